This is an optimization exercise on Yosys and OpenROAD, whose aim is small area, not a production implementation.
In this exercise RTL edits were held to simulation tests only and were not proved equivalent to the original.
Runs are listed by start time; runs that overlapped did not see each other's results, and the first one shown may already differ from the original design.
Not every run is shown, and edits may drop behaviour that the tests do not exercise.
No driver is modelled on the clock port, so clocking that relies on it looks cheaper here than on a real chip.

File: flow/config.mk
export PLATFORM = sky130hd
export DESIGN_NAME = sd_controller
export DESIGN_NICKNAME = sd_controller
export VERILOG_FILES = /design/flow/design.v
export SDC_FILE = /design/flow/constraint.sdc
export NUM_CORES = 4
export LEC_CHECK = 0
export CAP_MARGIN = 20
export CORE_MARGIN = 2
export CORE_UTILIZATION = 40
export SLEW_MARGIN = 20
File: flow/constraint.sdc
create_clock -name core_clock -period 6.0 [get_ports {clk}]
set_input_delay 1.2000 -clock core_clock [delete_from_list [all_inputs] [get_ports {clk}]]
set_output_delay 1.2000 -clock core_clock [all_outputs]
set_load 0.01 [all_outputs]
File: flow/design.v
`timescale 1ns / 1ps
module sd_controller(
    output reg cs,  
    output mosi,  
    input miso,  
    output sclk,  
    input rd,    
    output reg [7:0] dout,  
    output reg byte_available,  
    input wr,    
    input [7:0] din,  
    output reg ready_for_next_byte,  
    input reset,  
    output ready,  
    input [31:0] address,    
    input clk,   
    output [4:0] status,  
    output reg [7:0] recv_data
);
    parameter RST = 0;
    parameter INIT = 1;
    parameter CMD0 = 2;
    parameter CMD8 = 20;
    parameter CMD55 = 3;
    parameter CMD41 = 4;
    parameter POLL_CMD = 5;
    parameter IDLE = 6;
    parameter READ_BLOCK = 7;
    parameter READ_BLOCK_WAIT = 8;
    parameter READ_BLOCK_DATA = 9;
    parameter READ_BLOCK_CRC = 10;
    parameter SEND_CMD = 11;
    parameter RECEIVE_BYTE_WAIT = 12;
    parameter RECEIVE_BYTE = 13;
    parameter WRITE_BLOCK_CMD = 14;
    parameter WRITE_BLOCK_INIT = 15;
    parameter WRITE_BLOCK_DATA = 16;
    parameter WRITE_BLOCK_BYTE = 17;
    parameter WRITE_BLOCK_WAIT = 18;
    parameter WRITE_DATA_SIZE = 515;
    parameter BOOT_TICKS = 27'd1_000;
    (*mark_debug = "true"*) reg [4:0] state;
    assign status = state;
    reg [4:0] return_state;
    reg sclk_sig;
    reg [55:0] cmd_out;
    reg cmd_mode;
    reg [7:0] data_sig;
    reg [2:0] response_type;
    reg [9:0] byte_counter;
    reg [9:0] bit_counter;
    reg [26:0] boot_counter;
    reg [7:0] reset_counter;
    reg [7:0] slow_div; 
    reg [3:0] fast_div;       
    reg high_speed_mode;
    always @(posedge clk) begin
        if (reset) begin
            slow_div <= 0;
            fast_div <= 0;
            high_speed_mode <= 0;
        end else begin
            slow_div <= slow_div + 1;
            fast_div <= fast_div + 1;
            if (state >= 6) high_speed_mode <= 1; 
        end
    end
    wire tick_slow = (slow_div == 0);
    wire tick_fast = (fast_div == 0);
    wire clock_enable = high_speed_mode ? tick_fast : tick_slow; 
    always @(posedge clk) begin
        if(reset == 1) begin
            state <= RST;
            sclk_sig <= 0;
            boot_counter <= BOOT_TICKS;
            cmd_mode <= 1;
            cs <= 1;
            cmd_out <= {56{1'b1}};
            data_sig <= 8'hFF;
            byte_available <= 0;
            ready_for_next_byte <= 0;
            dout <= 8'h00;
            recv_data <= 8'h00;
            byte_counter <= 0;
            bit_counter <= 0;
            return_state <= RST;
            response_type <= 3'b1;
            if (clock_enable) begin
                reset_counter <= reset_counter + 1;
                if (reset_counter[2]) sclk_sig <= ~sclk_sig;
            end
        end
        else begin
            if (clock_enable) begin
            case(state)
                RST: begin
                    if(boot_counter == 0) begin
                        sclk_sig <= 0;
                        cmd_out <= {56{1'b1}};
                        byte_counter <= 0;
                        byte_available <= 0;
                        ready_for_next_byte <= 0;
                        cmd_mode <= 1;
                        bit_counter <= 160;
                        cs <= 1;
                        state <= INIT;
                    end
                    else begin
                        boot_counter <= boot_counter - 1;
                        sclk_sig <= 1;  
                    end
                end
                INIT: begin
                    if(bit_counter == 0) begin
                        cs <= 0;
                        state <= CMD0;
                    end
                    else begin
                        bit_counter <= bit_counter - 1;
                        sclk_sig <= ~sclk_sig;
                    end
                end
                CMD0: begin
                    cmd_out <= 56'hFF_40_00_00_00_00_95;
                    bit_counter <= 55;
                    response_type <= 3'b1;
                    return_state <= CMD8;
                    state <= SEND_CMD;
                end
                CMD8: begin
                    cmd_out <= 56'hFF_48_00_00_01_AA_87;
                    bit_counter <= 55;
                    response_type <= 3'b111;
                    return_state <= CMD55;
                    state <= SEND_CMD;
                end
                CMD55: begin
                    cmd_out <= 56'hFF_77_00_00_00_00_01;
                    bit_counter <= 55;
                    response_type <= 3'b1;
                    return_state <= CMD41;
                    state <= SEND_CMD;
                end
                CMD41: begin
                    cmd_out <= 56'hFF_69_40_00_00_00_01;
                    bit_counter <= 55;
                    response_type <= 3'b1;
                    return_state <= POLL_CMD;
                    state <= SEND_CMD;
                end
                POLL_CMD: begin
                    if(recv_data[0] == 0) begin
                        state <= IDLE;  
                    end
                    else begin
                        state <= CMD55;  
                    end
                end
                IDLE: begin
                    byte_available <= 0;
                    if(rd == 1) begin
                        state <= READ_BLOCK;
                    end
                    else if(wr == 1) begin
                        state <= WRITE_BLOCK_CMD;
                    end
                    else begin
                        state <= IDLE;
                    end
                end
                READ_BLOCK: begin
                    cmd_out <= {16'hFF_51, address, 8'hFF};
                    bit_counter <= 55;
                    response_type <= 3'b1;
                    boot_counter <= 65_000;  
                    return_state <= READ_BLOCK_WAIT;
                    state <= SEND_CMD;
                end
                READ_BLOCK_WAIT: begin
                    if(sclk_sig == 1 && miso == 0) begin
                        byte_counter <= 511;
                        bit_counter <= 7;
                        return_state <= READ_BLOCK_DATA;
                        state <= RECEIVE_BYTE;
                    end else if (boot_counter == 0) begin
                        state <= IDLE;  
                    end else begin
                        boot_counter <= boot_counter - 1;
                    end
                    sclk_sig <= ~sclk_sig;
                end
                READ_BLOCK_DATA: begin
                    dout <= recv_data;
                    byte_available <= 1;
                    if (rd) begin  
                        if (byte_counter == 0) begin
                            bit_counter <= 7;
                            return_state <= READ_BLOCK_CRC;
                            state <= RECEIVE_BYTE;
                        end
                        else begin
                            byte_counter <= byte_counter - 1;
                            return_state <= READ_BLOCK_DATA;
                            bit_counter <= 7;
                            state <= RECEIVE_BYTE;
                        end
                    end
                end
                READ_BLOCK_CRC: begin
                    bit_counter <= 7;
                    return_state <= IDLE;
                    state <= RECEIVE_BYTE;
                end
                SEND_CMD: begin
                    if (sclk_sig == 1) begin
                        if (bit_counter == 0) begin
                            state <= RECEIVE_BYTE_WAIT;
                        end
                        else begin
                            bit_counter <= bit_counter - 1;
                            cmd_out <= {cmd_out[54:0], 1'b1};
                        end
                    end
                    sclk_sig <= ~sclk_sig;
                end
                RECEIVE_BYTE_WAIT: begin
                    if (sclk_sig == 1) begin
                        if (miso == 0) begin
                            recv_data <= 0;
                            case (response_type)
                                1: bit_counter <= 6;
                                7: bit_counter <= 38;
                                default: bit_counter <= 6;
                            endcase
                            state <= RECEIVE_BYTE;
                        end
                    end
                    sclk_sig <= ~sclk_sig;
                end
                RECEIVE_BYTE: begin
                    byte_available <= 0;
                    if (sclk_sig == 1) begin
                        recv_data <= {recv_data[6:0], miso};
                        if (bit_counter == 0) begin
                            state <= return_state;
                        end
                        else begin
                            bit_counter <= bit_counter - 1;
                        end
                    end
                    sclk_sig <= ~sclk_sig;
                end
                WRITE_BLOCK_CMD: begin
                    cmd_out <= {16'hFF_58, address, 8'hFF};
                    bit_counter <= 55;
                    return_state <= WRITE_BLOCK_INIT;
                    response_type <= 1;
                    state <= SEND_CMD;
                    ready_for_next_byte <= 1;
                end
                WRITE_BLOCK_INIT: begin
                    cmd_mode <= 0;
                    byte_counter <= WRITE_DATA_SIZE; 
                    state <= WRITE_BLOCK_DATA;
                    ready_for_next_byte <= 0;
                end
                WRITE_BLOCK_DATA: begin
                    if (byte_counter == 0) begin
                        state <= RECEIVE_BYTE_WAIT;
                        return_state <= WRITE_BLOCK_WAIT;
                    end
                    else begin
                        if ((byte_counter == 2) || (byte_counter == 1)) begin
                            data_sig <= 8'hFF;
                        end
                        else if (byte_counter == WRITE_DATA_SIZE) begin
                            data_sig <= 8'hFE;
                        end
                        else begin
                            data_sig <= din;
                            ready_for_next_byte <= 1;
                        end
                        bit_counter <= 7;
                        state <= WRITE_BLOCK_BYTE;
                        byte_counter <= byte_counter - 1;
                    end
                end
                WRITE_BLOCK_BYTE: begin
                    if (sclk_sig == 1) begin
                        if (bit_counter == 0) begin
                            state <= WRITE_BLOCK_DATA;
                            ready_for_next_byte <= 0;
                        end
                        else begin
                            data_sig <= {data_sig[6:0], 1'b1};
                            bit_counter <= bit_counter - 1;
                        end;
                    end;
                    sclk_sig <= ~sclk_sig;
                end
                WRITE_BLOCK_WAIT: begin
                    if (sclk_sig == 1) begin
                        if (miso == 1) begin
                            state <= IDLE;
                            cmd_mode <= 1;
                        end
                    end
                    sclk_sig <= ~sclk_sig;
                end
                default: begin
                    state <= RST;
                    sclk_sig <= 0;
                    boot_counter <= 27'd005_000;
                    cmd_mode <= 1;
                    cs <= 1;
                    cmd_out <= {56{1'b1}};
                    data_sig <= 8'hFF;
                end
            endcase
            end
        end
    end
    assign sclk = sclk_sig;
    assign mosi = cmd_mode ? cmd_out[55] : data_sig[7];
    assign ready = (state == IDLE);
endmodule
File: flow/run.sh
#!/bin/bash
# synth_recipe.tcl (not shown) runs the flow's synth.tcl, then flattens the netlist and writes it again
# the make line also repeats each setting of config.mk as NAME=value (left out here)
make -C /OpenROAD-flow-scripts/flow DESIGN_CONFIG=/design/flow/config.mk WORK_HOME=/design/flow/orfs CLKGATE_MAP_FILE= SYNTH_SCRIPT=/design/flow/synth_recipe.tcl finish
==> results of run 1 <==
critical path, stage by stage, from the launching register on:
cell and delay, ns:
dfxtp_1 0.30, buf_4 0.39, nand2b_1 0.33, nor4_1 0.48, clkdlybuf4s50_1 0.64
cell families after synthesis:
kind of cell	count (synthesis)	synth area share
buffers and inverters	119	0.0567
multiplexers	10	0.0115
AO/OA/AOI/OAI	375	0.286
AND/OR/NAND/NOR	410	0.248
flip-flops	158	0.356
adder cells (fa/ha/maj)	13	0.0178
XOR/XNOR	26	0.0253
Yosys cell counts, types with 6 or more instances:
library cell  instances
a211o_1              44
a211oi_1             14
a21oi_1              86
a221oi_1             36
a22oi_1               7
a2bb2oi_1             7
a31oi_1              25
and3_1                7
and4_1               11
buf_1                 8
buf_6                 7
clkbuf_1             72
dfxtp_1             154
ha_1                 12
inv_1                22
mux2i_1               7
nand2_1              69
nand2b_1             17
nand3_1              27
nand4_1               6
nor2_1               94
nor2b_1              17
nor3_1               36
nor3b_1               7
nor4_1               61
nor4b_1               6
o21ai_0              75
o22ai_1               9
or2_2                10
or3_1                 7
or4_1                 8
xnor2_1              19
xor2_1                7
stage by stage:
stage	util	hold WS (ns)	setup slack, ns	std cells	instance area, sq um
2_1_floorplan	-	0.426	3.11	1111	9010
3_3_place_gp	0.449	0.441	2.18	1390	9850
3_5_place_dp	0.449	0.446	2.18	1390	9850
4_1_cts	0.478	0.454	2.19	1422	10500
5_1_grt	0.478	0.480	2.08	1422	10500
6_report	0.478	0.452	2.23	1422	10500
layout make-up:
| class | count | share of cell area |
|---|---|---|
| multi-input combinational | 834 | 0.508 |
| clock inverter | 12 | 0.0172 |
| tap | 280 | 0.0333 |
| sequential | 158 | 0.305 |
| clock buffer | 20 | 0.0444 |
| inverter | 25 | 0.00893 |
| timing repair buffer | 93 | 0.0831 |
how the worst max path moves through the flow:
stage | cells past startpoint | endpoint | slack, ns | from
floorplan | 7 | byte_counter[0] | 3.11 | miso
global placement | 7 | boot_counter[9] | 2.18 | miso
detailed placement | 7 | boot_counter[9] | 2.18 | miso
CTS | 4 | ready | 2.19 | state[2]
global route | 4 | ready | 2.08 | state[2]
finish | 4 | ready | 2.23 | state[2]
placed cells by master, fill, tap and decap left out, drive strengths merged, types with 6 or more instances in the layout:
cell type,n
inv,25
nand2,70
o22ai,9
clkbuf,20
a211oi,14
a22oi,7
nand2b,17
clkdlybuf4s50,70
clkinv,8
nor2b,17
o21ai,76
or4,10
ha,12
or3,7
nor2,96
xor2,7
a2bb2oi,7
mux2i,7
a211o,44
nand3,29
a2111oi,6
nor4b,7
nor4,62
a31oi,25
xnor2,19
dfxtp,154
nor3,37
or2,14
nor3b,7
a21oi,86
nand4,6
a221oi,37
buf,23
and4,11
and3,8
state kept, by name, summed over array words and instances (netlist names):
signal,cells
state,5
slow_div,8
response_type,1
bit_counter,10
dout,8
cmd_out,55
high_speed_mode,1
cs,1
ready_for_next_byte,1
boot_counter,27
return_state,5
reset_counter,3
data_sig,8
recv_data,8
byte_available,1
sclk_sig,1
cmd_mode,1
fast_div,4
byte_counter,10
metal layers:
metal | GRT usage | vias to the layer above
li1 | - | 4278
met1 | 0.317 | 4216
met2 | 0.333 | 325
met3 | 0.0443 | 43
met4 | 0.0668 | 0
met5 | 0 | -
==> results.cfg, run 1 <==
[finish]
layout-drive-gt1-share = 0.0814
multi_input_area_sq_um = 5340
layout.nets = 1186
register_area_sq_um = 3210
fill_cells = 2150
diodes = 0
area_delta_synth_final_pct = 16.6

[synthesis]
yosysWarnings = 1
syn_nets = 1168
yosysTopAreaCell = dfxtp_1
synth-main-ff-cell = dfxtp_1
ys_ff_latch = 158
synth_cell_type_count = 85
syn-cell-area_sq_um = 9010
synth_seq_area_share = 0.356
synth_top_area_share = 0.342
netlist_instances = 1111
synth_edf_count = 4
synth.top_cells.by_area = dfxtp_1 34%, a21oi_1 4.8%, a211o_1 4.3%, nor4_1 4.2%, o21ai_0 4.2%
async_reset_ff_frac = 0
synth_area_per_cell_sq_um = 8.11

[grt]
grt_usage = 0.221
grt_pass1_vias = 8083
grt_overflow_total = 0
grt_max_degree = 73
antenna_found_initial = 0
grt_pass1_wl_microns = 42900

[worst_setup_path]
critical_path.max_fanout = 44
rr_startpoint = boot_counter[18]
cp.required_ns = 4.80
r2r_cells = 6
cp-end-kind = output pin
path_class = reg2out
r2r_setup_slack_ns = 2.51
r2r-end = byte_counter[0]
cp-start-kind = register
arrival_ns = 2.57

[drt]
met1_length_microns = 12800
first_iter_violations = 830
avgRoutedWirePerCell_microns = 18.6
route.met2.wl_microns = 11500
drc_errors = 0
top_layer = met4
vias_per_cell = 6.23
first_pass_iters = 5
wl_met3_microns = 1530
drtAntennaViolNets = 0
drt-total-wl_microns = 26400
vias = 8862

[sta]
rsz0062_at_grt = no
max_freq_mhz = 265
worst_slew_pin_slew_ns = 1.09
finalCritPeriodShare = 0.628
finClkSkew_ns = 0.00853
report.final.hold_viol_count = 0
tns_ns = 0
drv_slew = 0
relSlewSlack = 0.267
finalSetupViolCount = 0
period_needed_ns = 3.77

[placement]
dp_hpwl_microns = 17000
portBuffers = 71
routabilityCongestion = 0.958

[job]
drv_cap = 0

[die]
rows = 54
die_w_microns = 154
dieArea_sq_um = 23700
fp.dieH_microns = 154
core_sq_um = 22000
initial_core_util = 0.410
ios = 72

[clocking]
cts_resized = 0
clockBufferDepth = 2
post_cts_buffers = 0
root_buffer = clkbuf_16
cts.clk_slew.worst_paths_ns = 0.07
cts_tree = done
cts_hold_buffers = 0
clk_latency_ns = 0.44
htreeDepth = 4
cts_inserted_buffers = 17
cts.sinks = 158

[min_path]
hp-start = dout[2]
hold_depth = 2
min_to = dout[2]
min_path_type = reg2reg

[outcome]
outcome = complete, no violations
Power of run 1 is not shown: the default activity estimate is doubtful for this run.
==> run 2, diff against run 1 <==
==> flow/design.v (replaced) <==
module sd_controller(
    output cs,
    output mosi,
    input miso,
    output sclk,
    input rd,
    output reg [7:0] dout,
    output reg byte_available,
    input wr,
    input [7:0] din,
    output reg ready_for_next_byte,
    input reset,
    output ready,
    input [31:0] address,
    input clk,
    output [4:0] status,
    output reg [7:0] recv_data
);
    localparam RST = 5'd0;
    localparam INIT = 5'd1;
    localparam CMD0 = 5'd2;
    localparam CMD8 = 5'd20;
    localparam CMD55 = 5'd3;
    localparam CMD41 = 5'd4;
    localparam POLL_CMD = 5'd5;
    localparam IDLE = 5'd6;
    localparam READ_BLOCK = 5'd7;
    localparam READ_BLOCK_WAIT = 5'd8;
    localparam READ_BLOCK_DATA = 5'd9;
    localparam READ_BLOCK_CRC = 5'd10;
    localparam SEND_CMD = 5'd11;
    localparam RECEIVE_BYTE_WAIT = 5'd12;
    localparam RECEIVE_BYTE = 5'd13;
    localparam WRITE_BLOCK_CMD = 5'd14;
    localparam WRITE_BLOCK_INIT = 5'd15;
    localparam WRITE_BLOCK_DATA = 5'd16;
    localparam WRITE_BLOCK_BYTE = 5'd17;
    localparam WRITE_BLOCK_WAIT = 5'd18;
    reg [4:0] state;
    reg [4:0] return_state;
    reg sclk_sig;
    reg [9:0] byte_counter;
    reg [7:0] bit_counter;
    reg [31:0] arg;
    reg [7:0] slow_div;
    assign status = state;
    assign sclk = sclk_sig;
    assign ready = (state == IDLE);
    assign cs = (state == RST) || (state == INIT);
    wire slow_mode = (state == RST) || (state == INIT) || (state == CMD0);
    wire tick_fast = (slow_div[3:0] == 4'd0);
    wire clock_enable = tick_fast && (!slow_mode || slow_div[7:4] == 4'd0);
    wire [7:0] bit_dec = bit_counter - 8'd1;
    wire [9:0] byte_dec = byte_counter - 10'd1;
    wire bit_zero = (bit_counter == 8'd0);
    wire byte_zero = (byte_counter == 10'd0);
    wire cnt_zero = bit_zero && byte_zero;
    always @(posedge clk) begin
        if (reset) slow_div <= 8'd0;
        else slow_div <= slow_div + 8'd1;
    end
    reg cmd_bit;
    always @(*) begin
        cmd_bit = 1'b1;
        if (bit_counter[5:0] >= 6'd48) cmd_bit = 1'b1;
        else if (bit_counter[5:0] >= 6'd40) begin
            case (return_state)
                CMD8: cmd_bit = 8'h40 >> (bit_counter[5:0] - 6'd40);
                CMD55: cmd_bit = 8'h48 >> (bit_counter[5:0] - 6'd40);
                CMD41: cmd_bit = 8'h77 >> (bit_counter[5:0] - 6'd40);
                POLL_CMD: cmd_bit = 8'h69 >> (bit_counter[5:0] - 6'd40);
                READ_BLOCK_WAIT: cmd_bit = 8'h51 >> (bit_counter[5:0] - 6'd40);
                default: cmd_bit = 8'h58 >> (bit_counter[5:0] - 6'd40);
            endcase
        end else if (bit_counter[5:0] >= 6'd8) begin
            case (return_state)
                CMD8: cmd_bit = 1'b0;
                CMD55: cmd_bit = 32'h0000_01AA >> (bit_counter[5:0] - 6'd8);
                CMD41: cmd_bit = 1'b0;
                POLL_CMD: cmd_bit = 32'h4000_0000 >> (bit_counter[5:0] - 6'd8);
                default: cmd_bit = arg[bit_counter[4:0]];
            endcase
        end else begin
            case (return_state)
                CMD8: cmd_bit = 8'h95 >> bit_counter[2:0];
                CMD55: cmd_bit = 8'h87 >> bit_counter[2:0];
                CMD41: cmd_bit = 8'h01 >> bit_counter[2:0];
                POLL_CMD: cmd_bit = 8'h01 >> bit_counter[2:0];
                default: cmd_bit = 1'b1;
            endcase
        end
    end
    wire first_wr = (byte_counter == 10'd515);
    assign mosi = (state == SEND_CMD) ? cmd_bit :
                  (state == WRITE_BLOCK_BYTE || (state == WRITE_BLOCK_DATA && !first_wr)) ? arg[bit_counter[2:0]] :
                  1'b1;
    always @(posedge clk) begin
        if (reset) begin
            state <= RST;
            byte_counter <= 10'd3;
            bit_counter <= 8'd232;
            byte_available <= 1'b0;
            ready_for_next_byte <= 1'b0;
            dout <= 8'h00;
            recv_data <= 8'h00;
            return_state <= RST;
        end else if (clock_enable) begin
            case (state)
                RST: begin
                    if (cnt_zero) begin
                        sclk_sig <= 1'b0;
                        bit_counter <= 8'd160;
                        state <= INIT;
                    end else begin
                        bit_counter <= bit_dec;
                        if (bit_zero) byte_counter <= byte_dec;
                        sclk_sig <= 1'b1;
                    end
                end
                INIT: begin
                    if (bit_zero) begin
                        state <= CMD0;
                    end else begin
                        bit_counter <= bit_dec;
                        sclk_sig <= ~sclk_sig;
                    end
                end
                CMD0: begin
                    bit_counter <= 8'd55;
                    return_state <= CMD8;
                    state <= SEND_CMD;
                end
                CMD8: begin
                    bit_counter <= 8'd55;
                    return_state <= CMD55;
                    state <= SEND_CMD;
                end
                CMD55: begin
                    bit_counter <= 8'd55;
                    return_state <= CMD41;
                    state <= SEND_CMD;
                end
                CMD41: begin
                    bit_counter <= 8'd55;
                    return_state <= POLL_CMD;
                    state <= SEND_CMD;
                end
                POLL_CMD: begin
                    if (recv_data[0] == 1'b0) state <= IDLE;
                    else state <= CMD55;
                end
                IDLE: begin
                    byte_available <= 1'b0;
                    if (rd) state <= READ_BLOCK;
                    else if (wr) state <= WRITE_BLOCK_CMD;
                end
                READ_BLOCK: begin
                    arg <= {address[23:0], address[31:24]};
                    bit_counter <= 8'd55;
                    return_state <= READ_BLOCK_WAIT;
                    state <= SEND_CMD;
                end
                READ_BLOCK_WAIT: begin
                    if (sclk_sig && !miso) begin
                        byte_counter <= 10'd511;
                        bit_counter <= 8'd7;
                        return_state <= READ_BLOCK_DATA;
                        state <= RECEIVE_BYTE;
                    end else if (cnt_zero) begin
                        state <= IDLE;
                    end else begin
                        bit_counter <= bit_dec;
                        if (bit_zero) byte_counter <= byte_dec;
                    end
                    sclk_sig <= ~sclk_sig;
                end
                READ_BLOCK_DATA: begin
                    dout <= recv_data;
                    byte_available <= 1'b1;
                    if (rd) begin
                        bit_counter <= 8'd7;
                        state <= RECEIVE_BYTE;
                        if (byte_zero) return_state <= READ_BLOCK_CRC;
                        else begin
                            byte_counter <= byte_dec;
                            return_state <= READ_BLOCK_DATA;
                        end
                    end
                end
                READ_BLOCK_CRC: begin
                    bit_counter <= 8'd7;
                    return_state <= IDLE;
                    state <= RECEIVE_BYTE;
                end
                SEND_CMD: begin
                    if (sclk_sig) begin
                        if (bit_zero) state <= RECEIVE_BYTE_WAIT;
                        else bit_counter <= bit_dec;
                    end
                    sclk_sig <= ~sclk_sig;
                end
                RECEIVE_BYTE_WAIT: begin
                    if (sclk_sig && !miso) begin
                        recv_data <= 8'h00;
                        bit_counter <= (return_state == CMD55) ? 8'd38 : 8'd6;
                        state <= RECEIVE_BYTE;
                    end
                    sclk_sig <= ~sclk_sig;
                end
                RECEIVE_BYTE: begin
                    byte_available <= 1'b0;
                    if (sclk_sig) begin
                        recv_data <= {recv_data[6:0], miso};
                        if (bit_zero) begin
                            state <= return_state;
                            if (return_state == READ_BLOCK_WAIT) begin
                                byte_counter <= 10'd253;
                                bit_counter <= 8'd232;
                            end
                        end else bit_counter <= bit_dec;
                    end
                    sclk_sig <= ~sclk_sig;
                end
                WRITE_BLOCK_CMD: begin
                    arg <= {address[23:0], address[31:24]};
                    bit_counter <= 8'd55;
                    return_state <= WRITE_BLOCK_INIT;
                    state <= SEND_CMD;
                    ready_for_next_byte <= 1'b1;
                end
                WRITE_BLOCK_INIT: begin
                    byte_counter <= 10'd515;
                    state <= WRITE_BLOCK_DATA;
                    ready_for_next_byte <= 1'b0;
                end
                WRITE_BLOCK_DATA: begin
                    if (byte_zero) begin
                        state <= RECEIVE_BYTE_WAIT;
                        return_state <= WRITE_BLOCK_WAIT;
                    end else begin
                        if (byte_counter == 10'd2 || byte_counter == 10'd1)
                            arg[7:0] <= 8'hFF;
                        else if (first_wr)
                            arg[7:0] <= 8'hFE;
                        else begin
                            arg[7:0] <= din;
                            ready_for_next_byte <= 1'b1;
                        end
                        bit_counter <= 8'd7;
                        state <= WRITE_BLOCK_BYTE;
                        byte_counter <= byte_dec;
                    end
                end
                WRITE_BLOCK_BYTE: begin
                    if (sclk_sig) begin
                        if (bit_zero) begin
                            state <= WRITE_BLOCK_DATA;
                            ready_for_next_byte <= 1'b0;
                        end else bit_counter <= bit_dec;
                    end
                    sclk_sig <= ~sclk_sig;
                end
                WRITE_BLOCK_WAIT: begin
                    if (sclk_sig && miso) state <= IDLE;
                    sclk_sig <= ~sclk_sig;
                end
                default: begin
                    state <= 5'bx;
                end
            endcase
        end
    end
endmodule
==> run 2 against run 1 <==
Maximum frequency shrank 18%. Die area fell by 39%. Setup slack worse by 0.85 ns. Synthesized area decreased by 40%. Worst hold slack better by 0.0094 ns. Global-route usage up 0.47 points. Sequential share of layout area is 1.1 points higher.
==> results.cfg, run 2 <==
[synthesis]
synth.most_common_cell = nor2_1
synth-main-ff-cell = dfxtp_1
syn_nets = 686
synth_cell_type_count = 75
ys_top_cells_by_count = 83 x nor2_1, 54 x dfxtp_1, 47 x nand2_1
synthXorXnorAreaFrac = 0.0274
synth_compound_area_frac = 0.232
syn-cell-area_sq_um = 5440
synth-adder-area-share = 0.0230
synth_seq_area_share = 0.381
yosys.area_share.simple = 0.222
async_reset_ff_frac = 0
ys_ff_latch = 87
synth_top_area_share = 0.199
yosysTopAreaCell = dfxtp_1
synth_edf_count = 33
yosysWarnings = 1
synth_area_per_cell_sq_um = 8.62
netlist_instances = 631
synth.top_cells.by_area = dfxtp_1 20%, edfxtp_1 18%, nor2_1 5.7%, o21ai_0 4.1%, a21oi_1 3.6%
synthMuxAreaShare = 0.0667
synth_top_family_by_area = compound AO/OA/AOI/OAI gates

[worst_setup_path]
cp-start-kind = register
cp.required_ns = 4.80
rr_startpoint = bit_counter[0]
path_class = reg2out
r2r-end = byte_counter[2]
arrival_ns = 3.42
r2r_setup_slack_ns = 2.16
cp-end-kind = output pin
critical_path.max_fanout = 14
r2r_cells = 9

[drt]
drc_errors = 0
vias_per_cell = 6.05
vias = 5188
avgRoutedWirePerCell_microns = 18.8
drtAntennaViolNets = 0
drt-total-wl_microns = 16100
first_pass_iters = 5
first_iter_violations = 514

[sta]
rsz0062_at_grt = no
period_needed_ns = 4.62
tns_ns = 0
max_freq_mhz = 216
worst_slew_pin_slew_ns = 0.834
relSlewSlack = 0.441
finalSetupViolCount = 0
report.final.hold_viol_count = 0
drv_slew = 0
finClkSkew_ns = 0.00622
finalCritPeriodShare = 0.771

[min_path]
hold_depth = 1
min_path_type = reg2reg
min_to = slow_div[0]
hp-start = slow_div[0]

[grt]
grt_max_degree = 51
antenna_found_initial = 0
grt_overflow_total = 0
grt_pass1_wl_microns = 25700
grt_usage = 0.225
grt_pass1_vias = 4796

[die]
ios = 72
core_sq_um = 13200
fp.dieH_microns = 121
die_w_microns = 121
rows = 42
dieArea_sq_um = 14600
initial_core_util = 0.411

[finish]
largest_register = arg
largest_reg_flops = 32
area_delta_synth_final_pct = 20.5
layout-drive-gt1-share = 0.0573
diodes = 0
layout_common_cells = 82 x nor2_1, 71 x clkdlybuf4s50_1, 54 x dfxtp_1
final_common_cell = nor2_1
layout.nets = 731
reg.largest.list = arg (32), byte_counter (10)

[job]
drv_cap = 0

[clocking]
clk_latency_ns = 0.36
clockBufferDepth = 2
post_cts_buffers = 0
cts_hold_buffers = 0
htreeDepth = 3
cts.sinks = 87
root_buffer = clkbuf_16
cts_resized = 0
cts_inserted_buffers = 9
cts.clk_slew.worst_paths_ns = 0.06
cts_tree = done

[placement]
dp_hpwl_microns = 11500
routabilityCongestion = 0.976
portBuffers = 71

[outcome]
outcome = complete, no violations
run 2: cell count changes after synthesis, moves of 21 or more:
cell and change:
nor4_1 -47, dfxtp_1 -100, nor3_1 -24, a31oi_1 -21, clkbuf_1 -38, o21ai_0 -30
a21oi_1 -47, a211o_1 -40, edfxtp_1 +29, nand2_1 -22, a221oi_1 -32
run 2: cell families after synthesis:
group,Yosys count
buffers and inverters,66
and+or+nand+nor,236
adders and majority gates,10
muxes,27
xor gates and xnor gates,17
AOI/OAI and AO/OA,188
DFF,87
run 2: layer usage:
layer	GRT usage	wire length, microns
met1	0.299	6900
met2	0.350	7230
met3	0.0547	1370
met4	0.0959	590
met5	0	0
run 2: area by class of cell:
cell class              count  area [sq um]
clock buffers              12           246
clock inverters             4          52.6
fillers                  1310          6690
inverters                  21          78.8
multi-input cells         478          3120
flip-flops and latches     87          2070
well taps                 176           220
repair buffers             79           771
run 2: how the worst max path moves through the flow:
| stage | from | to | slack (ns) | cells after the start |
|---|---|---|---|---|
| CTS | bit_counter[3] | mosi | 1.45 | 10 |
| global placement | bit_counter[2] | mosi | 2.04 | 8 |
| detailed placement | bit_counter[1] | mosi | 1.97 | 8 |
| global route | bit_counter[3] | mosi | 1.24 | 10 |
| floorplan | return_state[2] | mosi | 2.57 | 9 |
| finish | bit_counter[3] | mosi | 1.38 | 10 |
run 2: metrics by stage:
stage	hold WS, ns	instances	instance area [sq um]	setup slack (ns)	utilization
after floorplan	0.426	631	5440	2.57	-
after global placement	0.440	841	6250	2.04	0.472
after detailed placement	0.457	841	6250	1.97	0.472
after CTS	0.472	857	6550	1.45	0.495
after global routing	0.501	857	6560	1.24	0.495
final	0.462	857	6560	1.38	0.495
run 2: worst max-delay path, cell delays in order (launching register included):
cell,delay [ns]
dfxtp_1,0.61
inv_1,0.20
ha_1,0.37
nand4b_1,0.19
nor4_1,0.30
a31oi_1,0.11
o22ai_1,0.18
a211oi_1,0.06
a221oi_1,0.22
a2bb2oi_1,0.24
clkdlybuf4s50_1,0.58
Power of run 2 is not shown: the default activity estimate is doubtful for this run.
==> run 3, diff against run 2 <==
==> flow/flow/run.sh (new file) <==
#!/bin/bash
# Standard ORFS layout with smaller port buffers and a lighter clock tree.
set -uo pipefail
export BUFFER_PORTS_ARGS="-buffer_cell sky130_fd_sc_hd__buf_1"
export CTS_ARGS="-sink_clustering_enable -repair_clock_nets -dont_use_dummy_load -buf_list sky130_fd_sc_hd__clkbuf_8 -sink_clustering_size 30 -sink_clustering_max_diameter 80"
bash standard.sh > standard.log 2>&1
==> flow/standard.sh (new file) <==
#!/bin/bash
# synth_recipe.tcl (not shown) runs the flow's synth.tcl, then flattens the netlist and writes it again
# the make line also repeats each setting of config.mk as NAME=value (left out here)
make -C /OpenROAD-flow-scripts/flow DESIGN_CONFIG=/design/flow/config.mk WORK_HOME=/design/flow/orfs CLKGATE_MAP_FILE= SYNTH_SCRIPT=/design/flow/synth_recipe.tcl "${@:-finish}"
removed: flow/run.sh
==> run 3 against run 2 <==
Die area stayed put. First-iteration DRC count decreased by 3.3%. Sequential cell count stayed put. Setup slack better by 0.56 ns. Via count shrank 0.79%. Register-to-register slack gained 0.14 ns. Largest cell class unchanged.
==> results.cfg, run 3 <==
[outcome]
outcome = complete, no violations

[synthesis]
synth_area_per_cell_sq_um = 8.62
synth-adder-area-share = 0.0230
yosysTopAreaCell = dfxtp_1
netlist_instances = 631
ys_top_cells_by_count = 83 x nor2_1, 54 x dfxtp_1, 47 x nand2_1
synthXorXnorAreaFrac = 0.0274
yosys.area_share.simple = 0.222
synth_top_family_by_area = compound AO/OA/AOI/OAI gates
async_reset_ff_frac = 0
syn_nets = 686
synth_cell_type_count = 75
synthMuxAreaShare = 0.0667
synth_top_area_share = 0.199
synth.top_cells.by_area = dfxtp_1 20%, edfxtp_1 18%, nor2_1 5.7%, o21ai_0 4.1%, a21oi_1 3.6%
ys_ff_latch = 87
synth_seq_area_share = 0.381
synth-main-ff-cell = dfxtp_1
synth_edf_count = 33
synth.most_common_cell = nor2_1
syn-cell-area_sq_um = 5440
yosysWarnings = 1
synth_compound_area_frac = 0.232

[drt]
wl_met3_microns = 1220
top_layer = met4
vias_per_cell = 6.06
avgRoutedWirePerCell_microns = 18.4
first_pass_iters = 5
vias = 5147
route.met2.wl_microns = 7120
drt-total-wl_microns = 15600
drc_errors = 0
first_iter_violations = 497
drtAntennaViolNets = 0
met1_length_microns = 6910

[clocking]
cts_tree = done
clockBufferDepth = 2
cts_inserted_buffers = 9
cts.clk_slew.worst_paths_ns = 0.07
cts_resized = 0
post_cts_buffers = 0
clk_latency_ns = 0.38
cts.sinks = 87
cts_hold_buffers = 0
htreeDepth = 3
root_buffer = clkbuf_8

[die]
die_w_microns = 121
initial_core_util = 0.411
rows = 42
ios = 72
core_sq_um = 13200
dieArea_sq_um = 14600
fp.dieH_microns = 121

[sta]
finalCritPeriodShare = 0.677
finalSetupViolCount = 0
period_needed_ns = 4.06
rsz0062_at_grt = no
worst_slew_pin_slew_ns = 0.915
drv_slew = 0
relSlewSlack = 0.385
max_freq_mhz = 246
tns_ns = 0
finClkSkew_ns = 0.0231
report.final.hold_viol_count = 0

[worst_setup_path]
r2r-end = byte_counter[2]
rr_startpoint = bit_counter[0]
cp.required_ns = 4.80
critical_path.max_fanout = 21
r2r_cells = 9
cp-start-kind = register
path_cells = buf_4, nor3_1, nand2_1, o21ai_0, a2bb2oi_1, buf_1
critical_path.max_stage_delay_ns = 0.77
path_class = reg2out
arrival_ns = 2.86
r2r_setup_slack_ns = 2.30
cpMaxStageDelayCell = nor3_1
cp-end-kind = output pin

[grt]
grt_pass1_vias = 4669
antenna_found_initial = 0
grt_usage = 0.221
grt_max_degree = 51
grt_overflow_total = 0
grt_pass1_wl_microns = 25200

[min_path]
min_path_type = reg2reg
hp-start = byte_available
hold_depth = 2
min_to = byte_available

[placement]
routabilityCongestion = 0.970
dp_hpwl_microns = 11400
portBuffers = 71

[finish]
diodes = 0
largest_register = arg
largest_reg_flops = 32
fill_cells = 1346
layout.nets = 730
final_common_cell = nor2_1
layout_common_cells = 82 x nor2_1, 70 x buf_1, 54 x dfxtp_1
area_delta_synth_final_pct = 9.08
reg.largest.list = arg (32), byte_counter (10)
layout-drive-gt1-share = 0.0520

[job]
drv_cap = 0
[run 3: changes by cell type in the layout (fill, tap and decap cells not counted), moves of 2 or more]
| cell | before | now |
|---|---|---|
| clkbuf_1 | 2 | 0 |
| buf_1 | 0 | 70 |
| clkdlybuf4s50_1 | 71 | 0 |
| clkbuf_8 | 1 | 9 |
| clkbuf_16 | 9 | 0 |
[run 3: worst max-delay path: cells and delay by family, from the launching register on]
family,cells,cell delay (ns)
DFF,1,0.44
buffers and inverters,2,0.43
AOI/OAI and AO/OA,2,0.49
and+or+nand+nor,2,1.14
[run 3: through the flow]
| step | setup slack [ns] | cells | util | hold WS, ns | area [sq um] |
|---|---|---|---|---|---|
| final | 1.94 | 849 | 0.448 | 0.468 | 5940 |
| after global routing | 1.65 | 849 | 0.448 | 0.496 | 5940 |
| after CTS | 1.94 | 849 | 0.448 | 0.473 | 5930 |
| after detailed placement | 2.34 | 840 | 0.438 | 0.456 | 5810 |
| after global placement | 2.31 | 840 | 0.438 | 0.440 | 5800 |
| after floorplan | 2.57 | 631 | - | 0.426 | 5440 |
[run 3: layout make-up]
type | instances | area (sq um) | share of cell area
Multi-Input combinational cell | 478 | 3120 | 0.526
Sequential cell | 87 | 2070 | 0.349
Timing Repair Buffer | 78 | 320 | 0.0540
Tap cell | 176 | 220 | 0.0371
Clock buffer | 9 | 124 | 0.0209
Inverter | 21 | 78.8 | 0.0133
[run 3: kinds of logic (layout without fill, tap and decap cells)]
family,count (synthesis),count (layout)
muxes,27,27
buffers and inverters,66,108
AOI/OAI and AO/OA,188,188
xor gates and xnor gates,17,17
adders and majority gates,10,10
and+or+nand+nor,236,236
DFF,87,87
[run 3: metal layers]
| layer | vias to the layer above | track usage |
|---|---|---|
| met5 | - | 0 |
| met4 | 0 | 0.0858 |
| met3 | 31 | 0.0448 |
| met2 | 229 | 0.345 |
| met1 | 2422 | 0.302 |
| li1 | 2465 | - |
[run 3: worst max path at each step]
stage | start | cells after the start | endpoint | slack, ns
floorplan | return_state[2] | 9 | mosi | 2.57
global placement | state[1] | 6 | mosi | 2.31
detailed placement | state[1] | 6 | mosi | 2.34
CTS | state[1] | 6 | mosi | 1.94
global route | bit_counter[3] | 10 | mosi | 1.65
finish | state[1] | 6 | mosi | 1.94
Power of run 3 is not shown: the default activity estimate is doubtful for this run.
==> run 4, diff against run 3 <==
==> flow/flow/run.sh (replaced) <==
#!/bin/bash
# Layout flow: standard synthesis, then an area-oriented re-mapping of the
# combinational logic only (registers untouched), then the standard ORFS
# layout with minimum-size port buffers and a small clock tree.
set -uo pipefail
W=$(pwd)
R=$W/orfs/results/sky130hd/sd_controller/base
LIB=$FLOW_HOME/platforms/sky130hd/lib/sky130_fd_sc_hd__tt_025C_1v80.lib
export BUFFER_PORTS_ARGS="-buffer_cell sky130_fd_sc_hd__buf_1"
export CTS_ARGS="${CTS_ARGS_OVERRIDE:--sink_clustering_enable -repair_clock_nets -dont_use_dummy_load -buf_list sky130_fd_sc_hd__clkbuf_8 -sink_clustering_size 50 -sink_clustering_max_diameter 300}"

bash standard.sh synth > synth.log 2>&1 || exit 1

python3 flow/filt_lib.py $LIB flow/keep_cells.txt $W/comb.lib > filt.log 2>&1
cp $R/1_2_yosys.v $W/1_2_yosys.std.v
FFS=$(grep -oE "sky130_fd_sc_hd__(dfxtp|edfxtp|dfrtp|dfstp|sdfxtp|dfxbp|conb)_[0-9]+" $W/1_2_yosys.std.v | sort -u | tr '\n' ' ')
cat > $W/resynth.ys <<EOY
read_liberty -ignore_miss_func $LIB
read_verilog $W/1_2_yosys.std.v
hierarchy -top $FLOW_TOP
setattr -mod -set keep_hierarchy 1 $FFS
flatten
blackbox $FFS
hierarchy -top $FLOW_TOP
opt_clean -purge
abc -liberty $W/comb.lib -script $W/flow/deep.abc
opt_clean -purge
hilomap -singleton -hicell sky130_fd_sc_hd__conb_1 HI -locell sky130_fd_sc_hd__conb_1 LO
insbuf -buf sky130_fd_sc_hd__buf_4 A X
splitnets
opt_clean -purge
check -assert
stat -liberty $LIB
write_verilog -noattr -noexpr -nohex -nodec $W/1_2_yosys.resyn.v
EOY
# equivalence of the re-mapped logic with the standard netlist, registers cut
cat > $W/equiv.ys <<EOY
read_liberty -ignore_miss_func $LIB
read_verilog $W/1_2_yosys.std.v
rename $FLOW_TOP gold
read_verilog $W/1_2_yosys.resyn.v
rename $FLOW_TOP gate
setattr -mod -set keep_hierarchy 1 $FFS
flatten gold gate
blackbox $FFS
rename -hide w:_*
rename -hide w:*.*
opt_clean -purge
equiv_make gold gate equiv
hierarchy -top equiv
equiv_simple
equiv_status -assert
EOY
if yosys -s $W/resynth.ys > $W/resynth.log 2>&1 && yosys -s $W/equiv.ys > $W/equiv.log 2>&1; then
  cp $W/1_2_yosys.resyn.v $R/1_2_yosys.v
  rm -f $R/1_synth.odb $R/1_synth.sdc
  echo "using re-mapped netlist" > $W/resynth.status
else
  echo "re-mapping failed; using standard netlist" > $W/resynth.status
fi

bash standard.sh > standard.log 2>&1
==> flow/flow/deep.abc (new file) <==
strash
&get -n
&deepsyn -T 20
&put
dch -f
map -a
topo
==> flow/flow/filt_lib.py (new file) <==
import sys,re
lib, keep, out = sys.argv[1], set(open(sys.argv[2]).read().split()), sys.argv[3]
txt=open(lib).read()
res=[]; i=0
pat=re.compile(r'\n\s*cell\s*\(\s*"?([A-Za-z0-9_]+)"?\s*\)\s*\{')
pos=0
while True:
    m=pat.search(txt,pos)
    if not m: res.append(txt[pos:]); break
    res.append(txt[pos:m.start()])
    # find matching brace
    depth=0; j=m.end()-1
    while True:
        c=txt[j]
        if c=='{': depth+=1
        elif c=='}':
            depth-=1
            if depth==0: break
        j+=1
    if m.group(1) in keep: res.append(txt[m.start():j+1])
    pos=j+1
open(out,'w').write(''.join(res))
==> flow/flow/keep_cells.txt (new file) <==
sky130_fd_sc_hd__a2111o_1
sky130_fd_sc_hd__a2111oi_0
sky130_fd_sc_hd__a2111oi_1
sky130_fd_sc_hd__a211o_1
sky130_fd_sc_hd__a211oi_1
sky130_fd_sc_hd__a21bo_1
sky130_fd_sc_hd__a21boi_0
sky130_fd_sc_hd__a21boi_1
sky130_fd_sc_hd__a21o_1
sky130_fd_sc_hd__a21oi_1
sky130_fd_sc_hd__a221o_1
sky130_fd_sc_hd__a221oi_1
sky130_fd_sc_hd__a222oi_1
sky130_fd_sc_hd__a22o_1
sky130_fd_sc_hd__a22oi_1
sky130_fd_sc_hd__a2bb2o_1
sky130_fd_sc_hd__a2bb2oi_1
sky130_fd_sc_hd__a311o_1
sky130_fd_sc_hd__a311oi_1
sky130_fd_sc_hd__a31o_1
sky130_fd_sc_hd__a31oi_1
sky130_fd_sc_hd__a32o_1
sky130_fd_sc_hd__a32oi_1
sky130_fd_sc_hd__a41o_1
sky130_fd_sc_hd__a41oi_1
sky130_fd_sc_hd__and2_0
sky130_fd_sc_hd__and2_1
sky130_fd_sc_hd__and2b_1
sky130_fd_sc_hd__and3_1
sky130_fd_sc_hd__and3b_1
sky130_fd_sc_hd__and4_1
sky130_fd_sc_hd__and4b_1
sky130_fd_sc_hd__and4bb_1
sky130_fd_sc_hd__fa_1
sky130_fd_sc_hd__fah_1
sky130_fd_sc_hd__fahcin_1
sky130_fd_sc_hd__fahcon_1
sky130_fd_sc_hd__ha_1
sky130_fd_sc_hd__inv_1
sky130_fd_sc_hd__maj3_1
sky130_fd_sc_hd__mux2_1
sky130_fd_sc_hd__mux2i_1
sky130_fd_sc_hd__mux4_1
sky130_fd_sc_hd__nand2_1
sky130_fd_sc_hd__nand2b_1
sky130_fd_sc_hd__nand3_1
sky130_fd_sc_hd__nand3b_1
sky130_fd_sc_hd__nand4_1
sky130_fd_sc_hd__nand4b_1
sky130_fd_sc_hd__nand4bb_1
sky130_fd_sc_hd__nor2_1
sky130_fd_sc_hd__nor2b_1
sky130_fd_sc_hd__nor3_1
sky130_fd_sc_hd__nor3b_1
sky130_fd_sc_hd__nor4_1
sky130_fd_sc_hd__nor4b_1
sky130_fd_sc_hd__nor4bb_1
sky130_fd_sc_hd__o2111a_1
sky130_fd_sc_hd__o2111ai_1
sky130_fd_sc_hd__o211a_1
sky130_fd_sc_hd__o211ai_1
sky130_fd_sc_hd__o21a_1
sky130_fd_sc_hd__o21ai_0
sky130_fd_sc_hd__o21ai_1
sky130_fd_sc_hd__o21ba_1
sky130_fd_sc_hd__o21bai_1
sky130_fd_sc_hd__o221a_1
sky130_fd_sc_hd__o221ai_1
sky130_fd_sc_hd__o22a_1
sky130_fd_sc_hd__o22ai_1
sky130_fd_sc_hd__o2bb2a_1
sky130_fd_sc_hd__o2bb2ai_1
sky130_fd_sc_hd__o311a_1
sky130_fd_sc_hd__o311ai_0
sky130_fd_sc_hd__o311ai_1
sky130_fd_sc_hd__o31a_1
sky130_fd_sc_hd__o31ai_1
sky130_fd_sc_hd__o32a_1
sky130_fd_sc_hd__o32ai_1
sky130_fd_sc_hd__o41a_1
sky130_fd_sc_hd__o41ai_1
sky130_fd_sc_hd__or2_0
sky130_fd_sc_hd__or2_1
sky130_fd_sc_hd__or2b_1
sky130_fd_sc_hd__or3_1
sky130_fd_sc_hd__or3b_1
sky130_fd_sc_hd__or4_1
sky130_fd_sc_hd__or4b_1
sky130_fd_sc_hd__or4bb_1
sky130_fd_sc_hd__xnor2_1
sky130_fd_sc_hd__xnor3_1
sky130_fd_sc_hd__xor2_1
sky130_fd_sc_hd__xor3_1
==> run 4 against run 3 <==
Still clean. Sequential cell count unchanged. Clock-buffer cell count is the same. Worst hold slack unchanged. Core utilization unchanged. Global-route usage stayed put. Register-to-register slack about the same. Wire length is the same. Critical path depth is the same. First-iteration DRC count did not move. Sequential share of layout area unchanged. Die area unchanged. Largest cell class unchanged. Highest routed layer unchanged.
==> results.cfg, run 4 <==
[clocking]
clk_latency_ns = 0.38
cts_tree = done
cts.sinks = 87
cts_resized = 0
clockBufferDepth = 2
post_cts_buffers = 0
cts_hold_buffers = 0
htreeDepth = 3
cts_inserted_buffers = 9
root_buffer = clkbuf_8
cts.clk_slew.worst_paths_ns = 0.07

[sta]
max_freq_mhz = 246
report.final.hold_viol_count = 0
finClkSkew_ns = 0.0231
drv_slew = 0
period_needed_ns = 4.06
finalSetupViolCount = 0
worst_slew_pin_slew_ns = 0.915
tns_ns = 0
finalCritPeriodShare = 0.677
fin_ws_ns = 1.94
relSlewSlack = 0.385
rsz0062_at_grt = no

[synthesis]
synth_edf_count = 33
ys_ff_latch = 87
netlist_instances = 631
async_reset_ff_frac = 0
synth_seq_area_share = 0.381
synth.top_cells.by_area = dfxtp_1 20%, edfxtp_1 18%, nor2_1 5.7%, o21ai_0 4.1%, a21oi_1 3.6%
synth-main-ff-cell = dfxtp_1
ys_top_cells_by_count = 83 x nor2_1, 54 x dfxtp_1, 47 x nand2_1
syn-cell-area_sq_um = 5440
yosysWarnings = 1
syn_nets = 686
synth.most_common_cell = nor2_1
synth_area_per_cell_sq_um = 8.62
yosysTopAreaCell = dfxtp_1
synth_top_area_share = 0.199
synth_cell_type_count = 75

[grt]
use_met2 = 0.345
grt_use_met1 = 0.302
grt_pass1_vias = 4669
top_usage_layer = met2
grt_overflow_total = 0
antenna_found_initial = 0
grt_pass1_wl_microns = 25200
grt_usage = 0.221
grt_max_degree = 51
grtUsageMet3 = 0.0448

[die]
fp.dieH_microns = 121
ios = 72
rows = 42
dieArea_sq_um = 14600
die_w_microns = 121
core_sq_um = 13200
initial_core_util = 0.411

[finish]
layout.nets = 730
area_delta_synth_final_pct = 9.08
largest_reg_flops = 32
diodes = 0
largest_register = arg
layout_common_cells = 82 x nor2_1, 70 x buf_1, 54 x dfxtp_1
fill_cells = 1346
reg.largest.list = arg (32), byte_counter (10)
fin_area_sq_um = 5940
postLayoutCoreUtil = 0.448
layout-drive-gt1-share = 0.0520
final_common_cell = nor2_1

[drt]
first_iter_violations = 497
drt-total-wl_microns = 15600
vias_per_cell = 6.06
vias = 5147
drc_errors = 0
drtAntennaViolNets = 0
avgRoutedWirePerCell_microns = 18.4
first_pass_iters = 5

[placement]
pre_cts_slack_ns = 2.34
dp_hpwl_microns = 11400
place_area_sq_um = 5810
portBuffers = 71
routabilityCongestion = 0.970

[worst_setup_path]
cp-endpoint = mosi
critical_path.max_fanout = 21
r2r_cells = 9
crit_start = state[1]
cp-start-kind = register
arrival_ns = 2.86
r2r_setup_slack_ns = 2.30
path_class = reg2out
cp-end-kind = output pin
r2r-end = byte_counter[2]
rr_startpoint = bit_counter[0]
cp.required_ns = 4.80

[job]
drv_cap = 0

[min_path]
min_path_type = reg2reg

[outcome]
outcome = complete, no violations
run 4: cell counts in the layout (fill, tap and decap cells not counted):
No cell type changed its count.
run 4: worst min path at each step:
stage | start | end | slack [ns] | cells past startpoint
after floorplan | slow_div[0] | slow_div[0] | 0.43 | 1
after global placement | slow_div[0] | slow_div[0] | 0.44 | 1
after detailed placement | slow_div[0] | slow_div[0] | 0.46 | 1
after CTS | byte_available | byte_available | 0.47 | 2
after global routing | byte_available | byte_available | 0.50 | 2
final | byte_available | byte_available | 0.47 | 2
run 4: through the flow:
stage | hold slack (ns) | std cells
after floorplan | 0.426 | 631
after global placement | 0.440 | 840
after detailed placement | 0.456 | 840
after CTS | 0.473 | 849
after global routing | 0.496 | 849
final | 0.468 | 849
run 4: kinds of logic (layout without fill, tap and decap cells):
group,Yosys count,in the layout,synth area share
flip-flops,87,87,0.381
AO/OA/AOI/OAI,188,188,0.232
adder cells (fa/ha/maj),10,10,0.0230
XOR/XNOR,17,17,0.0274
AND/OR/NAND/NOR,236,236,0.222
multiplexers,27,27,0.0667
buffers and inverters,66,108,0.0481
run 4: layout make-up:
cell class | instances | area (sq um) | area share
Multi-Input combinational cell | 478 | 3120 | 0.526
Inverter | 21 | 78.8 | 0.0133
Timing Repair Buffer | 78 | 320 | 0.0540
Tap cell | 176 | 220 | 0.0371
Sequential cell | 87 | 2070 | 0.349
Clock buffer | 9 | 124 | 0.0209
run 4: layer usage:
layer / share of wire / up-vias
li1: - / 2465
met1: 0.44 / 2422
met2: 0.46 / 229
met3: 0.078 / 31
met4: 0.026 / 0
met5: 0 / -
run 4: worst max-delay path, stage by stage (launching register included):
cell and delay (ns):
dfxtp_1 0.44, buf_4 0.28, nor3_1 0.77, nand2_1 0.37, o21ai_0 0.37, a2bb2oi_1 0.12
buf_1 0.15
Power of run 4 is not shown: the default activity estimate is doubtful for this run.
==> run 5, diff against run 4 <==
--- a/flow/flow/run.sh
+++ b/flow/flow/run.sh
@@ -20,7 +20,9 @@
 hierarchy -top $FLOW_TOP
 setattr -mod -set keep_hierarchy 1 $FFS
 flatten
-blackbox $FFS
+hierarchy -top $FLOW_TOP
+delete $FFS
+read_liberty -lib $LIB
 hierarchy -top $FLOW_TOP
 opt_clean -purge
 abc -liberty $W/comb.lib -script $W/flow/deep.abc
==> run 5 against run 4 <==
Still clean on timing, DRC and antenna. Worst hold slack worse by 0.0097 ns. First-iteration DRC count shrank 34%. Synthesized cell count shrank 14%. Clock-buffer cell count is the same. Cell count is 13% lower. Critical path depth is 14 higher. Critical endpoint is now byte_counter[7].
==> results.cfg, run 5 <==
[die]
initial_core_util = 0.413
die_w_microns = 107
dieArea_sq_um = 11500
ios = 72
core_sq_um = 10400
fp.dieH_microns = 107
rows = 37

[clocking]
htreeDepth = 3
cts.sinks = 87
post_cts_buffers = 0
cts_resized = 0
cts_inserted_buffers = 9
cts.clk_slew.worst_paths_ns = 0.09
cts_tree = done
clockBufferDepth = 2
root_buffer = clkbuf_8
clk_latency_ns = 0.37
cts_hold_buffers = 0

[worst_setup_path]
critical_path.max_fanout = 11
crit_buf_inv = 5
path_class = reg2reg
cp-start-kind = register
r2r_cells = 20
cp.depth = 20
crit_top_cell = inv_1
crit_family = simple AND/OR/NAND/NOR gates
r2r-end = byte_counter[7]
arrival_ns = 4.69
critical_path.max_stage_delay_ns = 0.79
rr_startpoint = state[2]
path_cells = inv_1, nand2_1, nor3_1, inv_1, a21oi_1, a21oi_1, a21oi_1, nand2_1, a21oi_1, inv_1, nor2_1, inv_1, nor2_1, inv_1, nor3_1, or2_1, nand2_1, nor2_1, o21ai_0, o21ai_0
r2r_setup_slack_ns = 1.58
cp.required_ns = 6.28
cpMaxStageDelayCell = nor3_1
cp-end-kind = register

[placement]
pre_cts_slack_ns = 1.69
portBuffers = 71
dp_hpwl_microns = 8900
routabilityCongestion = 0.990

[grt]
grt_max_degree = 29
grt_pass1_vias = 3845
grt_usage = 0.218
grt_pass1_wl_microns = 19300
antenna_found_initial = 0
grt_overflow_total = 0

[drt]
first_iter_violations = 326
drt-total-wl_microns = 12000
drc_errors = 0
avgRoutedWirePerCell_microns = 16.2
first_pass_iters = 6
drtAntennaViolNets = 0
vias = 4074
vias_per_cell = 5.52

[sta]
relSlewSlack = 0.276
finalCritPeriodShare = 0.736
rsz0062_at_grt = no
finalSetupViolCount = 0
drv_slew = 0
max_freq_mhz = 226
finClkSkew_ns = 0.0195
report.final.hold_viol_count = 0
fin_ws_ns = 1.58
worst_slew_pin_slew_ns = 1.08
period_needed_ns = 4.42
tns_ns = 0

[finish]
layout.nets = 649
postLayoutCoreUtil = 0.454
largest_register = arg
reg.largest.list = arg (32), byte_counter (10)
final_common_cell = nor2_1
diodes = 0
layout-drive-gt1-share = 0.0199
area_delta_synth_final_pct = 9.91
largest_reg_flops = 32
layout_common_cells = 86 x nor2_1, 80 x inv_1, 71 x buf_1

[job]
drv_cap = 0

[min_path]
min_path_type = reg2reg
hp-start = slow_div[7]
min_to = slow_div[7]
hold_depth = 1

[synthesis]
synth_area_per_cell_sq_um = 7.91
yosysWarnings = 1
netlist_instances = 541
syn-cell-area_sq_um = 4280
syn_nets = 586

[outcome]
outcome = complete, no violations
run 5: worst max-delay path by stage:
stage / start / endpoint / slack, ns
after floorplan: state[3] / arg[0] / 1.35
after global placement: state[2] / byte_counter[5] / 1.91
after detailed placement: state[2] / byte_counter[7] / 1.69
after CTS: state[2] / byte_counter[5] / 1.62
after global routing: state[2] / byte_counter[5] / 0.82
final: state[2] / byte_counter[7] / 1.58
run 5: cell type report:
type,count,area (sq um)
sequential,87,2070
multi-input combinational,353,1760
clock buffer,9,124
tap,136,170
timing repair buffer,73,282
inverter,80,300
fill,1067,5670
run 5: per-stage QoR:
| step | instances | hold WS [ns] | instance area, sq um |
|---|---|---|---|
| floorplan | 541 | 0.407 | 4280 |
| global placement | 729 | 0.422 | 4580 |
| detailed placement | 729 | 0.436 | 4580 |
| CTS | 738 | 0.455 | 4700 |
| global route | 738 | 0.475 | 4700 |
| finish | 738 | 0.459 | 4700 |
run 5: layer usage:
metal	share of wire	global-route usage	routed length (microns)
met1	0.44	0.278	5280
met2	0.45	0.348	5370
met3	0.089	0.0581	1070
met4	0.022	0.0952	260
met5	0	0	0
Power of run 5 is not shown: the default activity estimate is doubtful for this run.
==> run 6, diff against run 5 <==
--- a/flow/design.v
+++ b/flow/design.v
@@ -40,7 +40,7 @@
     reg [4:0] return_state;
     reg sclk_sig;
     reg [9:0] byte_counter;
-    reg [7:0] bit_counter;
+    reg [6:0] bit_counter;
     reg [31:0] arg;
     reg [7:0] slow_div;
     assign status = state;
@@ -50,9 +50,9 @@
     wire slow_mode = (state == RST) || (state == INIT) || (state == CMD0);
     wire tick_fast = (slow_div[3:0] == 4'd0);
     wire clock_enable = tick_fast && (!slow_mode || slow_div[7:4] == 4'd0);
-    wire [7:0] bit_dec = bit_counter - 8'd1;
+    wire [6:0] bit_dec = bit_counter - 7'd1;
     wire [9:0] byte_dec = byte_counter - 10'd1;
-    wire bit_zero = (bit_counter == 8'd0);
+    wire bit_zero = (bit_counter == 7'd0);
     wire byte_zero = (byte_counter == 10'd0);
     wire cnt_zero = bit_zero && byte_zero;
     always @(posedge clk) begin
@@ -97,19 +97,18 @@
     always @(posedge clk) begin
         if (reset) begin
             state <= RST;
-            byte_counter <= 10'd3;
-            bit_counter <= 8'd232;
+            byte_counter <= 10'd7;
+            bit_counter <= 7'd104;
             byte_available <= 1'b0;
             ready_for_next_byte <= 1'b0;
             dout <= 8'h00;
             recv_data <= 8'h00;
-            return_state <= RST;
         end else if (clock_enable) begin
             case (state)
                 RST: begin
                     if (cnt_zero) begin
                         sclk_sig <= 1'b0;
-                        bit_counter <= 8'd160;
+                        bit_counter <= 7'd80;
                         state <= INIT;
                     end else begin
                         bit_counter <= bit_dec;
@@ -121,27 +120,27 @@
                     if (bit_zero) begin
                         state <= CMD0;
                     end else begin
-                        bit_counter <= bit_dec;
+                        if (sclk_sig) bit_counter <= bit_dec;
                         sclk_sig <= ~sclk_sig;
                     end
                 end
                 CMD0: begin
-                    bit_counter <= 8'd55;
+                    bit_counter <= 7'd55;
                     return_state <= CMD8;
                     state <= SEND_CMD;
                 end
                 CMD8: begin
-                    bit_counter <= 8'd55;
+                    bit_counter <= 7'd55;
                     return_state <= CMD55;
                     state <= SEND_CMD;
                 end
                 CMD55: begin
-                    bit_counter <= 8'd55;
+                    bit_counter <= 7'd55;
                     return_state <= CMD41;
                     state <= SEND_CMD;
                 end
                 CMD41: begin
-                    bit_counter <= 8'd55;
+                    bit_counter <= 7'd55;
                     return_state <= POLL_CMD;
                     state <= SEND_CMD;
                 end
@@ -156,14 +155,14 @@
                 end
                 READ_BLOCK: begin
                     arg <= {address[23:0], address[31:24]};
-                    bit_counter <= 8'd55;
+                    bit_counter <= 7'd55;
                     return_state <= READ_BLOCK_WAIT;
                     state <= SEND_CMD;
                 end
                 READ_BLOCK_WAIT: begin
                     if (sclk_sig && !miso) begin
                         byte_counter <= 10'd511;
-                        bit_counter <= 8'd7;
+                        bit_counter <= 7'd7;
                         return_state <= READ_BLOCK_DATA;
                         state <= RECEIVE_BYTE;
                     end else if (cnt_zero) begin
@@ -178,7 +177,7 @@
                     dout <= recv_data;
                     byte_available <= 1'b1;
                     if (rd) begin
-                        bit_counter <= 8'd7;
+                        bit_counter <= 7'd7;
                         state <= RECEIVE_BYTE;
                         if (byte_zero) return_state <= READ_BLOCK_CRC;
                         else begin
@@ -188,7 +187,7 @@
                     end
                 end
                 READ_BLOCK_CRC: begin
-                    bit_counter <= 8'd7;
+                    bit_counter <= 7'd7;
                     return_state <= IDLE;
                     state <= RECEIVE_BYTE;
                 end
@@ -202,7 +201,7 @@
                 RECEIVE_BYTE_WAIT: begin
                     if (sclk_sig && !miso) begin
                         recv_data <= 8'h00;
-                        bit_counter <= (return_state == CMD55) ? 8'd38 : 8'd6;
+                        bit_counter <= (return_state == CMD55) ? 7'd38 : 7'd6;
                         state <= RECEIVE_BYTE;
                     end
                     sclk_sig <= ~sclk_sig;
@@ -214,8 +213,8 @@
                         if (bit_zero) begin
                             state <= return_state;
                             if (return_state == READ_BLOCK_WAIT) begin
-                                byte_counter <= 10'd253;
-                                bit_counter <= 8'd232;
+                                byte_counter <= 10'd507;
+                                bit_counter <= 7'd104;
                             end
                         end else bit_counter <= bit_dec;
                     end
@@ -223,7 +222,7 @@
                 end
                 WRITE_BLOCK_CMD: begin
                     arg <= {address[23:0], address[31:24]};
-                    bit_counter <= 8'd55;
+                    bit_counter <= 7'd55;
                     return_state <= WRITE_BLOCK_INIT;
                     state <= SEND_CMD;
                     ready_for_next_byte <= 1'b1;
@@ -246,7 +245,7 @@
                             arg[7:0] <= din;
                             ready_for_next_byte <= 1'b1;
                         end
-                        bit_counter <= 8'd7;
+                        bit_counter <= 7'd7;
                         state <= WRITE_BLOCK_BYTE;
                         byte_counter <= byte_dec;
                     end
--- a/flow/flow/run.sh
+++ b/flow/flow/run.sh
@@ -7,7 +7,7 @@
 R=$W/orfs/results/sky130hd/sd_controller/base
 LIB=$FLOW_HOME/platforms/sky130hd/lib/sky130_fd_sc_hd__tt_025C_1v80.lib
 export BUFFER_PORTS_ARGS="-buffer_cell sky130_fd_sc_hd__buf_1"
-export CTS_ARGS="${CTS_ARGS_OVERRIDE:--sink_clustering_enable -repair_clock_nets -dont_use_dummy_load -buf_list sky130_fd_sc_hd__clkbuf_8 -sink_clustering_size 50 -sink_clustering_max_diameter 300}"
+export CTS_ARGS="-repair_clock_nets -dont_use_dummy_load -buf_list sky130_fd_sc_hd__clkbuf_16 -root_buf sky130_fd_sc_hd__clkbuf_16 -sink_clustering_enable -sink_clustering_size 100 -sink_clustering_max_diameter 1000 -sink_clustering_levels 1"
 
 bash standard.sh synth > synth.log 2>&1 || exit 1
 
==> flow/flow/deep.abc (replaced) <==
strash
&get -n
&deepsyn -T 20
&put
dch -f
amap
topo
==> run 6 against run 5 <==
Design area fell by 0.27%. Still clean. Synthesized area fell by 2.6%. Non-clock buffer count did not move. Die area fell by 2.5%. First-iteration DRC count rose by 2.1%. Highest routed layer unchanged.
==> results.cfg, run 6 <==
[worst_setup_path]
crit_top_cell = inv_1
r2r-end = byte_counter[8]
cp-end-kind = output pin
cp.depth = 10
crit_family = compound AO/OA/AOI/OAI gates
path_cells = inv_1, nor2_1, inv_1, o22a_1, a31oi_1, a22oi_1, o21ai_0, a21oi_1, o31a_1, buf_1
critical_path.max_stage_delay_ns = 0.67
cp-start-kind = register
path_class = reg2out
rr_startpoint = bit_counter[0]
arrival_ns = 3.04
crit_buf_inv = 3
critical_path.max_fanout = 9
cp.required_ns = 4.80
cpMaxStageDelayCell = nor2_1
r2r_setup_slack_ns = 2.05
r2r_cells = 21

[clocking]
cts_tree = done
root_buffer = clkbuf_16
cts.clk_slew.worst_paths_ns = 0.06
post_cts_buffers = 0
cts_resized = 0
cts_hold_buffers = 0
cts.sinks = 86
clk_latency_ns = 0.33
htreeDepth = 3
cts_inserted_buffers = 9
clockBufferDepth = 2

[drt]
first_iter_violations = 333
drtAntennaViolNets = 0
drt-total-wl_microns = 11100
first_pass_iters = 5
avgRoutedWirePerCell_microns = 16.3
vias_per_cell = 5.51
vias = 3758
drc_errors = 0

[sta]
tns_ns = 0
rsz0062_at_grt = no
relSlewSlack = 0.340
period_needed_ns = 4.24
worst_slew_pin_slew_ns = 0.981
finalSetupViolCount = 0
finalCritPeriodShare = 0.706
report.final.hold_viol_count = 0
finClkSkew_ns = 0.0113
drv_slew = 0
max_freq_mhz = 236

[grt]
grt_usage = 0.206
grt_overflow_total = 0
grt_pass1_vias = 3473
grt_max_degree = 26
grt_pass1_wl_microns = 17900
antenna_found_initial = 0

[synthesis]
syn-cell-area_sq_um = 4170
netlist_instances = 485
synth_area_per_cell_sq_um = 8.59
syn_nets = 530
yosysWarnings = 1

[job]
drv_cap = 0

[finish]
layout_common_cells = 83 x nor2_1, 71 x buf_1, 63 x inv_1
fill_cells = 1022
layout.nets = 593
area_delta_synth_final_pct = 12.6
final_common_cell = nor2_1
largest_reg_flops = 32
largest_register = arg
diodes = 0
layout-drive-gt1-share = 0.0220
reg.largest.list = arg (32), byte_counter (10)
multi_input_area_sq_um = 1680
register_area_sq_um = 2100

[min_path]
min_to = slow_div[0]
hold_depth = 1
min_path_type = reg2reg
hp-start = slow_div[0]

[die]
die_w_microns = 106
fp.dieH_microns = 106
initial_core_util = 0.407
dieArea_sq_um = 11300
core_sq_um = 10200
rows = 37
ios = 72

[outcome]
outcome = complete, no violations

[placement]
portBuffers = 71
dp_hpwl_microns = 8270
routabilityCongestion = 0.959
run 6: metal layers:
layer	vias up	global-route usage	routed length [microns]
li1	1847	-	-
met1	1745	0.285	5140
met2	143	0.313	4970
met3	23	0.0448	759
met4	0	0.0827	252
met5	-	0	0
run 6: worst max-delay path by stage:
stage,start,end
floorplan,reset,arg[0]
finish,bit_counter[0],mosi
global route,bit_counter[0],byte_counter[8]
CTS,bit_counter[0],mosi
detailed placement,miso,byte_counter[9]
global placement,miso,byte_counter[9]
run 6: layout make-up:
cell class | count | area share
timing repair buffer | 73 | 0.0600
multi-input combinational | 315 | 0.357
tap | 136 | 0.0363
clock buffer | 9 | 0.0480
sequential | 86 | 0.448
inverter | 63 | 0.0504
run 6: per-stage QoR:
step	util	instances	hold WS (ns)	cell area (sq um)	setup WS (ns)
final	0.459	682	0.431	4690	1.76
after global routing	0.459	682	0.471	4690	1.46
after CTS	0.459	682	0.429	4690	1.77
after detailed placement	0.437	673	0.415	4470	2.06
after global placement	0.437	673	0.409	4470	2.10
after floorplan	-	485	0.398	4170	2.15
run 6: worst reg2reg max path, cell delays in order (launching register included):
cell     delay, ns
dfxtp_1       0.37
nor2_1        0.50
inv_1         0.24
nor4_1        0.35
nand2_1       0.13
nor2_1        0.18
a31oi_1       0.13
nor2_1        0.09
o21ai_0       0.12
nor2_1        0.20
nand2_1       0.13
nor3_1        0.24
inv_1         0.09
nor2_1        0.13
inv_1         0.07
nor2_1        0.12
inv_1         0.08
nor3_1        0.22
inv_1         0.09
nor2_1        0.16
xnor2_1       0.13
o21ai_0       0.08
Power of run 6 is not shown: the default activity estimate is doubtful for this run.
==> run 7, diff against run 6 <==
==> flow/flow/run.sh (replaced) <==
#!/bin/bash
# Layout flow: the standard synthesis, then an area-oriented re-mapping of the
# combinational logic only (registers and their names untouched, each result
# proven equivalent to the standard netlist), then the standard ORFS layout
# with minimum-size port buffers and no CTS dummy loads.
set -uo pipefail
W=$(pwd)
R=$W/orfs/results/sky130hd/sd_controller/base
LIB=$FLOW_HOME/platforms/sky130hd/lib/sky130_fd_sc_hd__tt_025C_1v80.lib
export BUFFER_PORTS_ARGS="-buffer_cell sky130_fd_sc_hd__buf_1"
export CTS_ARGS="-sink_clustering_enable -repair_clock_nets -dont_use_dummy_load -buf_list sky130_fd_sc_hd__clkbuf_8 -sink_clustering_size 50 -sink_clustering_max_diameter 300"

bash standard.sh synth > synth.log 2>&1 || exit 1

python3 flow/filt_lib.py $LIB flow/keep_cells.txt $W/comb.lib > filt.log 2>&1
cp $R/1_2_yosys.v $W/1_2_yosys.std.v
FFS=$(grep -oE "sky130_fd_sc_hd__(dfxtp|edfxtp|dfrtp|dfstp|sdfxtp|dfxbp|conb)_[0-9]+" $W/1_2_yosys.std.v | sort -u | tr '\n' ' ')

remap() {
  local k=$1
  cat > $W/resynth_$k.ys <<EOY
read_liberty -ignore_miss_func $LIB
read_verilog $W/1_2_yosys.std.v
hierarchy -top $FLOW_TOP
setattr -mod -set keep_hierarchy 1 $FFS
flatten
hierarchy -top $FLOW_TOP
delete $FFS
read_liberty -lib $LIB
hierarchy -top $FLOW_TOP
opt_clean -purge
abc -liberty $W/comb.lib -script $W/flow/$k.abc
opt_clean -purge
hilomap -singleton -hicell sky130_fd_sc_hd__conb_1 HI -locell sky130_fd_sc_hd__conb_1 LO
insbuf -buf sky130_fd_sc_hd__buf_4 A X
splitnets
opt_clean -purge
check -assert
tee -o $W/area_$k.txt stat -liberty $LIB
write_verilog -noattr -noexpr -nohex -nodec $W/1_2_yosys.$k.v
EOY
  # equivalence with the standard netlist, registers cut and paired by name
  cat > $W/equiv_$k.ys <<EOY
read_liberty -ignore_miss_func $LIB
read_verilog $W/1_2_yosys.std.v
rename $FLOW_TOP gold
read_verilog $W/1_2_yosys.$k.v
rename $FLOW_TOP gate
setattr -mod -set keep_hierarchy 1 $FFS
flatten gold gate
blackbox $FFS
rename -hide w:_*
rename -hide w:*.*
opt_clean -purge
equiv_make gold gate equiv
hierarchy -top equiv
equiv_simple
equiv_status -assert
EOY
  if yosys -s $W/resynth_$k.ys > $W/resynth_$k.log 2>&1 && yosys -s $W/equiv_$k.ys > $W/equiv_$k.log 2>&1; then
    awk '/Chip area/{print $NF}' $W/area_$k.txt > $W/ok_$k.txt
  fi
}
for k in s1 s2 s3 s4; do remap $k & done
wait
best=""; bestA=""
for k in s1 s2 s3 s4; do
  [ -s $W/ok_$k.txt ] || continue
  a=$(cat $W/ok_$k.txt)
  if [ -z "$best" ] || awk -v a=$a -v b=$bestA 'BEGIN{exit !(a<b)}'; then best=$k; bestA=$a; fi
done
if [ -n "$best" ]; then
  cp $W/1_2_yosys.$best.v $R/1_2_yosys.v
  rm -f $R/1_synth.odb $R/1_synth.sdc
  echo "using re-mapped netlist $best (area $bestA)" > $W/resynth.status
else
  echo "re-mapping failed; using standard netlist" > $W/resynth.status
fi

bash standard.sh > standard.log 2>&1
==> flow/flow/s1.abc (new file) <==
strash
&get -n
&deepsyn -T 20
&put
dch -f
amap
topo
==> flow/flow/s2.abc (new file) <==
strash
&get -n
&deepsyn -T 20
&put
dch -f
amap -m
topo
==> flow/flow/s3.abc (new file) <==
strash
&get -n
&deepsyn -T 20
&put
dch -f
map -a
topo
==> flow/flow/s4.abc (new file) <==
strash
&get -n
&deepsyn -T 20
&put
dch -f
amap
mfs2
strash
dch -f
amap
topo
removed: flow/flow/deep.abc
==> run 7 against run 6 <==
Still clean on timing, DRC and antenna. Synthesized area fell by 0.45%. Non-clock buffer count did not move. Maximum frequency down 6.8%. Sequential cell count stayed put. Sequential share of layout area is 1.2 points higher. Die area down 0.43%. Register-to-register slack lost 0.60 ns. Worst hold slack better by 0.026 ns. Setup slack worse by 0.31 ns. Wire length decreased by 0.77%. Cell count decreased by 1.2%. Global-route usage grew 0.14 points. Critical endpoint is now byte_counter[8].
==> results.cfg, run 7 <==
[min_path]
hp-start = slow_div[0]
hold_depth = 1
min_to = slow_div[0]
min_path_type = reg2reg

[synthesis]
netlist_instances = 477
synth_area_per_cell_sq_um = 8.70
yosysWarnings = 1
syn-cell-area_sq_um = 4150
syn_nets = 522

[placement]
dp_hpwl_microns = 8250
routabilityCongestion = 1.04
portBuffers = 71
place_area_sq_um = 4450

[worst_setup_path]
cp.required_ns = 6.24
path_cells = nor2_1, inv_1, nor4_1, nand2_1, nor2_1, a31oi_1, nor4_1, o21ai_0, or3_1, nor2_1, nand2_1, nor2_1, inv_1, nor2_1, nand2_1, nor3_1, a21o_1, o21ai_0
rr_startpoint = bit_counter[0]
critical_path.max_fanout = 8
arrival_ns = 4.78
cp-start-kind = register
path_class = reg2reg
cpMaxStageDelayCell = nor2_1
critical_path.max_stage_delay_ns = 0.50
crit_start = bit_counter[0]
crit_top_cell = nor2_1
r2r_cells = 18
cp-end-kind = register
r2r-end = byte_counter[8]
r2r_setup_slack_ns = 1.45

[die]
ios = 72
fp.dieH_microns = 106
dieArea_sq_um = 11200
rows = 37
core_sq_um = 10200
initial_core_util = 0.407
die_w_microns = 106

[sta]
relSlewSlack = 0.411
worst_slew_pin_slew_ns = 0.875
period_needed_ns = 4.55
report.final.hold_viol_count = 0
finClkSkew_ns = 0.0233
max_freq_mhz = 220
finalCritPeriodShare = 0.758
tns_ns = 0
drv_slew = 0
finalSetupViolCount = 0
rsz0062_at_grt = no

[clocking]
clockBufferDepth = 2
cts_inserted_buffers = 9
post_cts_buffers = 0
cts_resized = 0
htreeDepth = 3
cts.sinks = 86
cts_hold_buffers = 0
cts.clk_slew.worst_paths_ns = 0.08
clk_latency_ns = 0.36
cts_tree = done
root_buffer = clkbuf_8

[drt]
first_pass_iters = 5
drc_errors = 0
drtAntennaViolNets = 0
drt-total-wl_microns = 11000
vias_per_cell = 5.63
avgRoutedWirePerCell_microns = 16.4
first_iter_violations = 454
vias = 3795

[grt]
grt_usage = 0.207
grt_pass1_vias = 3619
grt_pass1_wl_microns = 18100
grt_overflow_total = 0
grt_max_degree = 26
antenna_found_initial = 0

[finish]
diodes = 0
final_common_cell = nor2_1
fin_area_sq_um = 4570
reg.largest.list = arg (32), byte_counter (10)
largest_reg_flops = 32
layout-drive-gt1-share = 0.0223
largest_register = arg
layout.nets = 585
layout_common_cells = 78 x nor2_1, 71 x buf_1, 58 x inv_1
fill_cells = 1034
area_delta_synth_final_pct = 10.2

[job]
drv_cap = 0

[outcome]
outcome = complete, no violations
==> run 7: metrics by stage <==
step	hold slack [ns]	setup WS [ns]	instances	utilization
floorplan	0.415	2.15	477	-
global placement	0.433	1.51	665	0.437
detailed placement	0.439	1.54	665	0.437
CTS	0.456	1.51	674	0.449
global route	0.471	0.997	674	0.449
finish	0.457	1.45	674	0.449
==> run 7: worst max-delay path by stage <==
stage	to	slack [ns]	cells after the start
after CTS	byte_counter[8]	1.51	18
after global placement	byte_counter[8]	1.51	18
after detailed placement	byte_counter[8]	1.54	18
after floorplan	arg[0]	2.15	11
after global routing	byte_counter[8]	1.0	18
final	byte_counter[8]	1.45	18
==> run 7: cell type report <==
| class | instances | area [sq um] | share of cell area |
|---|---|---|---|
| inverters | 58 | 218 | 0.0476 |
| repair buffers | 73 | 282 | 0.0616 |
| clock buffers | 9 | 124 | 0.0271 |
| multi-input cells | 312 | 1680 | 0.367 |
| flip-flops and latches | 86 | 2100 | 0.460 |
| well taps | 136 | 170 | 0.0372 |
==> run 7: worst max-delay path: cells and delay by family, from the launching register on <==
kind | cells | cell delay [ns]
flip-flops | 1 | 0.38
AO/OA/AOI/OAI | 4 | 0.66
buffers and inverters | 2 | 0.31
AND/OR/NAND/NOR | 12 | 3.08
==> run 7: layer usage <==
layer	up-vias	wire length, microns	global-route usage
li1	1827	-	-
met2	181	4860	0.316
met3	45	816	0.0495
met1	1742	4890	0.276
met5	-	0	0
met4	0	464	0.101
Power of run 7 is not shown: the default activity estimate is doubtful for this run.
==> run 8, diff against run 7 <==
==> flow/design.v (replaced) <==
module sd_controller(
    output cs,
    output mosi,
    input miso,
    output sclk,
    input rd,
    output reg [7:0] dout,
    output reg byte_available,
    input wr,
    input [7:0] din,
    output reg ready_for_next_byte,
    input reset,
    output ready,
    input [31:0] address,
    input clk,
    output [4:0] status,
    output reg [7:0] recv_data
);
    localparam RST = 5'd0;
    localparam INIT = 5'd1;
    localparam CMD0 = 5'd2;
    localparam CMD8 = 5'd20;
    localparam CMD55 = 5'd3;
    localparam CMD41 = 5'd4;
    localparam POLL_CMD = 5'd5;
    localparam IDLE = 5'd6;
    localparam READ_BLOCK = 5'd7;
    localparam READ_BLOCK_WAIT = 5'd8;
    localparam READ_BLOCK_DATA = 5'd9;
    localparam READ_BLOCK_CRC = 5'd10;
    localparam SEND_CMD = 5'd11;
    localparam RECEIVE_BYTE_WAIT = 5'd12;
    localparam RECEIVE_BYTE = 5'd13;
    localparam WRITE_BLOCK_CMD = 5'd14;
    localparam WRITE_BLOCK_INIT = 5'd15;
    localparam WRITE_BLOCK_DATA = 5'd16;
    localparam WRITE_BLOCK_BYTE = 5'd17;
    localparam WRITE_BLOCK_WAIT = 5'd18;
    reg [4:0] state;
    reg [4:0] return_state;
    reg sclk_sig;
    reg [11:0] byte_counter;
    reg [2:0] bit_counter;
    wire [14:0] cnt = {byte_counter, bit_counter};
    reg [31:0] arg;
    reg [3:0] fast_div;
    assign status = state;
    assign sclk = sclk_sig;
    assign ready = (state == IDLE);
    assign cs = (state == RST) || (state == INIT);
    wire slow_mode = (state == RST) || (state == INIT) || (state == CMD0);
    wire tick_fast = (fast_div == 4'd0);
    wire clock_enable = tick_fast && (!slow_mode || state == RST || cnt[3:0] == 4'd0);
    wire cnt_step = tick_fast && (slow_mode || sclk_sig);
    wire [14:0] cnt_dec = cnt - 15'd1;
    wire bit_zero = (bit_counter == 3'd0);
    wire byte_zero = (byte_counter == 12'd0);
    wire cnt_zero = bit_zero && byte_zero;
    always @(posedge clk) begin
        if (reset) fast_div <= 4'd0;
        else fast_div <= fast_div + 4'd1;
    end
    reg cmd_bit;
    always @(*) begin
        cmd_bit = 1'b1;
        if (cnt[5:0] >= 6'd48) cmd_bit = 1'b1;
        else if (cnt[5:0] >= 6'd40) begin
            case (return_state)
                CMD8: cmd_bit = 8'h40 >> (cnt[5:0] - 6'd40);
                CMD55: cmd_bit = 8'h48 >> (cnt[5:0] - 6'd40);
                CMD41: cmd_bit = 8'h77 >> (cnt[5:0] - 6'd40);
                POLL_CMD: cmd_bit = 8'h69 >> (cnt[5:0] - 6'd40);
                READ_BLOCK_WAIT: cmd_bit = 8'h51 >> (cnt[5:0] - 6'd40);
                default: cmd_bit = 8'h58 >> (cnt[5:0] - 6'd40);
            endcase
        end else if (cnt[5:0] >= 6'd8) begin
            case (return_state)
                CMD8: cmd_bit = 1'b0;
                CMD55: cmd_bit = 32'h0000_01AA >> (cnt[5:0] - 6'd8);
                CMD41: cmd_bit = 1'b0;
                POLL_CMD: cmd_bit = 32'h4000_0000 >> (cnt[5:0] - 6'd8);
                default: cmd_bit = arg[cnt[4:0]];
            endcase
        end else begin
            case (return_state)
                CMD8: cmd_bit = 8'h95 >> bit_counter[2:0];
                CMD55: cmd_bit = 8'h87 >> bit_counter[2:0];
                CMD41: cmd_bit = 8'h01 >> bit_counter[2:0];
                POLL_CMD: cmd_bit = 8'h01 >> bit_counter[2:0];
                default: cmd_bit = 1'b1;
            endcase
        end
    end
    wire first_wr = (byte_counter == 12'd515);
    assign mosi = (state == SEND_CMD) ? cmd_bit :
                  (state == WRITE_BLOCK_BYTE) ? arg[bit_counter[2:0]] :
                  (state == WRITE_BLOCK_DATA) ? (first_wr | arg[0]) :
                  1'b1;
    always @(posedge clk) begin
        if (reset) begin
            state <= RST;
            sclk_sig <= 1'b1;
            {byte_counter, bit_counter} <= 15'd16000;
            byte_available <= 1'b0;
            ready_for_next_byte <= 1'b0;
            dout <= 8'h00;
            recv_data <= 8'h00;
        end else begin
            if (cnt_step) {byte_counter, bit_counter} <= cnt_dec;
            if (clock_enable) begin
            case (state)
                RST: begin
                    if (cnt_zero) begin
                        sclk_sig <= 1'b0;
                        {byte_counter, bit_counter} <= 15'd2575;
                        state <= INIT;
                    end else begin
                        sclk_sig <= 1'b1;
                    end
                end
                INIT: begin
                    if (cnt_zero) begin
                        state <= CMD0;
                    end else begin
                        sclk_sig <= ~sclk_sig;
                    end
                end
                CMD0: begin
                    {byte_counter, bit_counter} <= 15'd55;
                    return_state <= CMD8;
                    state <= SEND_CMD;
                end
                CMD8: begin
                    {byte_counter, bit_counter} <= 15'd55;
                    return_state <= CMD55;
                    state <= SEND_CMD;
                end
                CMD55: begin
                    {byte_counter, bit_counter} <= 15'd55;
                    return_state <= CMD41;
                    state <= SEND_CMD;
                end
                CMD41: begin
                    {byte_counter, bit_counter} <= 15'd55;
                    return_state <= POLL_CMD;
                    state <= SEND_CMD;
                end
                POLL_CMD: begin
                    if (recv_data[0] == 1'b0) state <= IDLE;
                    else state <= CMD55;
                end
                IDLE: begin
                    byte_available <= 1'b0;
                    if (rd) state <= READ_BLOCK;
                    else if (wr) state <= WRITE_BLOCK_CMD;
                end
                READ_BLOCK: begin
                    arg <= {address[23:0], address[31:24]};
                    {byte_counter, bit_counter} <= 15'd55;
                    return_state <= READ_BLOCK_WAIT;
                    state <= SEND_CMD;
                end
                READ_BLOCK_WAIT: begin
                    if (sclk_sig && !miso) begin
                        {byte_counter, bit_counter} <= {12'd512, 3'd7};
                        return_state <= READ_BLOCK_DATA;
                        state <= RECEIVE_BYTE;
                    end else if (cnt_zero) begin
                        state <= IDLE;
                    end
                    sclk_sig <= ~sclk_sig;
                end
                READ_BLOCK_DATA: begin
                    dout <= recv_data;
                    byte_available <= 1'b1;
                    if (rd) begin
                        state <= RECEIVE_BYTE;
                        if (byte_zero) return_state <= READ_BLOCK_CRC;
                        else return_state <= READ_BLOCK_DATA;
                    end
                end
                READ_BLOCK_CRC: begin
                    return_state <= IDLE;
                    state <= RECEIVE_BYTE;
                end
                SEND_CMD: begin
                    if (sclk_sig && cnt_zero) state <= RECEIVE_BYTE_WAIT;
                    sclk_sig <= ~sclk_sig;
                end
                RECEIVE_BYTE_WAIT: begin
                    if (sclk_sig && !miso) begin
                        recv_data <= 8'h00;
                        {byte_counter, bit_counter} <= (return_state == CMD55) ? 15'd38 : 15'd6;
                        state <= RECEIVE_BYTE;
                    end
                    sclk_sig <= ~sclk_sig;
                end
                RECEIVE_BYTE: begin
                    byte_available <= 1'b0;
                    if (sclk_sig) begin
                        recv_data <= {recv_data[6:0], miso};
                        if (bit_zero && (byte_zero || return_state != CMD55)) begin
                            state <= return_state;
                            if (return_state == READ_BLOCK_WAIT) begin
                                {byte_counter, bit_counter} <= 15'd32500;
                            end
                        end
                    end
                    sclk_sig <= ~sclk_sig;
                end
                WRITE_BLOCK_CMD: begin
                    arg <= {address[23:0], address[31:24]};
                    {byte_counter, bit_counter} <= 15'd55;
                    return_state <= WRITE_BLOCK_INIT;
                    state <= SEND_CMD;
                    ready_for_next_byte <= 1'b1;
                end
                WRITE_BLOCK_INIT: begin
                    byte_counter <= 12'd515;
                    state <= WRITE_BLOCK_DATA;
                    ready_for_next_byte <= 1'b0;
                end
                WRITE_BLOCK_DATA: begin
                    if (byte_zero) begin
                        state <= RECEIVE_BYTE_WAIT;
                        return_state <= WRITE_BLOCK_WAIT;
                    end else begin
                        if (byte_counter == 12'd2 || byte_counter == 12'd1)
                            arg[7:0] <= 8'hFF;
                        else if (first_wr)
                            arg[7:0] <= 8'hFE;
                        else begin
                            arg[7:0] <= din;
                            ready_for_next_byte <= 1'b1;
                        end
                        state <= WRITE_BLOCK_BYTE;
                    end
                end
                WRITE_BLOCK_BYTE: begin
                    if (sclk_sig && bit_zero) begin
                        state <= WRITE_BLOCK_DATA;
                        ready_for_next_byte <= 1'b0;
                    end
                    sclk_sig <= ~sclk_sig;
                end
                WRITE_BLOCK_WAIT: begin
                    if (sclk_sig && miso) state <= IDLE;
                    sclk_sig <= ~sclk_sig;
                end
                default: begin
                    state <= 5'bx;
                end
            endcase
            end
        end
    end
endmodule
==> run 8 against run 7 <==
Wire length down 3.6%. Register-to-register slack better by 0.76 ns. Design area down 5.5%. Global-route usage up 0.26 points. Die area down 5.9%. Sequential share of layout area down 0.35 points. Non-clock buffer count unchanged. Critical path type is now reg2out.
==> results.cfg, run 8 <==
[grt]
grt_pass1_vias = 3304
grt_pass1_wl_microns = 16800
antenna_found_initial = 0
grt_max_degree = 26
grt_overflow_total = 0
grt_usage = 0.210

[die]
dieArea_sq_um = 10500
ios = 72
die_w_microns = 103
core_sq_um = 9590
fp.dieH_microns = 103
initial_core_util = 0.406
rows = 36

[drt]
drtAntennaViolNets = 0
drc_errors = 0
first_pass_iters = 5
wl_met3_microns = 748
top_layer = met4
met1_length_microns = 4750
drt-total-wl_microns = 10600
avgRoutedWirePerCell_microns = 16.4
first_iter_violations = 230
vias = 3525
route.met2.wl_microns = 4880
vias_per_cell = 5.44

[finish]
largest_register = arg
diodes = 0
postLayoutCoreUtil = 0.450
layout.nets = 562
largest_reg_flops = 32
area_delta_synth_final_pct = 10.9
layout_common_cells = 77 x nor2_1, 71 x buf_1, 55 x inv_1
final_common_cell = nor2_1
reg.largest.list = arg (32), byte_counter (12)
layout-drive-gt1-share = 0.0252

[synthesis]
yosysWarnings = 1
netlist_instances = 454
synth_area_per_cell_sq_um = 8.58
syn-cell-area_sq_um = 3900
syn_nets = 499

[clocking]
cts.clk_slew.worst_paths_ns = 0.09
clockBufferDepth = 2
htreeDepth = 3
cts_resized = 0
post_cts_buffers = 0
clk_latency_ns = 0.36
cts_tree = done
cts.sinks = 80
root_buffer = clkbuf_8
cts_inserted_buffers = 9
cts_hold_buffers = 0

[sta]
worst_slew_pin_slew_ns = 0.905
report.final.hold_viol_count = 0
period_needed_ns = 4.47
max_freq_mhz = 224
finalSetupViolCount = 0
finalCritPeriodShare = 0.745
rsz0062_at_grt = no
drv_slew = 0
relSlewSlack = 0.391
tns_ns = 0
finClkSkew_ns = 0.0267

[worst_setup_path]
cp.required_ns = 4.80
crit_buf_inv = 3
cp-start-kind = register
path_cells = nor2_1, inv_1, nor2_1, inv_1, nor2_1, nor3_1, a222oi_1, nor4_1, nor4_1, a21oi_1, nor3_1, nor2_1, o21a_1, buf_1
path_class = reg2out
crit_family = simple AND/OR/NAND/NOR gates
crit_top_cell = nor2_1
critical_path.max_fanout = 14
cpMaxStageDelayCell = dfxtp_1
critical_path.max_stage_delay_ns = 0.47
arrival_ns = 3.27
cp-end-kind = output pin

[placement]
portBuffers = 71
routabilityCongestion = 1.02
dp_hpwl_microns = 7850

[job]
drv_cap = 0

[outcome]
outcome = complete, no violations

[min_path]
min_path_type = reg2reg
run 8: cell types whose count changed in the layout (fill, tap and decap cells not counted), moves of 3 or more:
cell / delta
inv_1: -3
nand2_1: +8
dfxtp_1: -5
a222oi_1: -4
o21ai_0: -7
a21oi_1: -6
nor4_1: -3
and3_1: -4
o22ai_1: +4
run 8: worst paths after layout:
path | to | cells after the start | slack, ns | from
worst max register to register | arg[6] | 11 | 2.21 | bit_counter[0]
worst max-delay path | mosi | 14 | 1.53 | bit_counter[0]
worst min-delay path | fast_div[0] | 1 | 0.43 | fast_div[0]
worst min register to register | fast_div[0] | 1 | 0.43 | fast_div[0]
run 8: routing by layer:
| metal | global-route usage | up-vias |
|---|---|---|
| li1 | - | 1737 |
| met1 | 0.281 | 1606 |
| met2 | 0.326 | 162 |
| met3 | 0.0481 | 20 |
| met4 | 0.0913 | 0 |
| met5 | 0 | - |
run 8: area by class of cell:
cell class,count,area (sq um)
clock buffers,9,124
flip-flops and latches,80,1970
inverters,55,206
repair buffers,73,282
fillers,994,5270
multi-input cells,298,1570
well taps,133,166
run 8: per-stage QoR:
stage / hold WS, ns / cell area (sq um) / instances / setup WS, ns
final: 0.435 / 4320 / 648 / 1.53
after detailed placement: 0.415 / 4190 / 639 / 2.02
after global routing: 0.481 / 4320 / 648 / 1.25
after floorplan: 0.398 / 3900 / 454 / 1.89
after CTS: 0.437 / 4320 / 648 / 1.62
after global placement: 0.412 / 4190 / 639 / 2.05
run 8: worst register-to-register path, stage by stage, from the launching register on:
cell and delay [ns]:
dfxtp_1 0.47, nor2_1 0.40, inv_1 0.15, nor2_1 0.27, inv_1 0.18, o22ai_1 0.20, o21bai_1 0.24, nor2_1 0.50
inv_1 0.21, nor3_2 0.14, buf_4 0.33, a21o_1 0.35
Power of run 8 is not shown: the default activity estimate is doubtful for this run.
==> run 9, diff against run 8 <==
--- a/flow/design.v
+++ b/flow/design.v
@@ -42,7 +42,10 @@
     reg [11:0] byte_counter;
     reg [2:0] bit_counter;
     wire [14:0] cnt = {byte_counter, bit_counter};
-    reg [31:0] arg;
+    assign argv = {cnt[14:6], arg};
+    wire frame_end = (cnt[5:0] == 6'd0);
+    reg [22:0] arg;
+    wire [31:0] argv;
     reg [3:0] fast_div;
     assign status = state;
     assign sclk = sclk_sig;
@@ -79,7 +82,7 @@
                 CMD55: cmd_bit = 32'h0000_01AA >> (cnt[5:0] - 6'd8);
                 CMD41: cmd_bit = 1'b0;
                 POLL_CMD: cmd_bit = 32'h4000_0000 >> (cnt[5:0] - 6'd8);
-                default: cmd_bit = arg[cnt[4:0]];
+                default: cmd_bit = argv[cnt[4:0]];
             endcase
         end else begin
             case (return_state)
@@ -126,22 +129,26 @@
                     end
                 end
                 CMD0: begin
-                    {byte_counter, bit_counter} <= 15'd55;
+                    arg <= {address[14:0], address[31:24]};
+                    {byte_counter, bit_counter} <= {address[23:15], 6'd55};
                     return_state <= CMD8;
                     state <= SEND_CMD;
                 end
                 CMD8: begin
-                    {byte_counter, bit_counter} <= 15'd55;
+                    arg <= {address[14:0], address[31:24]};
+                    {byte_counter, bit_counter} <= {address[23:15], 6'd55};
                     return_state <= CMD55;
                     state <= SEND_CMD;
                 end
                 CMD55: begin
-                    {byte_counter, bit_counter} <= 15'd55;
+                    arg <= {address[14:0], address[31:24]};
+                    {byte_counter, bit_counter} <= {address[23:15], 6'd55};
                     return_state <= CMD41;
                     state <= SEND_CMD;
                 end
                 CMD41: begin
-                    {byte_counter, bit_counter} <= 15'd55;
+                    arg <= {address[14:0], address[31:24]};
+                    {byte_counter, bit_counter} <= {address[23:15], 6'd55};
                     return_state <= POLL_CMD;
                     state <= SEND_CMD;
                 end
@@ -155,8 +162,8 @@
                     else if (wr) state <= WRITE_BLOCK_CMD;
                 end
                 READ_BLOCK: begin
-                    arg <= {address[23:0], address[31:24]};
-                    {byte_counter, bit_counter} <= 15'd55;
+                    arg <= {address[14:0], address[31:24]};
+                    {byte_counter, bit_counter} <= {address[23:15], 6'd55};
                     return_state <= READ_BLOCK_WAIT;
                     state <= SEND_CMD;
                 end
@@ -184,7 +191,7 @@
                     state <= RECEIVE_BYTE;
                 end
                 SEND_CMD: begin
-                    if (sclk_sig && cnt_zero) state <= RECEIVE_BYTE_WAIT;
+                    if (sclk_sig && frame_end) state <= RECEIVE_BYTE_WAIT;
                     sclk_sig <= ~sclk_sig;
                 end
                 RECEIVE_BYTE_WAIT: begin
@@ -209,8 +216,8 @@
                     sclk_sig <= ~sclk_sig;
                 end
                 WRITE_BLOCK_CMD: begin
-                    arg <= {address[23:0], address[31:24]};
-                    {byte_counter, bit_counter} <= 15'd55;
+                    arg <= {address[14:0], address[31:24]};
+                    {byte_counter, bit_counter} <= {address[23:15], 6'd55};
                     return_state <= WRITE_BLOCK_INIT;
                     state <= SEND_CMD;
                     ready_for_next_byte <= 1'b1;
==> run 9 against run 8 <==
Global-route usage up 0.28 points. Design area decreased by 6.1%. Sequential share of layout area shrank 3.7 points. Worst hold slack got worse by 0.0024 ns. Still clean. Core utilization grew 1.0 points. Setup slack better by 0.38 ns. Cell count down 4.6%.
==> results.cfg, run 9 <==
[drt]
first_pass_iters = 5
drc_errors = 0
vias = 3473
avgRoutedWirePerCell_microns = 16.8
first_iter_violations = 269
drt-total-wl_microns = 10400
vias_per_cell = 5.62
drtAntennaViolNets = 0

[grt]
antenna_found_initial = 0
grt_usage = 0.212
grt_pass1_vias = 3294
grt_overflow_total = 0
grt_pass1_wl_microns = 16700
grt_max_degree = 22

[clocking]
clk_latency_ns = 0.35
cts_resized = 0
cts.clk_slew.worst_paths_ns = 0.06
post_cts_buffers = 0
cts_inserted_buffers = 9
cts_hold_buffers = 0
clockBufferDepth = 2
cts.sinks = 71
htreeDepth = 3
cts_tree = done
root_buffer = clkbuf_8

[sta]
finClkSkew_ns = 0.0257
rsz0062_at_grt = no
finalCritPeriodShare = 0.681
finalSetupViolCount = 0
worst_slew_pin_slew_ns = 1.12
tns_ns = 0
period_needed_ns = 4.09
max_freq_mhz = 245
report.final.hold_viol_count = 0
relSlewSlack = 0.245
drv_slew = 0
fin_ws_ns = 1.91

[placement]
pre_cts_slack_ns = 2.24
portBuffers = 71
dp_hpwl_microns = 7980
routabilityCongestion = 0.944

[synthesis]
synth_area_per_cell_sq_um = 8.19
netlist_instances = 449
syn_nets = 494
yosysWarnings = 1
syn-cell-area_sq_um = 3680

[worst_setup_path]
crit_buf_inv = 3
crit_start = bit_counter[0]
cpMaxStageDelayCell = dfxtp_1
cp-end-kind = output pin
cp-start-kind = register
crit_family = simple AND/OR/NAND/NOR gates
rr_startpoint = state[3]
path_cells = inv_1, nor2_1, inv_1, o22ai_1, a2111oi_0, or3_1, o2111a_1, o21ai_0, o311a_1, nor2_1, buf_1
critical_path.max_stage_delay_ns = 0.51
path_class = reg2out
arrival_ns = 2.89
cp.required_ns = 4.80
critical_path.max_fanout = 10

[finish]
postLayoutCoreUtil = 0.461
area_delta_synth_final_pct = 10.4
layout-drive-gt1-share = 0.0216
largest_register = arg
largest_reg_flops = 23
diodes = 0
fill_cells = 906
layout.nets = 557
reg.largest.list = arg (23), byte_counter (12)
final_common_cell = nor2_1
layout_common_cells = 80 x nor2_1, 71 x buf_1, 57 x inv_1

[die]
rows = 34
initial_core_util = 0.417
core_sq_um = 8810
fp.dieH_microns = 99.9
dieArea_sq_um = 9970
die_w_microns = 99.9
ios = 72

[min_path]
min_path_type = reg2reg
hp-start = fast_div[0]

[outcome]
outcome = complete, no violations

[job]
drv_cap = 0
[run 9: path summary, 6_finish.rpt]
path,slack (ns),endpoint,depth (start not counted)
max,1.91,mosi,11
min,0.43,fast_div[0],1
max reg2reg,2.21,byte_counter[11],20
min reg2reg,0.43,fast_div[0],1
[run 9: metal layers]
| metal | wire [microns] | track usage |
|---|---|---|
| met2 | 4600 | 0.314 |
| met5 | 0 | 0 |
| met3 | 584 | 0.0474 |
| met4 | 138 | 0.0759 |
| met1 | 5030 | 0.306 |
[run 9: worst register-to-register path, stage by stage (launching register included)]
cell and delay (ns):
dfxtp_1 0.38, nor3_1 0.33, o21bai_1 0.22, nor2_1 0.16, nand2_1 0.10, nor2_1 0.23
inv_1 0.09, nor2_1 0.16, nand2_1 0.12, nor2_1 0.20, nand2_1 0.13, nor2_1 0.17
nand2_1 0.11, nor2_1 0.17, nand2_1 0.11, nor2_1 0.18, nand2_1 0.12, nor2_1 0.17
nor2_1 0.06, a2111oi_0 0.40, a211o_1 0.14
[run 9: cell type report]
class,count,area [sq um],share of cell area
sequential,71,1700,0.419
multi-input combinational,300,1600,0.395
timing repair buffer,73,282,0.0694
inverter,57,214,0.0527
tap,108,135,0.0333
clock buffer,9,124,0.0305
[run 9: per-stage QoR]
stage	cell area (sq um)	hold slack (ns)	instances
finish	4060	0.432	618
global route	4060	0.465	618
CTS	4060	0.431	618
detailed placement	3940	0.420	609
global placement	3940	0.406	609
floorplan	3680	0.398	449
Power of run 9 is not shown: the default activity estimate is doubtful for this run.
==> run 10, diff against run 9 <==
--- a/flow/design.v
+++ b/flow/design.v
@@ -37,7 +37,10 @@
     localparam WRITE_BLOCK_BYTE = 5'd17;
     localparam WRITE_BLOCK_WAIT = 5'd18;
     reg [4:0] state;
-    reg [4:0] return_state;
+    reg [3:0] ret_code;
+    wire [4:0] return_state = {ret_code[3:2] == 2'b00 && ret_code[0] == 1'b0,
+                               ret_code[3], ret_code[2] | (ret_code == 4'd0),
+                               ret_code[1:0]};
     reg sclk_sig;
     reg [11:0] byte_counter;
     reg [2:0] bit_counter;
@@ -131,25 +134,25 @@
                 CMD0: begin
                     arg <= {address[14:0], address[31:24]};
                     {byte_counter, bit_counter} <= {address[23:15], 6'd55};
-                    return_state <= CMD8;
+                    ret_code <= 4'd0;
                     state <= SEND_CMD;
                 end
                 CMD8: begin
                     arg <= {address[14:0], address[31:24]};
                     {byte_counter, bit_counter} <= {address[23:15], 6'd55};
-                    return_state <= CMD55;
+                    ret_code <= CMD55[3:0];
                     state <= SEND_CMD;
                 end
                 CMD55: begin
                     arg <= {address[14:0], address[31:24]};
                     {byte_counter, bit_counter} <= {address[23:15], 6'd55};
-                    return_state <= CMD41;
+                    ret_code <= CMD41[3:0];
                     state <= SEND_CMD;
                 end
                 CMD41: begin
                     arg <= {address[14:0], address[31:24]};
                     {byte_counter, bit_counter} <= {address[23:15], 6'd55};
-                    return_state <= POLL_CMD;
+                    ret_code <= POLL_CMD[3:0];
                     state <= SEND_CMD;
                 end
                 POLL_CMD: begin
@@ -164,13 +167,13 @@
                 READ_BLOCK: begin
                     arg <= {address[14:0], address[31:24]};
                     {byte_counter, bit_counter} <= {address[23:15], 6'd55};
-                    return_state <= READ_BLOCK_WAIT;
+                    ret_code <= READ_BLOCK_WAIT[3:0];
                     state <= SEND_CMD;
                 end
                 READ_BLOCK_WAIT: begin
                     if (sclk_sig && !miso) begin
                         {byte_counter, bit_counter} <= {12'd512, 3'd7};
-                        return_state <= READ_BLOCK_DATA;
+                        ret_code <= READ_BLOCK_DATA[3:0];
                         state <= RECEIVE_BYTE;
                     end else if (cnt_zero) begin
                         state <= IDLE;
@@ -182,12 +185,12 @@
                     byte_available <= 1'b1;
                     if (rd) begin
                         state <= RECEIVE_BYTE;
-                        if (byte_zero) return_state <= READ_BLOCK_CRC;
-                        else return_state <= READ_BLOCK_DATA;
+                        if (byte_zero) ret_code <= READ_BLOCK_CRC[3:0];
+                        else ret_code <= READ_BLOCK_DATA[3:0];
                     end
                 end
                 READ_BLOCK_CRC: begin
-                    return_state <= IDLE;
+                    ret_code <= IDLE[3:0];
                     state <= RECEIVE_BYTE;
                 end
                 SEND_CMD: begin
@@ -218,7 +221,7 @@
                 WRITE_BLOCK_CMD: begin
                     arg <= {address[14:0], address[31:24]};
                     {byte_counter, bit_counter} <= {address[23:15], 6'd55};
-                    return_state <= WRITE_BLOCK_INIT;
+                    ret_code <= WRITE_BLOCK_INIT[3:0];
                     state <= SEND_CMD;
                     ready_for_next_byte <= 1'b1;
                 end
@@ -230,7 +233,7 @@
                 WRITE_BLOCK_DATA: begin
                     if (byte_zero) begin
                         state <= RECEIVE_BYTE_WAIT;
-                        return_state <= WRITE_BLOCK_WAIT;
+                        ret_code <= WRITE_BLOCK_WAIT[3:0];
                     end else begin
                         if (byte_counter == 12'd2 || byte_counter == 12'd1)
                             arg[7:0] <= 8'hFF;
==> run 10 against run 9 <==
Still clean on timing, DRC and antenna. Via count grew 3.4%. Non-clock buffer count grew 1. Synthesized area grew 0.14%. Sequential cell count shrank 1. Clock-buffer cell count is the same. Design area grew 0.40%. Register-to-register slack lost 0.25 ns. Sequential share of layout area shrank 0.90 points. Synthesized cell count is the same. Die area grew 0.13%. Critical path depth grew 3.
==> results.cfg, run 10 <==
[grt]
grt_overflow_total = 0
grt_pass1_wl_microns = 17300
grt_max_degree = 22
grt_usage = 0.222
grt_pass1_vias = 3480
antenna_found_initial = 0

[drt]
vias = 3591
met1_length_microns = 4860
wl_met3_microns = 746
route.met2.wl_microns = 4850
vias_per_cell = 5.77
drc_errors = 0
top_layer = met4
drtAntennaViolNets = 0
drt-total-wl_microns = 10800
first_pass_iters = 5
avgRoutedWirePerCell_microns = 17.4
first_iter_violations = 185

[worst_setup_path]
cp-end-kind = output pin
path_cells = inv_1, nor2_1, inv_1, o221a_1, o221ai_1, o2111ai_1, nand2_1, a21oi_1, nor3_1, a21oi_1, nor4_1, o21bai_1, nor2b_1, buf_1
arrival_ns = 2.95
cpMaxStageDelayCell = dfxtp_1
rr_startpoint = state[3]
critical_path.max_fanout = 12
cp-start-kind = register
path_class = reg2out
r2r_cells = 23
r2r-end = byte_counter[11]
r2r_setup_slack_ns = 1.96
cp.required_ns = 4.80
critical_path.max_stage_delay_ns = 0.58

[synthesis]
synth_area_per_cell_sq_um = 8.20
syn-cell-area_sq_um = 3680
syn_nets = 494
netlist_instances = 449
yosysWarnings = 1

[min_path]
min_path_type = reg2reg
min_to = fast_div[0]
hold_depth = 1
hp-start = fast_div[0]

[sta]
finalCritPeriodShare = 0.692
max_freq_mhz = 241
drv_slew = 0
period_needed_ns = 4.15
rsz0062_at_grt = no
finClkSkew_ns = 0.0385
hold_ws_ns = 0.472
finalSetupViolCount = 0
report.final.hold_viol_count = 0
relSlewSlack = 0.426
tns_ns = 0
worst_slew_pin_slew_ns = 0.852

[clocking]
root_buffer = clkbuf_8
cts_tree = done
cts_inserted_buffers = 9
post_cts_buffers = 0
cts_hold_buffers = 0
cts.sinks = 70
cts_resized = 0
cts.clk_slew.worst_paths_ns = 0.10
htreeDepth = 3
clockBufferDepth = 2
clk_latency_ns = 0.35

[finish]
fin_area_sq_um = 4080
reg.largest.list = arg (23), byte_counter (12)
diodes = 0
largest_reg_flops = 23
largest_register = arg
layout_common_cells = 74 x nor2_1, 71 x buf_1, 54 x inv_1
final_common_cell = nor2_1
layout-drive-gt1-share = 0.0235
area_delta_synth_final_pct = 10.7
layout.nets = 558

[die]
core_sq_um = 9060
rows = 35
die_w_microns = 99.9
dieArea_sq_um = 9990
initial_core_util = 0.406
fp.dieH_microns = 99.9
ios = 72

[placement]
dp_hpwl_microns = 7950
routabilityCongestion = 0.968
place_area_sq_um = 3950
portBuffers = 71

[outcome]
outcome = complete, no violations

[job]
drv_cap = 0
-- run 10: worst max-delay path: cells and delay by family (launching register included) --
kind / cells / cell delay (ns)
AOI/OAI and AO/OA: 6 / 0.78
and+or+nand+nor: 5 / 0.85
buffers and inverters: 3 / 0.39
DFF: 1 / 0.58
-- run 10: per-layer routing --
| metal | track usage | vias to the layer above |
|---|---|---|
| li1 | - | 1732 |
| met1 | 0.289 | 1667 |
| met2 | 0.354 | 161 |
| met3 | 0.0578 | 31 |
| met4 | 0.0854 | 0 |
| met5 | 0 | - |
-- run 10: cell type report --
cell class / count / area (sq um)
Sequential cell: 70 / 1670
Timing Repair Buffer: 74 / 289
Multi-Input combinational cell: 304 / 1650
Clock buffer: 9 / 124
Tap cell: 111 / 139
Fill cell: 948 / 4990
Inverter: 54 / 203
-- run 10: worst max path at each step --
stage / start / end / slack [ns]
2_1_floorplan: state[3] / byte_counter[11] / 2.62
3_3_place_gp: state[3] / byte_counter[11] / 2.29
3_5_place_dp: state[3] / byte_counter[11] / 2.04
4_1_cts: bit_counter[1] / mosi / 1.86
5_1_grt: state[3] / byte_counter[11] / 1.53
6_report: bit_counter[1] / mosi / 1.85
-- run 10: metrics by stage --
stage	instances	util	setup WS (ns)
CTS	622	0.450	1.86
detailed placement	613	0.436	2.04
finish	622	0.450	1.85
global route	622	0.450	1.53
global placement	613	0.436	2.29
floorplan	449	-	2.62
Power of run 10 is not shown: the default activity estimate is doubtful for this run.
==> run 11, diff against run 10 <==
--- a/flow/design.v
+++ b/flow/design.v
@@ -8,7 +8,7 @@
     output reg byte_available,
     input wr,
     input [7:0] din,
-    output reg ready_for_next_byte,
+    output ready_for_next_byte,
     input reset,
     output ready,
     input [31:0] address,
@@ -97,6 +97,10 @@
             endcase
         end
     end
+    assign ready_for_next_byte =
+        ((return_state == WRITE_BLOCK_INIT) &&
+         (state == SEND_CMD || state == RECEIVE_BYTE_WAIT || state == RECEIVE_BYTE || state == WRITE_BLOCK_INIT)) ||
+        ((state == WRITE_BLOCK_BYTE) && !(byte_counter == 12'd515 || byte_counter == 12'd2 || byte_counter == 12'd1));
     wire first_wr = (byte_counter == 12'd515);
     assign mosi = (state == SEND_CMD) ? cmd_bit :
                   (state == WRITE_BLOCK_BYTE) ? arg[bit_counter[2:0]] :
@@ -105,10 +109,8 @@
     always @(posedge clk) begin
         if (reset) begin
             state <= RST;
-            sclk_sig <= 1'b1;
             {byte_counter, bit_counter} <= 15'd16000;
             byte_available <= 1'b0;
-            ready_for_next_byte <= 1'b0;
             dout <= 8'h00;
             recv_data <= 8'h00;
         end else begin
@@ -223,12 +225,10 @@
                     {byte_counter, bit_counter} <= {address[23:15], 6'd55};
                     ret_code <= WRITE_BLOCK_INIT[3:0];
                     state <= SEND_CMD;
-                    ready_for_next_byte <= 1'b1;
                 end
                 WRITE_BLOCK_INIT: begin
                     byte_counter <= 12'd515;
                     state <= WRITE_BLOCK_DATA;
-                    ready_for_next_byte <= 1'b0;
                 end
                 WRITE_BLOCK_DATA: begin
                     if (byte_zero) begin
@@ -241,7 +241,6 @@
                             arg[7:0] <= 8'hFE;
                         else begin
                             arg[7:0] <= din;
-                            ready_for_next_byte <= 1'b1;
                         end
                         state <= WRITE_BLOCK_BYTE;
                     end
@@ -249,7 +248,6 @@
                 WRITE_BLOCK_BYTE: begin
                     if (sclk_sig && bit_zero) begin
                         state <= WRITE_BLOCK_DATA;
-                        ready_for_next_byte <= 1'b0;
                     end
                     sclk_sig <= ~sclk_sig;
                 end
--- a/flow/flow/run.sh
+++ b/flow/flow/run.sh
@@ -61,10 +61,13 @@
     awk '/Chip area/{print $NF}' $W/area_$k.txt > $W/ok_$k.txt
   fi
 }
-for k in s1 s2 s3 s4; do remap $k & done
+# two rounds of four re-mappings (one per CPU); the smallest proven one is used
+for k in a b c d; do remap $k & done
+wait
+for k in e f g h; do remap $k & done
 wait
 best=""; bestA=""
-for k in s1 s2 s3 s4; do
+for k in a b c d e f g h; do
   [ -s $W/ok_$k.txt ] || continue
   a=$(cat $W/ok_$k.txt)
   if [ -z "$best" ] || awk -v a=$a -v b=$bestA 'BEGIN{exit !(a<b)}'; then best=$k; bestA=$a; fi
==> flow/flow/a.abc (new file) <==
strash
&get -n
&deepsyn -T 20 
&put
dch -f
amap
topo
==> flow/flow/b.abc (new file) <==
strash
&get -n
&deepsyn -T 20 
&put
dch -f
amap -m
topo
==> flow/flow/c.abc (new file) <==
strash
&get -n
&deepsyn -T 20 
&put
dch -f
amap
mfs2
strash
dch -f
amap
topo
==> flow/flow/d.abc (new file) <==
strash
&get -n
&deepsyn -T 20 -S 1
&put
dch -f
amap
mfs2
strash
dch -f
amap
topo
==> flow/flow/e.abc (new file) <==
strash
&get -n
&deepsyn -T 20 -S 2
&put
dch -f
amap -m
topo
==> flow/flow/f.abc (new file) <==
strash
&get -n
&deepsyn -T 20 -S 3
&put
dch -f
amap
topo
==> flow/flow/g.abc (new file) <==
strash
&get -n
&deepsyn -T 20 -o
&put
dch -f
amap
mfs2
strash
dch -f
amap
topo
==> flow/flow/h.abc (new file) <==
strash
&get -n
&deepsyn -T 20 
&put
dch -f
map -a
topo
removed: flow/flow/s1.abc
removed: flow/flow/s2.abc
removed: flow/flow/s3.abc
removed: flow/flow/s4.abc
==> run 11 against run 10 <==
Via count down 1.6%. Sequential share of layout area up 0.47 points. Register-to-register slack about the same. Clock skew down 0.013 ns. Synthesized cell count unchanged. First-iteration DRC count up 86%. Clock-buffer cell count unchanged. Design area down 1.7%. Setup slack better by 0.064 ns.
==> results.cfg, run 11 <==
[die]
initial_core_util = 0.412
rows = 34
dieArea_sq_um = 9810
core_sq_um = 8760
die_w_microns = 99.1
fp.dieH_microns = 99.1
ios = 72

[placement]
routabilityCongestion = 0.989
portBuffers = 71
pre_cts_slack_ns = 2.06
dp_hpwl_microns = 7640

[grt]
grt_pass1_wl_microns = 16700
grt_max_degree = 19
antenna_found_initial = 0
grt_usage = 0.215
grt_overflow_total = 0
grt_pass1_vias = 3299

[drt]
vias = 3532
first_pass_iters = 5
vias_per_cell = 5.71
first_iter_violations = 344
drc_errors = 0
drt-total-wl_microns = 10100
avgRoutedWirePerCell_microns = 16.4
drtAntennaViolNets = 0

[finish]
layout_common_cells = 79 x nor2_1, 71 x buf_1, 64 x inv_1
layout-drive-gt1-share = 0.0235
diodes = 0
area_delta_synth_final_pct = 10.8
reg.largest.list = arg (23), byte_counter (12)
layout.nets = 558
largest_register = arg
largest_reg_flops = 23
fill_cells = 917
final_common_cell = nor2_1

[clocking]
cts_inserted_buffers = 9
htreeDepth = 3
cts.sinks = 69
post_cts_buffers = 0
clockBufferDepth = 2
cts_hold_buffers = 0
root_buffer = clkbuf_8
clk_latency_ns = 0.35
cts_resized = 0
cts.clk_slew.worst_paths_ns = 0.06
cts_tree = done

[synthesis]
yosysWarnings = 1
syn-cell-area_sq_um = 3610
syn_nets = 494
synth_area_per_cell_sq_um = 8.05
netlist_instances = 449

[worst_setup_path]
path_class = reg2out
cpMaxStageDelayCell = nor3_1
crit_buf_inv = 1
arrival_ns = 2.89
critical_path.max_stage_delay_ns = 0.45
cp.required_ns = 4.80
path_cells = nand2_1, nor3_1, nor3_1, a21oi_1, o221ai_1, o21a_1, a311o_1, o32ai_1, nand2_1, o21a_1, o31a_1, buf_1
cp.depth = 12
r2r_setup_slack_ns = 1.95
cp-start-kind = register
critical_path.max_fanout = 6
cp-end-kind = output pin
r2r_cells = 30
crit_family = compound AO/OA/AOI/OAI gates

[sta]
max_freq_mhz = 245
finalSetupViolCount = 0
period_needed_ns = 4.09
worst_slew_pin_slew_ns = 0.884
finClkSkew_ns = 0.0254
rsz0062_at_grt = no
report.final.hold_viol_count = 0
drv_slew = 0
finalCritPeriodShare = 0.681
relSlewSlack = 0.405
tns_ns = 0
fin_ws_ns = 1.91

[job]
drv_cap = 0

[outcome]
outcome = complete, no violations

[min_path]
hold_depth = 1
min_path_type = reg2reg
==> run 11: per-layer routing <==
layer	vias up	wire [microns]	GRT usage
met5	-	0	0
met4	0	283	0.0759
met3	27	914	0.0539
met2	196	4570	0.329
met1	1600	4370	0.297
li1	1709	-	-
==> run 11: worst reg2reg max path, delay by kind of cell, from the launching register on <==
family | cells | cell delay, ns
AO/OA/AOI/OAI | 1 | 0.14
flip-flops | 1 | 0.39
AND/OR/NAND/NOR | 18 | 2.59
XOR/XNOR | 1 | 0.07
buffers and inverters | 10 | 0.77
==> run 11: path summary, 6_finish.rpt <==
path | endpoint | start
setup / recovery | mosi | ret_code[1]
hold / removal | fast_div[0] | fast_div[0]
setup reg to reg | byte_counter[11] | state[3]
hold reg to reg | fast_div[0] | fast_div[0]
==> run 11: area by class of cell <==
type / instances / area, sq um / share of cell area
Clock buffer: 9 / 124 / 0.0309
Inverter: 64 / 240 / 0.0600
Multi-Input combinational cell: 295 / 1560 / 0.388
Sequential cell: 69 / 1660 / 0.415
Tap cell: 108 / 135 / 0.0337
Timing Repair Buffer: 74 / 289 / 0.0722
==> run 11: per-stage QoR <==
stage	util	cell area (sq um)	hold WS (ns)	cells
after global placement	0.442	3870	0.409	609
final	0.457	4010	0.435	619
after CTS	0.457	4010	0.435	619
after floorplan	-	3610	0.398	449
after global routing	0.457	4010	0.449	619
after detailed placement	0.443	3880	0.423	610
Power of run 11 is not shown: the default activity estimate is doubtful for this run.
==> run 12, diff against run 11 <==
--- a/flow/flow/run.sh
+++ b/flow/flow/run.sh
@@ -2,13 +2,15 @@
 # Layout flow: the standard synthesis, then an area-oriented re-mapping of the
 # combinational logic only (registers and their names untouched, each result
 # proven equivalent to the standard netlist), then the standard ORFS layout
-# with minimum-size port buffers and no CTS dummy loads.
+# with minimum-size port buffers, no CTS dummy loads and small clock buffers
+# (upsized after CTS where a flip-flop clock pin would see too slow a slew).
 set -uo pipefail
 W=$(pwd)
 R=$W/orfs/results/sky130hd/sd_controller/base
 LIB=$FLOW_HOME/platforms/sky130hd/lib/sky130_fd_sc_hd__tt_025C_1v80.lib
 export BUFFER_PORTS_ARGS="-buffer_cell sky130_fd_sc_hd__buf_1"
-export CTS_ARGS="-sink_clustering_enable -repair_clock_nets -dont_use_dummy_load -buf_list sky130_fd_sc_hd__clkbuf_8 -sink_clustering_size 50 -sink_clustering_max_diameter 300"
+export CTS_ARGS="-sink_clustering_enable -repair_clock_nets -dont_use_dummy_load -buf_list sky130_fd_sc_hd__clkbuf_4"
+export POST_CTS_TCL=$W/flow/post_cts.tcl
 
 bash standard.sh synth > synth.log 2>&1 || exit 1
 
==> flow/flow/post_cts.tcl (new file) <==
# After CTS (built from clkbuf_4): upsize to clkbuf_8 every clock buffer
# whose flip-flop clock pins would see a slew above the threshold.
set thr 1.10e-10
estimate_parasitics -placement
set worst [dict create]
foreach pin [get_pins -hierarchical */CLK] {
  set s [get_property $pin slew_max]
  set n [get_full_name [get_nets -of_objects $pin]]
  if {![dict exists $worst $n] || [dict get $worst $n] < $s} { dict set worst $n $s }
}
set block [ord::get_db_block]
set m8 [[ord::get_db] findMaster sky130_fd_sc_hd__clkbuf_8]
set up 0
foreach inst [$block getInsts] {
  if {[[$inst getMaster] getName] ne "sky130_fd_sc_hd__clkbuf_4"} { continue }
  set net [[$inst findITerm X] getNet]
  if {$net eq "NULL"} { continue }
  set n [$net getName]
  if {[dict exists $worst $n] && [dict get $worst $n] > $thr} {
    puts "post_cts: upsizing [$inst getName] (clock pin slew [dict get $worst $n])"
    $inst swapMaster $m8
    incr up
  }
}
puts "post_cts: upsized $up clock buffers"
if {$up > 0} {
  detailed_placement
  check_placement -verbose
  estimate_parasitics -placement
}
set mx 0
foreach pin [get_pins -hierarchical */CLK] { set s [get_property $pin slew_max]; if {$s > $mx} {set mx $s} }
puts "post_cts: max flip-flop clock pin slew $mx"
==> run 12 against run 11 <==
Still clean. Critical path depth unchanged. First-iteration DRC count up 19%. Cell count unchanged. Core utilization down 0.071 points. Global-route usage down 0.15 points. Clock skew up 0.00066 ns. Synthesized cell count unchanged. Highest routed layer unchanged.
==> results.cfg, run 12 <==
[synthesis]
yosysWarnings = 1
synth_area_per_cell_sq_um = 8.05
syn-cell-area_sq_um = 3610
syn_nets = 494
netlist_instances = 449

[grt]
grt_usage = 0.214
grt_pass1_wl_microns = 16600
use_met2 = 0.329
grtUsageMet3 = 0.0468
top_usage_layer = met2
antenna_found_initial = 0
grt_pass1_vias = 3291
grt_overflow_total = 0
grt_max_degree = 19
grt_use_met1 = 0.297

[die]
core_sq_um = 8760
rows = 34
fp.dieH_microns = 99.1
dieArea_sq_um = 9810
ios = 72
initial_core_util = 0.412
die_w_microns = 99.1

[min_path]
min_to = fast_div[0]
min_path_type = reg2reg
hp-start = fast_div[0]
hold_depth = 1

[worst_setup_path]
crit_family = compound AO/OA/AOI/OAI gates
r2r_cells = 30
path_cells = nand2_1, nor3_1, nor3_1, a21oi_1, o221ai_1, o21a_1, a311o_1, o32ai_1, nand2_1, o21a_1, o31a_1, buf_1
cp-start-kind = register
r2r_setup_slack_ns = 1.95
cpMaxStageDelayCell = nor3_1
critical_path.max_stage_delay_ns = 0.46
critical_path.max_fanout = 6
arrival_ns = 2.98
r2r-end = byte_counter[11]
path_class = reg2out
crit_buf_inv = 1
cp.required_ns = 4.80
rr_startpoint = state[3]
cp-end-kind = output pin

[placement]
place_area_sq_um = 3880
portBuffers = 71
routabilityCongestion = 0.989
pre_cts_slack_ns = 2.06
dp_hpwl_microns = 7640

[clocking]
cts.sinks = 69
clk_latency_ns = 0.43
cts.clk_slew.worst_paths_ns = 0.06
cts_tree = done

[sta]
finalSetupViolCount = 0
finClkSkew_ns = 0.0261
fin_ws_ns = 1.82
relSlewSlack = 0.378
finalCritPeriodShare = 0.696
report.final.hold_viol_count = 0
period_needed_ns = 4.18
max_freq_mhz = 240
worst_slew_pin_slew_ns = 0.924
tns_ns = 0
rsz0062_at_grt = no
drv_slew = 0

[finish]
largest_register = arg
register_area_sq_um = 1660
diodes = 0
layout_common_cells = 79 x nor2_1, 71 x buf_1, 64 x inv_1
fill_cells = 919
multi_input_area_sq_um = 1560
final_common_cell = nor2_1
fin_area_sq_um = 4000
postLayoutCoreUtil = 0.456
area_delta_synth_final_pct = 10.6
layout-drive-gt1-share = 0.0235
reg.largest.list = arg (23), byte_counter (12)
largest_reg_flops = 23
layout.nets = 558

[drt]
vias_per_cell = 5.78
first_pass_iters = 8
drc_errors = 0
vias = 3580
first_iter_violations = 411
drt-total-wl_microns = 10200
avgRoutedWirePerCell_microns = 16.4
drtAntennaViolNets = 0

[job]
drv_cap = 0

[outcome]
outcome = complete, no violations
-- run 12: cell count changes in the layout (fill, tap and decap cells not counted) --
cell      change
clkbuf_4      +1
clkbuf_8      -1
-- run 12: worst max-delay path by stage --
stage / end / from / cells past startpoint / slack (ns)
final: mosi / ret_code[1] / 12 / 1.82
after global routing: byte_counter[11] / state[3] / 30 / 1.28
after detailed placement: byte_counter[11] / state[3] / 30 / 2.06
after global placement: byte_counter[11] / state[3] / 30 / 2.29
after floorplan: byte_counter[11] / state[3] / 30 / 2.58
-- run 12: cell type report --
class                           instances  share of cell area
Clock buffer                            9              0.0294
Inverter                               64              0.0601
Timing Repair Buffer                   74              0.0723
Tap cell                              108              0.0338
Sequential cell                        69               0.416
Multi-Input combinational cell        295               0.389
-- run 12: through the flow --
step	cells	hold slack (ns)
after global routing	619	0.449
after floorplan	449	0.398
after detailed placement	610	0.423
final	619	0.438
after global placement	609	0.409
-- run 12: routing by layer --
| layer | up-vias | wire, microns |
|---|---|---|
| met5 | - | 0 |
| met4 | 0 | 268 |
| met3 | 31 | 902 |
| met2 | 201 | 4570 |
| met1 | 1637 | 4420 |
| li1 | 1711 | - |
Power of run 12 is not shown: the default activity estimate is doubtful for this run.
==> run 13, diff against run 12 <==
--- a/flow/flow/run.sh
+++ b/flow/flow/run.sh
@@ -63,13 +63,15 @@
     awk '/Chip area/{print $NF}' $W/area_$k.txt > $W/ok_$k.txt
   fi
 }
-# two rounds of four re-mappings (one per CPU); the smallest proven one is used
+# three rounds of four re-mappings (one per CPU); the smallest proven one is used
 for k in a b c d; do remap $k & done
 wait
 for k in e f g h; do remap $k & done
 wait
+for k in i j k l; do remap $k & done
+wait
 best=""; bestA=""
-for k in a b c d e f g h; do
+for k in a b c d e f g h i j k l; do
   [ -s $W/ok_$k.txt ] || continue
   a=$(cat $W/ok_$k.txt)
   if [ -z "$best" ] || awk -v a=$a -v b=$bestA 'BEGIN{exit !(a<b)}'; then best=$k; bestA=$a; fi
==> flow/flow/i.abc (new file) <==
strash
&get -n
&deepsyn -T 20 -S 4
&put
dch -f
amap
mfs2
strash
dch -f
amap
topo
==> flow/flow/j.abc (new file) <==
strash
&get -n
&deepsyn -T 20 -S 5
&put
dch -f
amap
topo
==> flow/flow/k.abc (new file) <==
strash
&get -n
&deepsyn -T 20 -o -S 2
&put
dch -f
amap -m
topo
==> flow/flow/l.abc (new file) <==
strash
&get -n
&deepsyn -T 20 -S 6
&put
dch -f
amap
mfs2
strash
dch -f
amap
topo
--- a/flow/flow/post_cts.tcl
+++ b/flow/flow/post_cts.tcl
@@ -1,6 +1,6 @@
 # After CTS (built from clkbuf_4): upsize to clkbuf_8 every clock buffer
-# whose flip-flop clock pins would see a slew above the threshold.
-set thr 1.10e-10
+# whose flip-flop clock pins would see a slew above the threshold (ns).
+set thr 0.110
 estimate_parasitics -placement
 set worst [dict create]
 foreach pin [get_pins -hierarchical */CLK] {
==> run 13 against run 12 <==
Wire length about the same. Sequential share of layout area grew 0.46 points. Via count shrank 0.50%. First-iteration DRC count down 4.6%. Setup slack got worse by 0.0045 ns. Register-to-register slack got worse by 0.03 ns. Global-route usage about the same.
==> results.cfg, run 13 <==
[finish]
reg.largest.list = arg (23), byte_counter (12)
layout-drive-gt1-share = 0.0235
largest_reg_flops = 23
final_common_cell = nor2_1
fill_cells = 920
area_delta_synth_final_pct = 9.41
layout.nets = 558
layout_common_cells = 79 x nor2_1, 71 x buf_1, 64 x inv_1
postLayoutCoreUtil = 0.451
largest_register = arg
diodes = 0

[worst_setup_path]
r2r-end = byte_counter[11]
cp-end-kind = output pin
r2r_cells = 30
path_class = reg2out
arrival_ns = 2.98
rr_startpoint = state[3]
cp.required_ns = 4.80
critical_path.max_fanout = 6
r2r_setup_slack_ns = 1.92
cp-start-kind = register

[die]
dieArea_sq_um = 9810
fp.dieH_microns = 99.1
die_w_microns = 99.1
core_sq_um = 8760
rows = 34
initial_core_util = 0.412
ios = 72

[grt]
grt_max_degree = 19
grt_pass1_wl_microns = 16600
antenna_found_initial = 0
use_met2 = 0.329
top_usage_layer = met2
grt_overflow_total = 0
grt_usage = 0.213
grt_use_met1 = 0.295
grtUsageMet3 = 0.0468
grt_pass1_vias = 3299

[synthesis]
netlist_instances = 449
synth_area_per_cell_sq_um = 8.05
yosysWarnings = 1
syn-cell-area_sq_um = 3610
syn_nets = 494

[placement]
portBuffers = 71
routabilityCongestion = 0.989
dp_hpwl_microns = 7640

[min_path]
min_path_type = reg2reg
hold_depth = 1
hp-start = fast_div[0]
min_to = fast_div[0]

[sta]
finalCritPeriodShare = 0.697
drv_slew = 0
hold_ws_ns = 0.441
finClkSkew_ns = 0.0200
rsz0062_at_grt = no
max_freq_mhz = 239
finalSetupViolCount = 0
report.final.hold_viol_count = 0
period_needed_ns = 4.18
tns_ns = 0
relSlewSlack = 0.369
worst_slew_pin_slew_ns = 0.937

[clocking]
cts_tree = done
clk_latency_ns = 0.41
cts.clk_slew.worst_paths_ns = 0.10
cts.sinks = 69

[drt]
avgRoutedWirePerCell_microns = 16.4
drtAntennaViolNets = 0
first_iter_violations = 392
vias = 3562
drt-total-wl_microns = 10200
vias_per_cell = 5.75
drc_errors = 0
first_pass_iters = 5

[job]
drv_cap = 0

[outcome]
outcome = complete, no violations
[run 13: how the worst max path moves through the flow]
stage           startpoint          endpoint  slack [ns]  depth (start not counted)
2_1_floorplan     state[3]  byte_counter[11]        2.58                         30
5_1_grt           state[3]  byte_counter[11]        1.26                         30
6_report       ret_code[1]              mosi        1.82                         12
3_5_place_dp      state[3]  byte_counter[11]        2.06                         30
3_3_place_gp      state[3]  byte_counter[11]        2.29                         30
[run 13: final cells by class]
type / count / area (sq um) / area share
repair buffers: 74 / 289 / 0.0731
multi-input cells: 295 / 1560 / 0.393
well taps: 108 / 135 / 0.0342
flip-flops and latches: 69 / 1660 / 0.420
clock buffers: 9 / 73.8 / 0.0187
inverters: 64 / 240 / 0.0607
[run 13: metal layers]
layer,vias to the layer above,share of wire
met5,-,0
met4,0,0.031
met3,30,0.085
met2,195,0.45
met1,1628,0.44
li1,1709,-
[run 13: stage by stage]
stage          cells  worst slack [ns]  area [sq um]
2_1_floorplan    449              2.58          3610
3_3_place_gp     609              2.29          3870
3_5_place_dp     610              2.06          3880
5_1_grt          619              1.26          3960
6_report         619              1.82          3960
[run 13: critical path, stage by stage (launching register included)]
cell and delay, ns:
edfxtp_1 0.45, nand2_1 0.10, nor3_1 0.45, nor3_1 0.21, a21oi_1 0.17, o221ai_1 0.14
o21a_1 0.21, a311o_1 0.26, o32ai_1 0.11, nand2_1 0.09, o21a_1 0.16, o31a_1 0.10
buf_1 0.13
Power of run 13 is not shown: the default activity estimate is doubtful for this run.

[separate check: timing with driven ports]
In the flow no input, the clock included, has a driving cell. The finished layouts below were timed again as built, in two steps.
Step 1 (the two cells are an assumption about what drives the block):
set clk [get_ports {clk}]
set_driving_cell -lib_cell sky130_fd_sc_hd__clkbuf_16 $clk
set_driving_cell -lib_cell sky130_fd_sc_hd__buf_2 [delete_from_list [all_inputs] $clk]
Step 2 moves the port delays by t, midway between the first and last clock arrival at a register: inputs arrive t later, outputs are due t later. That takes back most of the time a late clock gives input paths.
Slacks: ideal / step 1 / step 2; pairs: ideal / step 1.
run	shift t [ns]	setup slack, ns	hold slack, ns	worst setup path at the end	cell pins on the clock port's net
run 1	0.480	2.230 / 2.182 / 2.080	0.452 / 0.452 / 0.452	input to register	1
run 2	0.392	1.376 / 1.337 / 1.729	0.462 / 0.462 / 0.462	register to output	1
run 3	0.403	1.937 / 1.900 / 2.301	0.468 / 0.468 / 0.468	register to register	1
run 4	0.403	1.937 / 1.900 / 2.301	0.468 / 0.468 / 0.468	register to register	1
run 5	0.393	1.584 / 1.584 / 1.584	0.459 / 0.459 / 0.459	register to register	1
run 6	0.368	1.763 / 1.724 / 1.941	0.431 / 0.431 / 0.431	input to register	1
run 7	0.379	1.455 / 1.455 / 1.455	0.457 / 0.457 / 0.457	register to register	1
run 8	0.376	1.533 / 1.499 / 1.875	0.435 / 0.435 / 0.435	register to output	1
run 9	0.367	1.911 / 1.881 / 2.212	0.432 / 0.432 / 0.432	register to register	1
run 10	0.365	1.851 / 1.819 / 1.956	0.472 / 0.472 / 0.472	register to register	1
run 11	0.370	1.914 / 1.882 / 1.948	0.435 / 0.435 / 0.435	register to register	1
run 12	0.449	1.825 / 1.794 / 1.948	0.438 / 0.438 / 0.438	register to register	1
run 13	0.433	1.820 / 1.789 / 1.917	0.441 / 0.441 / 0.441	register to register	1
After both steps setup and hold are still met in every run listed. For run 1, which loses most, drivers alone change the setup slack by -0.048 ns; drivers and shift together by -0.150 ns.
